Background: an optimization exercise with open tools, aiming at a short achievable clock period and few clock cycles. Do not read the settings as production practice.
RTL that was checked went through simulation tests only; none was proved equivalent to the original.
The runs stand in the order in which they began. Some may have run side by side, so a run need not build on the results above it, and the first need not be the original design.
Not every run is shown, and edits may drop behaviour that the tests do not exercise.
No functional check of the RTL was part of run 2.
Power and IR drop assume default switching activity.

$ cat design/flow/run.sh
#!/bin/bash
# synth_recipe.tcl (not shown) runs the flow's synth.tcl, then flattens the netlist and writes it again
# the make line also repeats each setting of config.mk as NAME=value (left out here)
make -C /OpenROAD-flow-scripts/flow DESIGN_CONFIG=/design/flow/config.mk WORK_HOME=/design/flow/orfs CLKGATE_MAP_FILE= SYNTH_SCRIPT=/design/flow/synth_recipe.tcl finish
$ cat design/flow/config.mk
export PLATFORM = sky130hd
export DESIGN_NAME = CPU_RV32I
export DESIGN_NICKNAME = CPU_RV32I
export VERILOG_FILES = /design/flow/design.v
export SDC_FILE = /design/flow/constraint.sdc
export NUM_CORES = 4
export LEC_CHECK = 0
export CAP_MARGIN = 20
export CORE_MARGIN = 2
export CORE_UTILIZATION = 40
export SLEW_MARGIN = 20
$ cat design/flow/constraint.sdc
create_clock -name core_clock -period 8.0 [get_ports {clk}]
set_input_delay 1.6000 -clock core_clock [delete_from_list [all_inputs] [get_ports {clk}]]
set_output_delay 1.6000 -clock core_clock [all_outputs]
set_load 0.01 [all_outputs]
$ cat design/flow/design.v
`timescale 1ns / 1ps
`timescale 1ns / 1ps
 `timescale 1ns / 1ps
module ControlUnit (
    input  logic        clk,
    input  logic        reset,
    input  logic [31:0] instrCode,
    output logic        PCEn,
    output logic        regFileWe,
    output logic        aluSrcMuxSel,
    output logic [ 3:0] aluControl,
    output logic [ 2:0] RFWDSrcMuxSel,
    output logic        branch,
    output logic        jal,
    output logic        jalr,
    output logic        busWe,
    output logic        transfer,
    input  logic        ready
);
    wire  [ 6:0] opcode = instrCode[6:0];
    wire  [ 3:0] operator = {instrCode[30], instrCode[14:12]};
    logic [10:0] signals;
    assign {PCEn, regFileWe, aluSrcMuxSel, busWe, RFWDSrcMuxSel, branch, jal, jalr, transfer} = signals;
    typedef enum {
        FETCH,
        DECODE,
        R_EXE,
        I_EXE,
        B_EXE,
        LU_EXE,
        AU_EXE,
        J_EXE,
        JL_EXE,
        S_EXE,
        S_MEM,
        L_EXE,
        L_MEM,
        L_WB
    } state_t;
    state_t state, state_next;
    always_ff @(posedge clk, posedge reset) begin
        if (reset) begin
            state <= FETCH;
        end else begin
            state <= state_next;
        end
    end
    always_comb begin
        state_next = state;
        case (state)
            FETCH:  state_next = DECODE;
            DECODE: begin
                state_next = R_EXE;
                case (opcode)
                    7'b0110011:  state_next = R_EXE;
                    7'b0010011:  state_next = I_EXE;
                    7'b1100011:  state_next = B_EXE;
                    7'b0110111: state_next = LU_EXE;
                    7'b0010111: state_next = AU_EXE;
                    7'b1101111:  state_next = J_EXE;
                    7'b1100111: state_next = JL_EXE;
                    7'b0100011:  state_next = S_EXE;
                    7'b0000011:  state_next = L_EXE;
                    default:     state_next = R_EXE;
                endcase
            end
            R_EXE:  state_next = FETCH;
            I_EXE:  state_next = FETCH;
            B_EXE:  state_next = FETCH;
            LU_EXE: state_next = FETCH;
            AU_EXE: state_next = FETCH;
            J_EXE:  state_next = FETCH;
            JL_EXE: state_next = FETCH;
            S_EXE:   state_next = S_MEM;
            S_MEM:   if(ready) state_next = FETCH;
            L_EXE:   state_next = L_MEM;
            L_MEM:   if(ready) state_next = L_WB;
            L_WB:    state_next = FETCH;
            default: state_next = FETCH;
        endcase
    end
    always_comb begin
        signals = 0;
        aluControl = 4'b0000;
        case (state)
            FETCH:  signals = 11'b1_0_0_0_000_0_0_0_0;
            DECODE: signals = 11'b0_0_0_0_000_0_0_0_0;
            R_EXE: begin
                signals = 11'b0_1_0_0_000_0_0_0_0;
                aluControl = operator;
            end
            I_EXE: begin
                signals = 11'b0_1_1_0_000_0_0_0_0;
                if (operator == 4'b1101) aluControl = operator;
                else aluControl = {1'b0, operator[2:0]};
            end
            B_EXE: begin
                signals = 11'b0_0_0_0_000_1_0_0_0;
                aluControl = operator;
            end
            LU_EXE: signals = 11'b0_1_0_0_010_0_0_0_0;
            AU_EXE: signals = 11'b0_1_0_0_011_0_0_0_0;
            J_EXE:  signals = 11'b0_1_0_0_100_0_1_0_0;
            JL_EXE: signals = 11'b0_1_0_0_100_0_1_1_0;
            S_EXE:  signals = 11'b0_0_1_0_000_0_0_0_0;
            S_MEM:  signals = 11'b0_0_1_1_000_0_0_0_1;
            L_EXE:  signals = 11'b0_0_1_0_001_0_0_0_0;
            L_MEM:  signals = 11'b0_0_1_0_001_0_0_0_1;
            L_WB:   signals = 11'b0_1_1_0_001_0_0_0_0;
            default: begin
                signals = 0;
                aluControl = 4'b0000;
            end
        endcase
    end
endmodule
`timescale 1ns / 1ps
 `timescale 1ns / 1ps
module DataPath (
    input  logic        clk,
    input  logic        reset,
    input  logic [31:0] instrCode,
    input  logic        PCEn,
    input  logic        regFileWe,
    input  logic        aluSrcMuxSel,
    input  logic [ 3:0] aluControl,
    output logic [31:0] instrMemAddr,
    output logic [31:0] busAddr,
    output logic [31:0] busWData,
    input  logic [31:0] busRData,
    input  logic [ 2:0] RFWDSrcMuxSel,
    input  logic        branch,
    input  logic        jal,
    input  logic        jalr
);
    logic [31:0] RFReadData1, RFReadData2, RFWriteData;
    logic [31:0] PC_4_AdderResult;
    logic [31:0] immExt;
    logic [31:0] aluSrcMuxOut, PC_Out;
    logic [31:0] aluResult, RFWDSrcMuxOut;
    logic [31:0] PC_Imm_AdderResult, PCSrcMuxOut;
    logic [31:0] PC_Imm_AdderSrcMuxOut;
    logic PCSrcMuxSel, btaken;
    logic [31:0] ExeReg_aluResult, ExeReg_RFRData2;
    logic [31:0] ExeReg_PCSrcMuxOut;
    logic [31:0] DecReg_immExt;
    logic [31:0] DecReg_RFRData1, DecReg_RFRData2;
    logic [31:0] WBReg_busRData;
    assign RFWriteData  = aluResult;
    assign busAddr      = ExeReg_aluResult;
    assign busWData     = ExeReg_RFRData2;
    assign instrMemAddr = PC_Out;
    assign PCSrcMuxSel  = jal | (btaken & branch);
    register U_ExeReg_ALU (
        .clk  (clk),
        .reset(reset),
        .en   (1'b1),
        .d    (aluResult),
        .q    (ExeReg_aluResult)
    );
    register U_ExeReg_RFRD2 (
        .clk  (clk),
        .reset(reset),
        .en   (1'b1),
        .d    (DecReg_RFRData2),
        .q    (ExeReg_RFRData2)
    );
    RegisterFile U_RegFile (
        .clk(clk),
        .we (regFileWe),
        .RA1(instrCode[19:15]),
        .RA2(instrCode[24:20]),
        .WA (instrCode[11:7]),
        .WD (RFWDSrcMuxOut),
        .RD1(RFReadData1),
        .RD2(RFReadData2)
    );
    register U_DecReg_RFRD1 (
        .clk  (clk),
        .reset(reset),
        .en   (1'b1),
        .d    (RFReadData1),
        .q    (DecReg_RFRData1)
    );
    register U_DecReg_RFRD2 (
        .clk  (clk),
        .reset(reset),
        .en   (1'b1),
        .d    (RFReadData2),
        .q    (DecReg_RFRData2)
    );
    mux_2x1 U_AluSrcMux (
        .sel(aluSrcMuxSel),
        .x0 (DecReg_RFRData2),
        .x1 (DecReg_immExt),
        .y  (aluSrcMuxOut)
    );
    alu U_ALU (
        .aluControl(aluControl),
        .a         (DecReg_RFRData1),
        .b         (aluSrcMuxOut),
        .result    (aluResult),
        .btaken    (btaken)
    );
    register U_WBReg_busRData (
        .clk  (clk),
        .reset(reset),
        .en   (1'b1),
        .d    (busRData),
        .q    (WBReg_busRData)
    );
    mux_5x1 U_RFWDSrcMux (
        .sel(RFWDSrcMuxSel),
        .x0 (aluResult),
        .x1 (WBReg_busRData),
        .x2 (DecReg_immExt),
        .x3 (PC_Imm_AdderResult),
        .x4 (PC_4_AdderResult),
        .y  (RFWDSrcMuxOut)
    );
    immExtend U_ImmExtend (
        .instrCode(instrCode),
        .immExt(immExt)
    );
    register U_DecReg_immExt (
        .clk  (clk),
        .reset(reset),
        .en   (1'b1),
        .d    (immExt),
        .q    (DecReg_immExt)
    );
    adder U_4Adder (
        .a(32'd4),
        .b(PC_Out),
        .y(PC_4_AdderResult)
    );
    mux_2x1 U_PC_Imm_AdderSrcMux (
        .sel(jalr),
        .x0 (PC_Out),
        .x1 (DecReg_RFRData1),
        .y  (PC_Imm_AdderSrcMuxOut)
    );
    adder U_PC_Imm_Adder (
        .a(DecReg_immExt),
        .b(PC_Imm_AdderSrcMuxOut),
        .y(PC_Imm_AdderResult)
    );
    mux_2x1 U_PCSrcMux (
        .sel(PCSrcMuxSel),
        .x0 (PC_4_AdderResult),
        .x1 (PC_Imm_AdderResult),
        .y  (PCSrcMuxOut)
    );
    register U_ExeReg_PCSrcMux (
        .clk  (clk),
        .reset(reset),
        .en   (1'b1),
        .d    (PCSrcMuxOut),
        .q    (ExeReg_PCSrcMuxOut)
    );
    register U_PC (
        .clk  (clk),
        .reset(reset),
        .en   (PCEn),
        .d    (ExeReg_PCSrcMuxOut),
        .q    (PC_Out)
    );
endmodule
module alu (
    input logic [3:0] aluControl,
    input logic [31:0] a,
    input logic [31:0] b,
    output logic [31:0] result,
    output logic btaken
);
    always_comb begin
        result = 0;
        case (aluControl)
            4'b0000: result = a + b;
            4'b1000: result = a - b;
            4'b0001: result = a << b[4:0];
            4'b0101: result = a >> b[4:0];
            4'b1101: result = $signed(a) >>> b[4:0];
            4'b0010: result = ($signed(a) < $signed(b)) ? 1 : 0;
            4'b0011: result = a < b ? 1 : 0;
            4'b0100: result = a ^ b;
            4'b0110: result = a | b;
            4'b0111: result = a & b;
            default: result = 0;
        endcase
    end
    always_comb begin
        btaken = 1'b0;
        case (aluControl[2:0])
            3'b000: btaken = (a == b);
            3'b001: btaken = (a != b);
            3'b100: btaken = ($signed(a) < $signed(b));
            3'b101: btaken = ($signed(a) >= $signed(b));
            3'b110: btaken = (a < b);
            3'b111: btaken = (a >= b);
            default: btaken = 1'b0;
        endcase
    end
endmodule
module RegisterFile (
    input  logic        clk,
    input  logic        we,
    input  logic [ 4:0] RA1,
    input  logic [ 4:0] RA2,
    input  logic [ 4:0] WA,
    input  logic [31:0] WD,
    output logic [31:0] RD1,
    output logic [31:0] RD2
);
    logic [31:0] mem[0:2**5-1];
    always_ff @(posedge clk) begin
        if (we) mem[WA] <= WD;
    end
    assign RD1 = (RA1 != 0) ? mem[RA1] : 32'b0;
    assign RD2 = (RA2 != 0) ? mem[RA2] : 32'b0;
endmodule
module register (
    input  logic        clk,
    input  logic        reset,
    input  logic        en,
    input  logic [31:0] d,
    output logic [31:0] q
);
    always_ff @(posedge clk, posedge reset) begin
        if (reset) begin
            q <= 0;
        end else begin
            if (en) q <= d;
        end
    end
endmodule
module adder (
    input  logic [31:0] a,
    input  logic [31:0] b,
    output logic [31:0] y
);
    assign y = a + b;
endmodule
module mux_2x1 (
    input  logic        sel,
    input  logic [31:0] x0,
    input  logic [31:0] x1,
    output logic [31:0] y
);
    always_comb begin
        y = 32'b0;
        case (sel)
            1'b0: y = x0;
            1'b1: y = x1;
            default: y = 32'b0;
        endcase
    end
endmodule
module immExtend (
    input  logic [31:0] instrCode,
    output logic [31:0] immExt
);
    wire [6:0] opcode = instrCode[6:0];
    always_comb begin
        immExt = 32'b0;
        case (opcode)
            7'b0010011: immExt = {{20{instrCode[31]}}, instrCode[31:20]};
            7'b0000011: immExt = {{20{instrCode[31]}}, instrCode[31:20]};
            7'b0100011:
            immExt = {{20{instrCode[31]}}, instrCode[31:25], instrCode[11:7]};
            7'b1100011:
            immExt = {
                {20{instrCode[31]}},
                instrCode[7],
                instrCode[30:25],
                instrCode[11:8],
                1'b0
            };
            7'b0110111: immExt = {instrCode[31:12], 12'b0};
            7'b0010111: immExt = {instrCode[31:12], 12'b0};
            7'b1101111:
            immExt = {
                {12{instrCode[31]}},
                instrCode[19:12],
                instrCode[20],
                instrCode[30:21],
                1'b0
            };
            7'b1100111: immExt = {{20{instrCode[31]}}, instrCode[31:20]};
            default immExt = 32'b0;
        endcase
    end
endmodule
module mux_5x1 (
    input  logic [ 2:0] sel,
    input  logic [31:0] x0,
    input  logic [31:0] x1,
    input  logic [31:0] x2,
    input  logic [31:0] x3,
    input  logic [31:0] x4,
    output logic [31:0] y
);
    always_comb begin
        y = 0;
        case (sel)
            3'd0: y = x0;
            3'd1: y = x1;
            3'd2: y = x2;
            3'd3: y = x3;
            3'd4: y = x4;
            default: y = 0;
        endcase
    end
endmodule
`timescale 1ns / 1ps
module CPU_RV32I (
    input  logic        clk,
    input  logic        reset,
    input  logic [31:0] instrCode,
    output logic [31:0] instrMemAddr,
    output logic        busWe,
    output logic [31:0] busAddr,
    output logic [31:0] busWData,
    input  logic [31:0] busRData,
    output logic        transfer,
    input  logic        ready
);
    logic       PCEn;
    logic       regFileWe;
    logic       aluSrcMuxSel;
    logic [3:0] aluControl;
    logic [2:0] RFWDSrcMuxSel;
    logic       branch;
    logic       jal;
    logic       jalr;
    ControlUnit U_ControlUnit (.*);
    DataPath U_DataPath (.*);
endmodule
==> results of run 1 <==
cells by family after synthesis:
family,Yosys count
buf+inv,431
mux,939
simple gates,787
flops,1284
compound gates,744
fa+ha+maj,126
xor+xnor,80
final timing paths:
kind	cells after the start	end	slack [ns]	from
worst max-delay path	19	U_DataPath.U_RegFile.mem[22][31]	0.92	U_ControlUnit.state[1]
worst min-delay path	0	U_DataPath.U_ExeReg_RFRD2.q[13]	0.45	U_DataPath.U_DecReg_RFRD2.q[13]
worst max register to register	19	U_DataPath.U_RegFile.mem[22][31]	0.92	U_ControlUnit.state[1]
worst min register to register	0	U_DataPath.U_ExeReg_RFRD2.q[13]	0.45	U_DataPath.U_DecReg_RFRD2.q[13]
max in group asynchronous	4	U_DataPath.U_ExeReg_ALU.q[5]	5.28	reset
min in group asynchronous	3	U_DataPath.U_DecReg_immExt.q[25]	1.30	reset
layer usage:
metal  vias up  GRT usage [%]  part of all wire, %
li1      18099              -                    -
met1     23517           35.7                   38
met2      2408           45.1                   48
met3       575           4.64                  8.0
met4         2           13.4                  5.4
met5         -              0               0.0054
power by group through the flow:
stage               logic, mW  registers, mW  clock network [mW]
floorplan                4.70           9.81                   0
finish                   8.23           9.84                6.87
CTS                      8.02           9.84                6.96
global placement         7.95           9.96                   0
global route             8.71           9.87                7.20
detailed placement       7.99           9.98                   0
worst max-delay path, cell delays in order (launching register included):
cell,delay [ns]
dfrtp_1,0.63
and2b_1,0.38
o22ai_4,0.84
buf_4,0.31
nand2_1,0.07
nand2_1,0.11
inv_1,0.07
ha_1,0.60
and3_1,0.26
and2_1,0.18
nand3_1,0.10
o21bai_1,0.23
a211oi_1,0.74
o41a_1,0.36
a221o_1,0.24
nor3_1,0.06
nor3_1,0.63
o21ai_0,0.16
a211o_1,0.45
buf_4,0.29
cell type report:
cell class | count | area (sq um) | share of cell area [%]
Antenna cell | 9 | 22.5 | 0.0292
Tap cell | 2204 | 2760 | 3.57
Inverter | 125 | 475 | 0.616
Sequential cell | 1284 | 37300 | 48.3
Clock buffer | 188 | 3860 | 5.00
Clock inverter | 76 | 1030 | 1.33
Multi-Input combinational cell | 2676 | 29000 | 37.6
Timing Repair Buffer | 291 | 2710 | 3.52
layout by cell type, fill, tap and decap left out, types with 30 or more instances in the layout:
cell             instances
nor2_4                  36
nand2_1                237
a22oi_1                 30
o21ai_0                127
clkdlybuf4s50_1        153
buf_4                  121
edfxtp_1              1024
a211oi_1                44
clkbuf_1                36
nor2_1                 245
nor3_1                  38
nand3_1                 50
mux4_2                 650
xnor2_1                 45
a21oi_1                152
mux2_2                  70
o211ai_1                33
dfrtp_1                260
xor2_1                  35
mux2i_1                216
clkbuf_16              145
a21o_1                  65
ha_1                   124
inv_1                  120
through the flow:
step           hold WS, ns  power (mW)  cell area [sq um]
3_5_place_dp         0.436        18.0              72200
3_3_place_gp         0.430        17.9              72200
5_1_grt              0.459        25.8              77100
6_report             0.448        24.9              77100
2_1_floorplan        0.350        14.5              67600
4_1_cts              0.454        24.8              77100
==> metrics.md, run 1 <==
| Metric | Value |
|---|---|
| Result of the run | `finished clean` |
| Post-synthesis adder-cell area fraction | `2.36%` |
| Initial antenna violation count | `10` |
| Post-layout util | `46.1%` |
| Remaining global-route overflow | `0` |
| Pre-CTS setup slack | `1.26 ns` |
| I/O pin cnt | `165` |
| Fin. Hold Viols | `0` |
| Hold buffers post-CTS | `0` |
| Full die area | `172000 sq um` |
| 1st-pass router iterations | `7` |
| Top cells by count, synth | `1024 x edfxtp_1, 650 x mux4_2, 282 x nor2_1, 260 x dfrtp_1, 238 x nand2_1` |
| RSZ-0062 raised after global routing | `no` |
| Nets | `about 4700` |
| Synth Instances | `about 4400` |
| Number of remaining DRC errors | `0` |
| Maximum vdd drop | `~0.21 mV` |
| Primary FF master, synth | `edfxtp_1` |
| DRC violation total after the first TritonRoute iteration | `5569` |
| CP max FO | `32` |
| Biggest area consumer among synthesized cells | `edfxtp_1` |
| Critical path required time | `about 8.5 ns` |
| CTS Buf Count | `143` |
| Sw Pwr | `8.96 mW` |
| First-pass GRT wire length | `338 mm` |
| Synthesized flop and latch total | `1284` |
| Final Wtd Congestion | `between 1 and 1.5` |
| PortBufs | `164` |
| Largest family of logic cells by synthesized area | `multiplexers` |
| EDFF count, synth | `1024` |
| Total negative setup slack | `0 ns` |
| Netlist cell types | `93` |
| Sw frac | `a little over a third` |
| Placement Rows | `150` |
| Peak Freq | `roughly 0.14 GHz` |
| TritonCTS clock tree | `built` |
| Final setup vio count | `0` |
| Yosys top cell area share | `45.5%` |
| CP Launch Type | `flop` |
| H-tree levels | `4` |
| Most flops, register | `U_DataPath.U_RegFile.mem` |
| Worst skew pair latency | `about 0.79 ns` |
| Core area | `167000 sq um` |
| Most common cell in the netlist | `edfxtp_1` |
| Max-cap violations | `0` |
| Overall Global Routing Usage | `27.6%` |
| Hold Path Class | `reg -> reg` |
| Detailed Route WL | `around 240 mm` |
| Clock group share of total power | `27.5%` |
| Die width | `415 um` |
| Sequential area share after synthesis | `55.1%` |
| Synth Area in Simple Gates | `under 10%` |
| Leak pwr | `27.4 nW` |
| Power share of the combinational group | `33.0%` |
| Max transition margin | `19.7%` |
| Arr. time, crit path | `7.56 ns` |
| Share of cells above drive strength 1 | `25.0%` |
| Max Buffers Root-to-Sink | `3` |
| FILL cells | `around 14000` |
| Min cycle time layout | `about 7 ns` |
| Layout area overhead | `14.2%` |
| Setup Skew | `0.0444 ns` |
| Slew at the pin with the worst max-slew slack | `1.21 ns` |
| Avg Cell Area, Syn | `15.4 sq um` |
| DRT antenna net count | `0` |
| Sequential share of power | `39.5%` |
| Synth Area in Compound Gates | `7.64%` |
| Wire length per cell | `between 30 and 40 um` |
| Vias in the first global route | `44359` |
| Final worst slack | `0.920 ns` |
| HPWL Detailed | `157 mm` |
| Root Driver | `clkbuf_16` |
| Internal power | `16.0 mW` |
| Routed via count | `about 45000` |
| Ratio of final minimum period to clock period | `roughly nine tenths` |
| Dpl cells | `roughly 6600` |
| Max reg flops | `1024` |
| Setup Buffers After CTS | `0` |
| Worst Setup Path Type | `reg -> reg` |
| PwrDens | `323 nW/um^2` |
| Post-Synth XOR/XNOR Area | `1.04%` |
| Via density | `roughly 6.5` |
| Pins Over Slew Limit | `0` |
| Clk pin slew, worst setup/hold paths | `0.06 ns` |
| PostCTS Resize Cnt | `0` |
| Die Ht | `415 um` |
| Pin count of the biggest net entering global routing | `163` |
| Fraction of synthesized area in multiplexers | `26.1%` |
| Cell area after synthesis | `slightly below 70000 sq um` |
| Fin cells | `6853` |
| Starting density of the core | `40.4%` |
| Synth warn | `7` |
| Ys async rst share | `20.2%` |
| TritonCTS sink count | `1284` |
| Area contributors post-synth | `edfxtp_1 46%, mux4_2 22%, dfrtp_1 9.6%` |
| CP endpoint kind | `flop` |
Testbench counts, summed over its fixed seeds: cycles 215,014.
==> run 2, diff against run 1 <==
==> design/flow/design.v (replaced) <==
`timescale 1ns / 1ps
module ControlUnit (
    input  logic [31:0] instrCode,
    output logic        isR,
    output logic        isI,
    output logic        isLd,
    output logic        isSt,
    output logic        isBr,
    output logic        isLui,
    output logic        isAui,
    output logic        isJal,
    output logic        isJalr,
    output logic        usesRs1,
    output logic        usesRs2,
    output logic        writesRd,
    output logic [31:0] imm
);
    wire [4:0] opc = instrCode[6:2];
    assign isR    = (opc == 5'b01100);
    assign isI    = (opc == 5'b00100);
    assign isLd   = (opc == 5'b00000);
    assign isSt   = (opc == 5'b01000);
    assign isBr   = (opc == 5'b11000);
    assign isLui  = (opc == 5'b01101);
    assign isAui  = (opc == 5'b00101);
    assign isJal  = (opc == 5'b11011);
    assign isJalr = (opc == 5'b11001);
    assign usesRs1  = isR | isI | isLd | isSt | isBr | isJalr;
    assign usesRs2  = isR | isSt | isBr;
    assign writesRd = (isR | isI | isLd | isLui | isAui | isJal | isJalr) & (instrCode[11:7] != 5'd0);
    always_comb begin
        if (isSt)
            imm = {{20{instrCode[31]}}, instrCode[31:25], instrCode[11:7]};
        else if (isBr)
            imm = {{20{instrCode[31]}}, instrCode[7], instrCode[30:25], instrCode[11:8], 1'b0};
        else if (isLui | isAui)
            imm = {instrCode[31:12], 12'b0};
        else if (isJal)
            imm = {{12{instrCode[31]}}, instrCode[19:12], instrCode[20], instrCode[30:21], 1'b0};
        else
            imm = {{20{instrCode[31]}}, instrCode[31:20]};
    end
endmodule
`timescale 1ns / 1ps
module RegisterFile (
    input  logic        clk,
    input  logic        weA,
    input  logic [ 4:0] waA,
    input  logic [31:0] wdA,
    input  logic        weB,
    input  logic [ 4:0] waB,
    input  logic [31:0] wdB,
    input  logic [ 4:0] ra1,
    input  logic [ 4:0] ra2,
    output logic [31:0] rd1,
    output logic [31:0] rd2
);
    logic [31:0][31:0] regs;
    assign regs[0] = 32'd0;
    genvar i;
    generate
        for (i = 1; i < 32; i++) begin : g_reg
            always_ff @(posedge clk) begin
                if (weA && waA == i) regs[i] <= wdA;
                else if (weB && waB == i) regs[i] <= wdB;
            end
        end
    endgenerate
    assign rd1 = regs[ra1];
    assign rd2 = regs[ra2];
endmodule
module add32 (
    input  logic [31:0] a,
    input  logic [31:0] b,
    input  logic        cin,
    output logic [31:0] s,
    output logic        cout
);
    logic [31:0] g [0:5];
    logic [31:0] p [0:5];
    logic [31:0] x;
    assign x    = a ^ b;
    assign g[0] = (a & b) | {31'b0, x[0] & cin};
    assign p[0] = {x[31:1], 1'b0};
    genvar l, i;
    generate
        for (l = 0; l < 5; l++) begin : g_lvl
            for (i = 0; i < 32; i++) begin : g_bit
                if (i >= (1 << l)) begin : g_op
                    assign g[l+1][i] = g[l][i] | (p[l][i] & g[l][i-(1<<l)]);
                    assign p[l+1][i] = p[l][i] & p[l][i-(1<<l)];
                end else begin : g_pass
                    assign g[l+1][i] = g[l][i];
                    assign p[l+1][i] = p[l][i];
                end
            end
        end
    endgenerate
    assign s    = x ^ {g[5][30:0], cin};
    assign cout = g[5][31];
endmodule
module alu (
    input  logic [31:0] a,
    input  logic [31:0] b,
    input  logic [31:0] bx,
    input  logic        sub,
    input  logic        sra,
    input  logic [ 7:0] sel,       
    output logic [31:0] sum,
    output logic [31:0] result,
    output logic        eq,
    output logic        lt,
    output logic        ltu
);
    logic cout;
    add32 U_ADD (.a(a), .b(bx), .cin(sub), .s(sum), .cout(cout));
    wire [31:0] axb = a ^ b;
    assign eq  = ~|axb;
    assign ltu = ~cout;
    assign lt  = (a[31] ^ b[31]) ? a[31] : sum[31];
    logic [31:0] sll, srx;
    assign sll = a << b[4:0];
    assign srx = $signed({sra & a[31], a}) >>> b[4:0];
    assign result = ({32{sel[0]}} & sum)
                  | ({32{sel[1]}} & sll)
                  | ({32{sel[2]}} & {31'b0, lt})
                  | ({32{sel[3]}} & {31'b0, ltu})
                  | ({32{sel[4]}} & axb)
                  | ({32{sel[5]}} & srx)
                  | ({32{sel[6]}} & (a | b))
                  | ({32{sel[7]}} & (a & b));
endmodule
`timescale 1ns / 1ps
module CPU_RV32I (
    input  logic        clk,
    input  logic        reset,
    input  logic [31:0] instrCode,
    output logic [31:0] instrMemAddr,
    output logic        busWe,
    output logic [31:0] busAddr,
    output logic [31:0] busWData,
    input  logic [31:0] busRData,
    output logic        transfer,
    input  logic        ready
);
    localparam int QB = 4;   
    localparam int QW = $clog2(QB);
    logic [31:0] pc;
    logic        d_valid;
    logic [31:0] d_ir, d_pc;
    logic        e_valid;
    logic [31:0] e_a, e_b, e_bx, e_s, e_alt, e_link;
    logic        e_fwdA, e_fwdB, e_fwdS;
    logic        e_sub, e_sra;
    logic [ 7:0] e_sel;
    logic        e_linksel;
    logic        e_isLd, e_isSt, e_isBr, e_isJalr, e_pred;
    logic [ 2:0] e_bf3;
    logic        e_wr;
    logic [ 4:0] e_rd;
    logic        w_we;
    logic [ 4:0] w_rd;
    logic [31:0] w_res;
    logic        q0_v, q0_we;
    logic [31:0] q0_addr, q0_data;
    logic [ 4:0] q0_rd;         
    logic          b_we  [QB];
    logic [31:0]   b_addr[QB];
    logic [31:0]   b_data[QB];
    logic [ 4:0]   b_rd  [QB];  
    logic [QW-1:0] b_rp, b_wp;
    logic [QW:0]   b_cnt;
    logic        l_v;
    logic [ 4:0] l_rd;
    logic [31:0] l_data;
    assign instrMemAddr = pc;
    assign transfer     = q0_v;
    assign busWe        = q0_we;
    assign busAddr      = q0_addr;
    assign busWData     = q0_data;
    logic isR, isI, isLd, isSt, isBr, isLui, isAui, isJal, isJalr;
    logic usesRs1, usesRs2, writesRd;
    logic [31:0] imm;
    ControlUnit U_ControlUnit (
        .instrCode(d_ir),
        .isR(isR), .isI(isI), .isLd(isLd), .isSt(isSt), .isBr(isBr),
        .isLui(isLui), .isAui(isAui), .isJal(isJal), .isJalr(isJalr),
        .usesRs1(usesRs1), .usesRs2(usesRs2), .writesRd(writesRd),
        .imm(imm)
    );
    wire [4:0] rd  = d_ir[11:7];
    wire [4:0] rs1 = d_ir[19:15];
    wire [4:0] rs2 = d_ir[24:20];
    wire [2:0] f3  = d_ir[14:12];
    logic [31:0] rf1, rf2;
    RegisterFile U_RegFile (
        .clk(clk),
        .weA(w_we), .waA(w_rd), .wdA(w_res),
        .weB(l_v), .waB(l_rd), .wdB(l_data),
        .ra1(rs1), .ra2(rs2),
        .rd1(rf1), .rd2(rf2)
    );
    wire [31:0] v1 = (w_we && w_rd == rs1) ? w_res : ((l_v && l_rd == rs1) ? l_data : rf1);
    wire [31:0] v2 = (w_we && w_rd == rs2) ? w_res : ((l_v && l_rd == rs2) ? l_data : rf2);
    wire [4:0] e_ldrd = (e_valid & e_isLd) ? e_rd : 5'd0;
    logic pend1, pend2;
    always_comb begin
        pend1 = (e_ldrd == rs1) | (q0_rd == rs1);
        pend2 = (e_ldrd == rs2) | (q0_rd == rs2);
        for (int k = 0; k < QB; k++) begin
            pend1 = pend1 | (b_rd[k] == rs1);
            pend2 = pend2 | (b_rd[k] == rs2);
        end
        pend1 = pend1 & (rs1 != 5'd0);
        pend2 = pend2 & (rs2 != 5'd0);
    end
    wire e_mem = e_valid & (e_isLd | e_isSt);
    wire haz_ld  = (usesRs1 & pend1) | (usesRs2 & pend2);
    wire haz_mem = (isLd | isSt) & ((b_cnt + q0_v + e_mem) >= QB + 1);
    wire d_stall = d_valid & (haz_ld | haz_mem);
    wire e_fw = e_valid & e_wr;
    wire fwdA = usesRs1 & e_fw & (e_rd == rs1);
    wire fwdB = (isR | isBr) & e_fw & (e_rd == rs2);
    wire fwdS = isSt & e_fw & (e_rd == rs2);
    logic [31:0] d_tgt, d_pc4;
    logic        co0, co1;
    add32 U_TGT (.a(d_pc), .b(imm), .cin(1'b0), .s(d_tgt), .cout(co0));
    add32 U_PC4 (.a(d_pc), .b(32'd4), .cin(1'b0), .s(d_pc4), .cout(co1));
    wire d_pred = isJal | (isBr & d_ir[31]);
    logic ex_redirect;
    wire  d_go       = d_valid & ~d_stall & ~ex_redirect;
    wire  d_redirect = d_valid & ~d_stall & d_pred;
    wire d_sub = (isR & d_ir[30] & (f3 == 3'b000)) | ((isR | isI) & (f3[2:1] == 2'b01)) | isBr;
    wire [31:0] d_b = (isR | isBr) ? v2 : imm;
    wire [31:0] A  = e_fwdA ? w_res : e_a;
    wire [31:0] B  = e_fwdB ? w_res : e_b;
    wire [31:0] Bx = e_fwdB ? (w_res ^ {32{e_sub}}) : e_bx;
    wire [31:0] S  = e_fwdS ? w_res : e_s;
    logic [31:0] sum, alu_res;
    logic        eq, lt, ltu;
    alu U_ALU (
        .a(A), .b(B), .bx(Bx), .sub(e_sub), .sra(e_sra), .sel(e_sel),
        .sum(sum), .result(alu_res), .eq(eq), .lt(lt), .ltu(ltu)
    );
    wire [31:0] e_result = e_linksel ? e_link : alu_res;
    logic taken;
    always_comb begin
        case (e_bf3)
            3'b000:  taken = eq;
            3'b001:  taken = ~eq;
            3'b100:  taken = lt;
            3'b101:  taken = ~lt;
            3'b110:  taken = ltu;
            default: taken = ~ltu;
        endcase
    end
    assign ex_redirect = e_valid & (e_isJalr | (e_isBr & (taken ^ e_pred)));
    wire [31:0] ex_target = e_isJalr ? {sum[31:1], 1'b0} : e_alt;
    wire deq     = q0_v & ready;
    wire q0_free = ~q0_v | deq;
    wire b_empty = (b_cnt == '0);
    wire b_deq   = q0_free & ~b_empty;                  
    wire e_to_q0 = q0_free & b_empty & e_mem;           
    wire b_enq   = e_mem & ~(q0_free & b_empty);        
    wire       cancel = e_valid & (e_wr | e_isLd);
    wire [4:0] e_nrd  = e_isLd ? e_rd : 5'd0;
    function automatic logic [4:0] kept(input logic [4:0] r);
        kept = (cancel && r == e_rd) ? 5'd0 : r;
    endfunction
    always_ff @(posedge clk, posedge reset) begin
        if (reset) begin
            pc      <= 32'd0;
            d_valid <= 1'b0;
            e_valid <= 1'b0;
            w_we    <= 1'b0;
            q0_v    <= 1'b0;
            q0_rd   <= 5'd0;
            b_rp    <= '0;
            b_wp    <= '0;
            b_cnt   <= '0;
            l_v     <= 1'b0;
            for (int k = 0; k < QB; k++) b_rd[k] <= 5'd0;
        end else begin
            if (ex_redirect) pc <= ex_target;
            else if (d_redirect) pc <= d_tgt;
            else if (!d_stall) pc <= pc + 32'd4;
            if (ex_redirect || d_redirect) d_valid <= 1'b0;
            else if (!d_stall) d_valid <= 1'b1;
            e_valid <= d_go;
            w_we    <= e_valid & e_wr;
            l_v     <= deq & ~q0_we & (kept(q0_rd) != 5'd0);
            if (q0_free) begin
                if (!b_empty) begin
                    q0_v  <= 1'b1;
                    q0_rd <= kept(b_rd[b_rp]);
                end else if (e_mem) begin
                    q0_v  <= 1'b1;
                    q0_rd <= e_nrd;
                end else begin
                    q0_v  <= 1'b0;
                    q0_rd <= 5'd0;
                end
            end else begin
                q0_rd <= kept(q0_rd);
            end
            for (int k = 0; k < QB; k++) begin
                if (b_enq && b_wp == k) b_rd[k] <= e_nrd;
                else if (b_deq && b_rp == k) b_rd[k] <= 5'd0;
                else b_rd[k] <= kept(b_rd[k]);
            end
            if (b_enq) b_wp <= b_wp + 1'b1;
            if (b_deq) b_rp <= b_rp + 1'b1;
            b_cnt <= b_cnt + b_enq - b_deq;
        end
    end
    always_ff @(posedge clk) begin
        if (!d_stall) begin
            d_ir <= instrCode;
            d_pc <= pc;
        end
        e_a       <= isLui ? 32'd0 : (isAui ? d_pc : v1);
        e_b       <= d_b;
        e_bx      <= d_sub ? ~d_b : d_b;
        e_s       <= v2;
        e_alt     <= d_pred ? d_pc4 : d_tgt;
        e_link    <= d_pc4;
        e_fwdA    <= fwdA;
        e_fwdB    <= fwdB;
        e_fwdS    <= fwdS;
        e_sub     <= d_sub;
        e_sra     <= d_ir[30];
        e_sel[0]  <= ~(isR | isI) | (f3 == 3'b000);
        e_sel[1]  <= (isR | isI) & (f3 == 3'b001);
        e_sel[2]  <= (isR | isI) & (f3 == 3'b010);
        e_sel[3]  <= (isR | isI) & (f3 == 3'b011);
        e_sel[4]  <= (isR | isI) & (f3 == 3'b100);
        e_sel[5]  <= (isR | isI) & (f3 == 3'b101);
        e_sel[6]  <= (isR | isI) & (f3 == 3'b110);
        e_sel[7]  <= (isR | isI) & (f3 == 3'b111);
        e_linksel <= isJal | isJalr;
        e_isLd    <= isLd;
        e_isSt    <= isSt;
        e_isBr    <= isBr;
        e_isJalr  <= isJalr;
        e_pred    <= d_pred;
        e_bf3     <= f3;
        e_wr      <= writesRd & ~isLd;
        e_rd      <= rd;
        w_rd      <= e_rd;
        w_res     <= e_result;
        l_rd      <= q0_rd;
        l_data    <= busRData;
        if (q0_free) begin
            if (!b_empty) begin
                q0_we   <= b_we[b_rp];
                q0_addr <= b_addr[b_rp];
                q0_data <= b_data[b_rp];
            end else begin
                q0_we   <= e_isSt;
                q0_addr <= sum;
                q0_data <= S;
            end
        end
        for (int k = 0; k < QB; k++) begin
            if (e_mem && b_wp == k) begin
                b_we[k]   <= e_isSt;
                b_addr[k] <= sum;
                b_data[k] <= S;
            end
        end
    end
endmodule
--- a/design/flow/config.mk
+++ b/design/flow/config.mk
@@ -6,6 +6,8 @@
 export NUM_CORES = 4
 export LEC_CHECK = 0
+export ABC_CLOCK_PERIOD_IN_PS = 2800
 export CAP_MARGIN = 20
 export CORE_MARGIN = 2
 export CORE_UTILIZATION = 40
+export SETUP_SLACK_MARGIN = 4.8
 export SLEW_MARGIN = 20
==> metrics.md, run 2 <==
| Metric | Value |
|---|---|
| Final setup vio count | `0 (unchanged)` |
| Fin cells | `11133 (was 6853)` |
| Overall Global Routing Usage | `31.9% (was 27.6%)` |
| Die Ht | `498 um (was 415 um)` |
| Area contributors post-synth | `edfxtp_1 42%, mux2_2 13%, mux4_2 13% (was edfxtp_1 46%, mux4_2 22%, dfrtp_1 9.6%)` |
| Via density | `6.56 (was 6.51)` |
| PwrDens | `364 nW/um^2 (was 323 nW/um^2)` |
| Cell area after synthesis | `97600 sq um (was 67600 sq um)` |
| Final hold slack | `0.437 ns (was 0.448 ns)` |
| Worst skew pair latency | `0.90 ns (was 0.79 ns)` |
| Internal power | `26.8 mW (was 16.0 mW)` |
| Wire length per cell | `37.2 um (was 35.0 um)` |
| Yosys top cell area share | `42.4% (was 45.5%)` |
| Synthesized flop and latch total | `1742 (was 1284)` |
| Placement Rows | `181 (was 150)` |
| H-tree levels | `4 (unchanged)` |
| Min cycle time layout | `4.20 ns (was 7.08 ns)` |
| Setup Skew | `0.0720 ns (was 0.0444 ns)` |
| CTS Buf Count | `195 (was 143)` |
| Critical Path Max Stage Delay | `0.43 ns (was 0.84 ns)` |
| DRC violation total after the first TritonRoute iteration | `9719 (was 5569)` |
| Most common cell after layout, fill and taps aside | `edfxtp_1 (unchanged)` |
| HPWL Detailed | `225 mm (was 157 mm)` |
| Layout area overhead | `26.4% (was 14.2%)` |
| Top cells by count, synth | `1379 x edfxtp_1, 1161 x mux2_2, 578 x mux4_2, 560 x clkbuf_1, 386 x nand2_1 (was 1024 x edfxtp_1, 650 x mux4_2, 282 x nor2_1, 260 x dfrtp_1, 238 x nand2_1)` |
| Total negative setup slack | `0 ns (unchanged)` |
| Pin count of the biggest net entering global routing | `77 (was 163)` |
| Sequential share of power | `28.5% (was 39.5%)` |
| Dpl cells | `10065 (was 6578)` |
| Slew at the pin with the worst max-slew slack | `1.23 ns (was 1.21 ns)` |
| EDFF count, synth | `1379 (was 1024)` |
| Primary FF master, synth | `edfxtp_1 (unchanged)` |
| Post-layout util | `50.8% (was 46.1%)` |
| Routed via count | `72977 (was 44601)` |
| CP endpoint kind | `flop (unchanged)` |
| Die width | `498 um (was 415 um)` |
| Clk pin slew, worst setup/hold paths | `0.06 ns (about the same)` |
| Max reg flops | `992 (was 1024)` |
| Netlist cell types | `84 (was 93)` |
| Maximum vdd drop | `0.243 mV (was 0.208 mV)` |
| CP Buf/Inv Count | `4 (was 3)` |
| Final worst slack | `3.80 ns (was 0.920 ns)` |
| Number of remaining DRC errors | `0 (unchanged)` |
| First-pass GRT wire length | `558 mm (was 338 mm)` |
| Cell family with most CP delay | `compound AO/OA/AOI/OAI gates (unchanged)` |
| Remaining global-route overflow | `0 (unchanged)` |
| Ys async rst share | `3.96% (was 20.2%)` |
| Max Buffers Root-to-Sink | `3 (unchanged)` |
| Critical path required time | `8.80 ns (was 8.48 ns)` |
| Commonest cells after routing, fill and taps aside | `1379 x edfxtp_1, 1099 x mux2_2, 578 x mux4_2, 500 x buf_4, 347 x nand2_1 (was 1024 x edfxtp_1, 650 x mux4_2, 260 x dfrtp_1, 245 x nor2_1, 237 x nand2_1)` |
| Vias in the first global route | `70263 (was 44359)` |
| PortBufs | `162 (was 164)` |
| TritonCTS clock tree | `built (unchanged)` |
| Detailed Route WL | `414 mm (was 240 mm)` |
| Final Wtd Congestion | `0.977 (was 1.01)` |
| Biggest area consumer among synthesized cells | `edfxtp_1 (unchanged)` |
| Hold Path Class | `reg -> reg (unchanged)` |
| Sw Pwr | `18.2 mW (was 8.96 mW)` |
| Sequential area share after synthesis | `50.2% (was 55.1%)` |
| RSZ-0062 raised after global routing | `yes (was no)` |
| Synth warn | `10 (was 7)` |
| Pre-CTS setup slack | `2.18 ns (was 1.26 ns)` |
| Nets | `7967 (was 4714)` |
| Hold buffers post-CTS | `0 (unchanged)` |
| Most flops, register | `U_RegFile.regs (was U_DataPath.U_RegFile.mem)` |
| Pins Over Slew Limit | `0 (unchanged)` |
| CP max-delay cell | `edfxtp_1 (was o22ai_4)` |
| TritonCTS sink count | `1742 (was 1284)` |
| Fin. Hold Viols | `0 (unchanged)` |
| Critical path cell sequence | `buf_12 > nor2b_4 > nand3_2 > inv_2 > and2_4 > nand2b_4 > o21ai_4 > ha_4 > inv_2 > fa_2 > nor2b_2 > o211ai_1 > a21oi_2 > o21ai_2 > and2_4 > o211ai_1 > a41oi_1 > xnor2_1 > buf_4 > nor2_2 > nor2_1 (was and2b_1 > o22ai_4 > buf_4 > nand2_1 > nand2_1 > inv_1 > ha_1 > and3_1 > and2_1 > nand3_1 > o21bai_1 > a211oi_1 > o41a_1 > a221o_1 > nor3_1 > nor3_1 > o21ai_0 > a211o_1 > buf_4)` |
| Full die area | `248000 sq um (was 172000 sq um)` |
| Leak pwr | `43.5 nW (was 27.4 nW)` |
| Peak Freq | `0.238 GHz (was 0.141 GHz)` |
| Starting density of the core | `40.2% (was 40.4%)` |
| Core area | `243000 sq um (was 167000 sq um)` |
| Sw frac | `40.4% (was 35.9%)` |
| DRT antenna net count | `0 (unchanged)` |
| Clock group share of total power | `20.6% (was 27.5%)` |
| 1st-pass router iterations | `7 (unchanged)` |
| CP Launch Type | `flop (unchanged)` |
| Initial antenna violation count | `11 (was 10)` |
| Avg Cell Area, Syn | `13.5 sq um (was 15.4 sq um)` |
| Arr. time, crit path | `4.99 ns (was 7.56 ns)` |
| Max transition margin | `17.2% (was 19.7%)` |
| Max-cap violations | `0 (unchanged)` |
| Power share of the combinational group | `50.9% (was 33.0%)` |
| Ratio of final minimum period to clock period | `52.5% (was 88.5%)` |
| CP max FO | `3 (was 32)` |
| Largest regs | `U_RegFile.regs: 992 flops, b_addr: 128 flops, b_data: 128 flops` |
| Worst Setup Path Type | `reg -> reg (unchanged)` |
| Most common cell in the netlist | `edfxtp_1 (unchanged)` |
| Result of the run | `finished clean (unchanged)` |
| Root Driver | `clkbuf_16 (unchanged)` |
| Share of cells above drive strength 1 | `46.0% (was 25.0%)` |
| Synth Instances | `7237 (was 4391)` |
| I/O pin cnt | `165 (unchanged)` |
## run 2: cell types whose count changed after synthesis, moves of 104 or more
cell      change
a21oi_1     +129
dfxtp_1     +294
edfxtp_1    +355
mux2_2     +1091
o21ai_0     +104
xnor2_1     +131
nand2_1     +148
clkbuf_1    +353
dfrtp_1     -191
## run 2: final timing paths
path / from / endpoint / depth (start not counted) / slack (ns)
max in group asynchronous: reset / pc[21] / 3 / 6.01
max reg2reg: d_ir[5] / e_alt[28] / 21 / 3.80
min reg2reg: e_link[2] / w_res[2] / 2 / 0.44
min: e_link[2] / w_res[2] / 2 / 0.44
min in group asynchronous: reset / b_cnt[1] / 3 / 1.29
max: d_ir[5] / e_alt[28] / 21 / 3.80
## run 2: power groups by stage
stage | logic [mW] | registers (mW) | clock network (mW)
2_1_floorplan | 9.88 | 12.4 | 0
3_3_place_gp | 15.6 | 12.9 | 0
3_5_place_dp | 15.7 | 12.9 | 0
4_1_cts | 20.3 | 12.8 | 9.32
5_1_grt | 23.6 | 12.9 | 9.67
6_report | 22.8 | 12.8 | 9.25
## run 2: stage by stage
stage | area [sq um] | power [mW]
final | 123000 | 44.9
after global routing | 123000 | 46.2
after CTS | 119000 | 42.4
after detailed placement | 103000 | 28.6
after global placement | 103000 | 28.5
after floorplan | 98000 | 22.3
## run 2: per-layer routing
layer | share of wire [%] | up-vias | GRT usage, %
met5 | 0.0099 | - | 0
met4 | 8.6 | 6 | 20.8
met3 | 11 | 1397 | 7.43
met2 | 45 | 4966 | 49.9
met1 | 36 | 37410 | 39.8
li1 | - | 29198 | -
## run 2: cell families (layout without fill, tap and decap cells)
logic type,Yosys count,in the layout,share of synthesized area (%)
simple gates,1097,1103,5.05
fa+ha+maj,147,147,1.92
xor+xnor,263,263,2.37
flops,1742,1742,50.2
buf+inv,889,1565,3.58
mux,2003,2003,29.4
other cells,0,9,0
compound gates,1096,1099,7.44
## run 2: area by class of cell
class | count | area (sq um)
tap | 3202 | 4010
inverter | 129 | 542
clock inverter | 105 | 1170
antenna | 9 | 22.5
timing repair inverter | 5 | 37.5
fill | 20321 | 120000
multi-input combinational | 4615 | 50200
sequential | 1742 | 49100
clock buffer | 261 | 5330
timing repair buffer | 1065 | 12900
## run 2: repair_timing
action,CTS,global route
resized for setup,1117,392
setup endpoints to repair,976,455
pin swaps,189,189
gates cloned,88,39
setup buffers,407,158
## run 2: worst register-to-register path: cells and delay by family (launching register included)
| kind | cells | cell delay [ns] |
|---|---|---|
| adders and majority gates | 2 | 0.55 |
| and+or+nand+nor | 8 | 0.97 |
| DFF | 1 | 0.43 |
| buffers and inverters | 4 | 0.41 |
| AOI/OAI and AO/OA | 6 | 1.47 |
| xor gates and xnor gates | 1 | 0.26 |
==> run 3, diff against run 2 <==
--- a/design/flow/design.v
+++ b/design/flow/design.v
@@ -145,5 +145,5 @@
 );
     localparam int QB = 4;   
-    localparam int QW = $clog2(QB);
+    localparam int QW = 2;      
     logic [31:0] pc;
     logic        d_valid;
==> metrics.md, run 3 <==
| Metric | Value |
|---|---|
| Result of the run | `finished clean (unchanged)` |
| Leak pwr | `43.5 nW (unchanged)` |
| Clk pin slew, worst setup/hold paths | `0.06 ns (about the same)` |
| Post-synthesis adder-cell area fraction | `1.92% (unchanged)` |
| H-tree levels | `4 (unchanged)` |
| CP max FO | `3 (unchanged)` |
| Share of cells above drive strength 1 | `46.0% (unchanged)` |
| Final setup vio count | `0 (unchanged)` |
| Number of remaining DRC errors | `0 (unchanged)` |
| Synth warn | `10 (unchanged)` |
| Max reg flops | `992 (unchanged)` |
| Largest regs | `U_RegFile.regs: 992 flops, b_addr: 128 flops, b_data: 128 flops (unchanged)` |
| Die width | `498 um (unchanged)` |
| Placed Area | `103000 sq um (unchanged)` |
| Biggest area consumer among synthesized cells | `edfxtp_1 (unchanged)` |
| Fin. Hold Viols | `0 (unchanged)` |
| Min cycle time layout | `4.20 ns (unchanged)` |
| First-pass GRT wire length | `558 mm (unchanged)` |
| Remaining global-route overflow | `0 (unchanged)` |
| Final Wtd Congestion | `0.977 (unchanged)` |
| Synth Area in Simple Gates | `5.05% (unchanged)` |
| CTS Buf Count | `195 (unchanged)` |
| Setup Skew | `0.0720 ns (unchanged)` |
| Core area | `243000 sq um (unchanged)` |
| Post-Synth XOR/XNOR Area | `2.37% (unchanged)` |
| Synthesized flop and latch total | `1742 (unchanged)` |
| TritonCTS clock tree | `built (unchanged)` |
| Final worst slack | `3.80 ns (unchanged)` |
| Placement Rows | `181 (unchanged)` |
| Ratio of final minimum period to clock period | `52.5% (unchanged)` |
| Worst skew pair latency | `0.90 ns (about the same)` |
| Initial antenna violation count | `11 (unchanged)` |
| Maximum vdd drop | `0.243 mV (unchanged)` |
| Wire length per cell | `37.2 um (unchanged)` |
| Synth Instances | `7237 (unchanged)` |
| Routed via count | `72977 (unchanged)` |
| Slew at the pin with the worst max-slew slack | `1.23 ns (unchanged)` |
| I/O pin cnt | `165 (unchanged)` |
| Area contributors post-synth | `edfxtp_1 42%, mux2_2 13%, mux4_2 13% (unchanged)` |
| Most common cell after layout, fill and taps aside | `edfxtp_1 (unchanged)` |
| Vias in the first global route | `70263 (unchanged)` |
| Final hold slack | `0.437 ns (unchanged)` |
| Worst R2R Start | `d_ir[5] (unchanged)` |
| Max transition margin | `17.2% (unchanged)` |
| Ys async rst share | `3.96% (unchanged)` |
| Pin count of the biggest net entering global routing | `77 (unchanged)` |
| Worst Setup Path Type | `reg -> reg (unchanged)` |
| Primary FF master, synth | `edfxtp_1 (unchanged)` |
| Hold Path Class | `reg -> reg (unchanged)` |
| Max Buffers Root-to-Sink | `3 (unchanged)` |
| Critical path required time | `8.80 ns (about the same)` |
| Crit path from | `d_ir[5] (unchanged)` |
| DRT antenna net count | `0 (unchanged)` |
| Nets | `7967 (unchanged)` |
| Arr. time, crit path | `4.99 ns (about the same)` |
| FILL cells | `20321 (unchanged)` |
| Detailed Route WL | `414 mm (unchanged)` |
| Yosys top cell area share | `42.4% (unchanged)` |
| PwrDens | `364 nW/um^2 (unchanged)` |
| Avg Cell Area, Syn | `13.5 sq um (unchanged)` |
| Via density | `6.56 (unchanged)` |
| Root Driver | `clkbuf_16 (unchanged)` |
| Cell area after synthesis | `97600 sq um (unchanged)` |
| Hold buffers post-CTS | `0 (unchanged)` |
| FF-to-FF setup slack | `3.80 ns (about the same)` |
| RSZ-0062 raised after global routing | `yes (unchanged)` |
| CP endpoint | `e_alt[28] (unchanged)` |
| Netlist cell types | `84 (unchanged)` |
| Die Ht | `498 um (unchanged)` |
| Layout area overhead | `26.4% (unchanged)` |
| DRC violation total after the first TritonRoute iteration | `9719 (unchanged)` |
| Fraction of synthesized area in multiplexers | `29.4% (unchanged)` |
| Starting density of the core | `40.2% (unchanged)` |
| R2R depth | `21 (unchanged)` |
| Overall Global Routing Usage | `31.9% (unchanged)` |
| Total negative setup slack | `0 ns (unchanged)` |
| Full die area | `248000 sq um (unchanged)` |
| CP Launch Type | `flop (unchanged)` |
| Top cells by count, synth | `1379 x edfxtp_1, 1161 x mux2_2, 578 x mux4_2, 560 x clkbuf_1, 386 x nand2_1 (unchanged)` |
| Largest family of logic cells by synthesized area | `multiplexers (unchanged)` |
| Max-cap violations | `0 (unchanged)` |
| Most flops, register | `U_RegFile.regs (unchanged)` |
| Sequential area share after synthesis | `50.2% (unchanged)` |
| EDFF count, synth | `1379 (unchanged)` |
| PortBufs | `162 (unchanged)` |
| TritonCTS sink count | `1742 (unchanged)` |
| Fin area | `123000 sq um (unchanged)` |
| Peak Freq | `0.238 GHz (unchanged)` |
| Pins Over Slew Limit | `0 (unchanged)` |
| FF-to-FF End | `e_alt[28] (unchanged)` |
| CP endpoint kind | `flop (unchanged)` |
| Commonest cells after routing, fill and taps aside | `1379 x edfxtp_1, 1099 x mux2_2, 578 x mux4_2, 500 x buf_4, 347 x nand2_1 (unchanged)` |
| Most common cell in the netlist | `edfxtp_1 (unchanged)` |
| Synth Area in Compound Gates | `7.44% (unchanged)` |
| Pre-CTS setup slack | `2.18 ns (unchanged)` |
| 1st-pass router iterations | `7 (unchanged)` |
| HPWL Detailed | `225 mm (unchanged)` |
[run 3: cell counts in the layout (fill, tap and decap cells not counted)]
No cell type changed its count.
[run 3: final cells by class]
class | instances | area, sq um | share of cell area [%]
antenna | 9 | 22.5 | 0.0183
inverter | 129 | 542 | 0.439
sequential | 1742 | 49100 | 39.8
clock inverter | 105 | 1170 | 0.952
timing repair buffer | 1065 | 12900 | 10.5
clock buffer | 261 | 5330 | 4.32
timing repair inverter | 5 | 37.5 | 0.0304
multi-input combinational | 4615 | 50200 | 40.7
tap | 3202 | 4010 | 3.25
[run 3: through the flow]
stage	total power, mW	instances	util (%)
floorplan	22.3	7237	-
global placement	28.5	10063	42.4
detailed placement	28.6	10065	42.4
CTS	42.4	10926	49.2
global route	46.2	11125	50.8
finish	44.9	11133	50.8
[run 3: kinds of logic after synthesis]
kind of cell / after synthesis
DFF: 1742
AOI/OAI and AO/OA: 1096
muxes: 2003
and+or+nand+nor: 1097
xor gates and xnor gates: 263
adders and majority gates: 147
buffers and inverters: 889
[run 3: what timing repair did]
action,in CTS,in global routing
gates cloned,88,39
pin swaps,189,189
setup endpoints to repair,976,455
gates resized for setup,1117,392
buffers inserted,407,158
[run 3: power breakdown]
| group | internal (mW) | leakage (nW) | total [mW] | switching (mW) |
|---|---|---|---|---|
| registers | 11.7 | 15.9 | 12.8 | 1.09 |
| clock network | 5.26 | 3.14 | 9.25 | 4.00 |
| logic | 9.78 | 24.5 | 22.8 | 13.1 |
[run 3: worst max-delay path, stage by stage, from the launching register on]
cell      delay, ns
edfxtp_1       0.43
buf_12         0.16
nor2b_4        0.12
nand3_2        0.09
inv_2          0.05
and2_4         0.13
nand2b_4       0.16
o21ai_4        0.32
ha_4           0.20
inv_2          0.04
fa_2           0.34
nor2b_2        0.14
o211ai_1       0.17
a21oi_2        0.31
o21ai_2        0.13
and2_4         0.21
o211ai_1       0.34
a41oi_1        0.20
xnor2_1        0.26
buf_4          0.16
nor2_2         0.03
nor2_1         0.09
[run 3: layer usage]
metal / vias to the layer above / global-route usage [%] / wire (um)
li1: 29198 / - / -
met5: - / 0 / 41
met1: 37410 / 39.8 / 149000
met2: 4966 / 49.9 / 186000
met4: 6 / 20.8 / 35700
met3: 1397 / 7.43 / 44000
[run 3: worst min-delay path by stage]
stage	endpoint	slack (ns)	cells past startpoint	start
after floorplan	w_rd[4]	0.35	0	e_rd[4]
after global placement	w_res[2]	0.42	2	e_link[2]
after detailed placement	w_res[2]	0.42	2	e_link[2]
after CTS	w_res[2]	0.43	2	e_link[2]
after global routing	w_res[2]	0.47	2	e_link[2]
final	w_res[2]	0.44	2	e_link[2]
Testbench counts for the RTL of run 3, summed over its fixed seeds: cycles 76,895.
==> run 4, diff against run 3 <==
==> design/flow/design.v (replaced) <==
`timescale 1ns / 1ps
module ControlUnit (
    input  logic [31:0] instrCode,
    output logic        isR,
    output logic        isI,
    output logic        isLd,
    output logic        isSt,
    output logic        isBr,
    output logic        isLui,
    output logic        isAui,
    output logic        isJal,
    output logic        isJalr,
    output logic        usesRs1,
    output logic        usesRs2,
    output logic        writesRd,
    output logic [31:0] imm
);
    wire [4:0] opc = instrCode[6:2];
    assign isR    = (opc == 5'b01100);
    assign isI    = (opc == 5'b00100);
    assign isLd   = (opc == 5'b00000);
    assign isSt   = (opc == 5'b01000);
    assign isBr   = (opc == 5'b11000);
    assign isLui  = (opc == 5'b01101);
    assign isAui  = (opc == 5'b00101);
    assign isJal  = (opc == 5'b11011);
    assign isJalr = (opc == 5'b11001);
    assign usesRs1  = isR | isI | isLd | isSt | isBr | isJalr;
    assign usesRs2  = isR | isSt | isBr;
    assign writesRd = (isR | isI | isLd | isLui | isAui | isJal | isJalr) & (instrCode[11:7] != 5'd0);
    always_comb begin
        if (isSt)
            imm = {{20{instrCode[31]}}, instrCode[31:25], instrCode[11:7]};
        else if (isBr)
            imm = {{20{instrCode[31]}}, instrCode[7], instrCode[30:25], instrCode[11:8], 1'b0};
        else if (isLui | isAui)
            imm = {instrCode[31:12], 12'b0};
        else if (isJal)
            imm = {{12{instrCode[31]}}, instrCode[19:12], instrCode[20], instrCode[30:21], 1'b0};
        else
            imm = {{20{instrCode[31]}}, instrCode[31:20]};
    end
endmodule
`timescale 1ns / 1ps
module RegRead (
    input  logic [31:1][31:0] q,
    input  logic [31:1]       sel,
    input  logic              hit0,
    input  logic [31:0]       wd0,
    input  logic              hit1,
    input  logic [31:0]       wd1,
    input  logic              hit2,
    input  logic [31:0]       wd2,
    output logic [31:0]       rd
);
    logic [31:0] rq;
    always_comb begin
        rq = 32'd0;
        for (int i = 1; i < 32; i++)
            rq = rq | ({32{sel[i]}} & q[i]);
        if (hit0) rd = wd0;
        else if (hit1) rd = wd1;
        else if (hit2) rd = wd2;
        else rd = rq;
    end
endmodule
module ksadd #(
    parameter int W = 32,
    parameter int L = 5        
) (
    input  logic [W-1:0] a,
    input  logic [W-1:0] b,
    input  logic         cin,
    output logic [W-1:0] s,
    output logic         cout
);
    logic [W-1:0] g [0:L];
    logic [W-1:0] p [0:L];
    logic [W-1:0] x;
    assign x    = a ^ b;
    assign g[0] = (a & b) | {{(W-1){1'b0}}, x[0] & cin};
    assign p[0] = {x[W-1:1], 1'b0};
    genvar l, i;
    generate
        for (l = 0; l < L; l++) begin : g_lvl
            for (i = 0; i < W; i++) begin : g_bit
                if (i >= (1 << l)) begin : g_op
                    assign g[l+1][i] = g[l][i] | (p[l][i] & g[l][i-(1<<l)]);
                    assign p[l+1][i] = p[l][i] & p[l][i-(1<<l)];
                end else begin : g_pass
                    assign g[l+1][i] = g[l][i];
                    assign p[l+1][i] = p[l][i];
                end
            end
        end
    endgenerate
    assign s    = x ^ {g[L][W-2:0], cin};
    assign cout = g[L][W-1];
endmodule
`timescale 1ns / 1ps
module CPU_RV32I (
    input  logic        clk,
    input  logic        reset,
    input  logic [31:0] instrCode,
    output logic [31:0] instrMemAddr,
    output logic        busWe,
    output logic [31:0] busAddr,
    output logic [31:0] busWData,
    input  logic [31:0] busRData,
    output logic        transfer,
    input  logic        ready
);
    localparam int QN = 4;      
    localparam int QW = 2;      
    localparam int CI = 5;      
    localparam int CT = 10 - CI;
    logic [31:0] pc;
    logic        d_valid;
    logic [31:0] d_ir, d_pc, d_pc4, d_btgt, d_imm;
    logic        d_isR, d_isI, d_isLd, d_isSt, d_isBr, d_isLui, d_isAui, d_isJal, d_isJalr;
    logic        d_usesRs1, d_usesRs2, d_writesRd, d_pred;
    logic [31:0] d_rv1, d_rv2;    
    logic        e_valid;
    logic [31:0] e_a, e_b, e_bx, e_x, e_s, e_alt, e_link;
    logic [ 4:0] e_shamt;
    logic        e_sub, e_sra;
    logic [ 7:0] e_sel;
    logic        e_linksel;
    logic        e_isLd, e_isSt, e_isBr, e_isJal, e_isJalr, e_pred;
    logic [ 2:0] e_bf3;
    logic        e_wr;
    logic [ 4:0] e_rd;
    logic        l_red;
    logic [31:0] l_tgt;
    logic        w_we;
    logic [31:1] w_oh, l_oh, h_oh;    
    logic [ 4:0] w_rd;
    logic [31:0] w_res;
    logic          m_v, m_we;
    logic [31:0]   m_addr, m_data;
    logic [ 4:0]   m_rd;
    logic [2**CI-1:0] m_oh;     
    logic          h_v;
    logic [ 4:0]   h_rd;
    logic [31:0]   h_data;
    logic          c_v   [2**CI];
    logic [CT-1:0] c_tag [2**CI];
    logic [31:0]   c_data[2**CI];
    logic          b_we  [QN];
    logic [31:0]   b_addr[QN];
    logic [31:0]   b_data[QN];
    logic [ 4:0]   b_rd  [QN];  
    logic          b_sv  [QN];  
    logic [QW-1:0] b_rp, b_wp;  
    logic [QN-1:0] q_occ;       
    logic        q0_v, q0_we;
    logic [31:0] q0_addr, q0_data;
    logic          l_v;
    logic [ 4:0]   l_rd;
    logic [31:0]   l_data;
    logic          l_fill;
    logic [CI-1:0] l_idx;
    logic [CT-1:0] l_tag;
    assign instrMemAddr = pc;
    assign transfer     = q0_v;
    assign busWe        = q0_we;
    assign busAddr      = q0_addr;
    assign busWData     = q0_data;
    logic isR, isI, isLd, isSt, isBr, isLui, isAui, isJal, isJalr;
    logic usesRs1, usesRs2, writesRd;
    logic [31:0] imm;
    ControlUnit U_ControlUnit (
        .instrCode(instrCode),
        .isR(isR), .isI(isI), .isLd(isLd), .isSt(isSt), .isBr(isBr),
        .isLui(isLui), .isAui(isAui), .isJal(isJal), .isJalr(isJalr),
        .usesRs1(usesRs1), .usesRs2(usesRs2), .writesRd(writesRd),
        .imm(imm)
    );
    wire f_pred = isBr & (instrCode[31] | instrCode[12]);
    logic [31:0] f_pc4;
    logic [18:0] bhi_p1, bhi_m1;
    logic        co0, co1, co2;
    ksadd #(32, 5) U_FPC4 (.a(pc), .b(32'd4), .cin(1'b0), .s(f_pc4), .cout(co0));
    ksadd #(19, 5) U_BHP1 (.a(pc[31:13]), .b(19'd1), .cin(1'b0), .s(bhi_p1), .cout(co1));
    ksadd #(19, 5) U_BHM1 (.a(pc[31:13]), .b(19'h7ffff), .cin(1'b0), .s(bhi_m1), .cout(co2));
    wire [12:0] immB = {instrCode[31], instrCode[7], instrCode[30:25], instrCode[11:8], 1'b0};
    logic [12:0] blo;
    logic        bc;
    ksadd #(13, 4) U_BLO (.a(pc[12:0]), .b(immB), .cin(1'b0), .s(blo), .cout(bc));
    logic [18:0] bhi;
    always_comb begin
        case ({instrCode[31], bc})
            2'b01:   bhi = bhi_p1;
            2'b10:   bhi = bhi_m1;
            default: bhi = pc[31:13];
        endcase
    end
    wire [31:0] f_btgt = {bhi, blo};
    wire [31:0] f_next = f_pred ? f_btgt : f_pc4;
    logic [31:1] f_oh1, f_oh2;
    always_comb begin
        for (int i = 1; i < 32; i++) begin
            f_oh1[i] = (instrCode[19:15] == i);
            f_oh2[i] = (instrCode[24:20] == i);
        end
    end
    logic [31:1][31:0] regs;
    logic [31:0]       f_rv1, f_rv2;
    RegRead U_RD1 (
        .q(regs), .sel(f_oh1),
        .hit0(w_we & (w_rd == instrCode[19:15])), .wd0(w_res),
        .hit1(l_v & (l_rd == instrCode[19:15])), .wd1(l_data),
        .hit2(h_v & (h_rd == instrCode[19:15])), .wd2(h_data),
        .rd(f_rv1)
    );
    RegRead U_RD2 (
        .q(regs), .sel(f_oh2),
        .hit0(w_we & (w_rd == instrCode[24:20])), .wd0(w_res),
        .hit1(l_v & (l_rd == instrCode[24:20])), .wd1(l_data),
        .hit2(h_v & (h_rd == instrCode[24:20])), .wd2(h_data),
        .rd(f_rv2)
    );
    wire [4:0] rd  = d_ir[11:7];
    wire [4:0] rs1 = d_ir[19:15];
    wire [4:0] rs2 = d_ir[24:20];
    wire [2:0] f3  = d_ir[14:12];
    always_ff @(posedge clk) begin
        for (int i = 1; i < 32; i++) begin
            if (w_oh[i]) regs[i] <= w_res;
            else if (l_oh[i]) regs[i] <= l_data;
            else if (h_oh[i]) regs[i] <= h_data;
        end
    end
    logic [31:0] v1, v2;
    always_comb begin
        if (w_we && w_rd == rs1) v1 = w_res;
        else if (l_v && l_rd == rs1) v1 = l_data;
        else if (h_v && h_rd == rs1) v1 = h_data;
        else v1 = d_rv1;
        if (w_we && w_rd == rs2) v2 = w_res;
        else if (l_v && l_rd == rs2) v2 = l_data;
        else if (h_v && h_rd == rs2) v2 = h_data;
        else v2 = d_rv2;
    end
    wire [4:0] e_ldrd = (e_valid & e_isLd) ? e_rd : 5'd0;
    wire [4:0] m_ldrd = (m_v & ~m_we) ? m_rd : 5'd0;
    logic pend1, pend2;
    always_comb begin
        pend1 = (e_ldrd == rs1) | (m_ldrd == rs1);
        pend2 = (e_ldrd == rs2) | (m_ldrd == rs2);
        for (int k = 0; k < QN; k++) begin
            pend1 = pend1 | (b_rd[k] == rs1);
            pend2 = pend2 | (b_rd[k] == rs2);
        end
        pend1 = pend1 & (rs1 != 5'd0);
        pend2 = pend2 & (rs2 != 5'd0);
    end
    wire e_mem = e_valid & (e_isLd | e_isSt);
    wire haz_ld  = (d_usesRs1 & pend1) | (d_usesRs2 & pend2);
    wire q_full  = q_occ[QN-1] | (q_occ[QN-2] & (e_mem | m_v)) | (q_occ[QN-3] & e_mem & m_v);
    wire haz_mem = (d_isLd | d_isSt) & q_full;
    wire d_stall = d_valid & (haz_ld | haz_mem);
    wire e_fw = e_valid & e_wr;
    wire fwdA = d_usesRs1 & e_fw & (e_rd == rs1);
    wire fwdB = (d_isR | d_isBr) & e_fw & (e_rd == rs2);
    wire fwdS = d_isSt & e_fw & (e_rd == rs2);
    logic [31:0] e_result;
    logic ex_redirect;
    wire  d_go  = d_valid & ~d_stall & ~ex_redirect & ~l_red;
    wire        f_go   = ~l_red & ~ex_redirect & ~d_stall;
    wire [31:0] pc_alt = l_red ? l_tgt : (ex_redirect ? e_alt : pc);
    logic [31:0] d_jtgt;
    logic        co3;
    ksadd #(32, 5) U_JTGT (.a(d_pc), .b(d_imm), .cin(1'b0), .s(d_jtgt), .cout(co3));
    wire d_alu = d_isR | d_isI;
    wire d_sub = (d_isR & d_ir[30] & (f3 == 3'b000)) | (d_alu & (f3[2:1] == 2'b01)) | d_isBr;
    wire [31:0] d_a0 = d_isLui ? 32'd0 : (d_isAui ? d_pc : v1);
    wire [31:0] d_b0 = (d_isR | d_isBr) ? v2 : d_imm;
    wire [31:0] d_a  = fwdA ? e_result : d_a0;
    wire [31:0] d_b  = fwdB ? e_result : d_b0;
    wire [31:0] d_bx = d_b ^ {32{d_sub}};
    wire [31:0] d_x  = d_a ^ d_bx;
    wire e_ok = e_valid & ~l_red;
    wire [31:0] A  = e_a;
    wire [31:0] Bx = e_bx;
    wire [31:0] S  = e_s;
    logic [31:0] ag [0:5];
    logic [31:0] ap [0:5];
    assign ag[0] = (A & Bx) | {31'b0, e_x[0] & e_sub};
    assign ap[0] = {e_x[31:1], 1'b0};
    for (genvar l = 0; l < 5; l++) begin : g_alvl
        for (genvar i = 0; i < 32; i++) begin : g_abit
            if (i >= (1 << l)) begin : g_op
                assign ag[l+1][i] = ag[l][i] | (ap[l][i] & ag[l][i-(1<<l)]);
                assign ap[l+1][i] = ap[l][i] & ap[l][i-(1<<l)];
            end else begin : g_pass
                assign ag[l+1][i] = ag[l][i];
                assign ap[l+1][i] = ap[l][i];
            end
        end
    end
    wire [31:0] sum  = e_x ^ {ag[5][30:0], e_sub};
    wire        cout = ag[5][31];
    wire [31:0] lx  = e_x ^ {32{e_sub}};
    wire        eq  = &e_x;
    wire        ltu = ~cout;
    wire        lt  = (A[31] ^ e_b[31]) ? A[31] : sum[31];
    wire [31:0] sll = A << e_shamt;
    wire [31:0] srx = $signed({e_sra & A[31], A}) >>> e_shamt;
    wire [31:0] e_rest = ({32{e_sel[1]}} & sll)
                    | ({32{e_sel[2]}} & {31'b0, lt})
                    | ({32{e_sel[3]}} & {31'b0, ltu})
                    | ({32{e_sel[4]}} & lx)
                    | ({32{e_sel[5]}} & srx)
                    | ({32{e_sel[6]}} & (A | e_b))
                    | ({32{e_sel[7]}} & (A & e_b))
                    | ({32{e_linksel}} & e_link);
    assign e_result = ({32{e_sel[0]}} & sum) | e_rest;
    wire eq_type  = ~e_bf3[2];
    wire eq_taken = eq ^ e_bf3[0];
    wire lt_taken = (e_bf3[1] ? ltu : lt) ^ e_bf3[0];
    assign ex_redirect = e_ok & (e_isJal | (e_isBr & eq_type & (eq_taken ^ e_pred)));
    wire   late_red    = e_ok & (e_isJalr | (e_isBr & ~eq_type & (lt_taken ^ e_pred)));
    wire [CI-1:0] m_idx = m_addr[CI+1:2];
    wire [CT-1:0] m_tag = m_addr[11:CI+2];
    logic         m_hit;
    always_comb begin
        m_hit = 1'b0;
        for (int j = 0; j < 2**CI; j++)
            m_hit = m_hit | (m_oh[j] & c_v[j] & (c_tag[j] == m_tag));
    end
    wire          m_enq = m_v & (m_we | ~m_hit);
    wire          m_st  = m_v & m_we;
    wire deq = q0_v & ready;
    wire [QW-1:0] rp_n   = deq ? b_rp + 1'b1 : b_rp;
    wire          m_head = m_enq & (b_wp == rp_n);
    wire       cancel = e_ok & (e_wr | e_isLd);
    function automatic logic [4:0] kept(input logic [4:0] r);
        kept = (cancel && r == e_rd) ? 5'd0 : r;
    endfunction
    wire [4:0] m_nrd = m_we ? 5'd0 : kept(m_rd);
    wire [4:0] q0_rd = b_rd[b_rp];
    wire [CI-1:0] q0_idx = q0_addr[CI+1:2];
    logic         fill_skip;
    always_comb begin
        fill_skip = m_st & (m_idx == q0_idx);
        for (int k = 0; k < QN; k++)
            fill_skip = fill_skip | (b_sv[k] & (b_addr[k][CI+1:2] == q0_idx));
    end
    always_ff @(posedge clk, posedge reset) begin
        if (reset) begin
            pc      <= 32'd0;
            d_valid <= 1'b0;
            e_valid <= 1'b0;
            l_red   <= 1'b0;
            w_we    <= 1'b0;
            h_v     <= 1'b0;
            w_oh    <= '0;
            l_oh    <= '0;
            h_oh    <= '0;
            q0_v    <= 1'b0;
            b_rp    <= '0;
            b_wp    <= '0;
            q_occ   <= '0;
            l_v     <= 1'b0;
            l_fill  <= 1'b0;
            m_v     <= 1'b0;
            for (int k = 0; k < QN; k++) begin
                b_rd[k] <= 5'd0;
                b_sv[k] <= 1'b0;
            end
            for (int j = 0; j < 2**CI; j++) c_v[j] <= 1'b0;
        end else begin
            if (f_go) pc <= f_next;
            else pc <= pc_alt;
            if (l_red || ex_redirect) d_valid <= 1'b0;
            else if (!d_stall) d_valid <= 1'b1;
            e_valid <= d_go;
            l_red   <= late_red;
            w_we    <= e_ok & e_wr;
            h_v     <= m_v & ~m_we & m_hit & (m_rd != 5'd0);
            l_v     <= deq & ~q0_we & (kept(q0_rd) != 5'd0);
            for (int i = 1; i < 32; i++) begin
                w_oh[i] <= e_ok & e_wr & (e_rd == i);
                l_oh[i] <= deq & ~q0_we & (kept(q0_rd) == i);
                h_oh[i] <= m_v & ~m_we & m_hit & (m_rd == i);
            end
            l_fill  <= deq & ~q0_we & ~fill_skip;
            m_v     <= e_ok & (e_isLd | e_isSt);
            for (int j = 0; j < 2**CI; j++) begin
                if ((m_st && m_idx == j) || (l_fill && l_idx == j)) c_v[j] <= 1'b1;
            end
            q0_v <= q_occ[1] | (q_occ[0] & ~deq) | m_enq;
            for (int k = 0; k < QN; k++) begin
                if (m_enq && b_wp == k) begin
                    b_rd[k] <= m_nrd;
                    b_sv[k] <= m_we;
                end else if (deq && b_rp == k) begin
                    b_rd[k] <= 5'd0;
                    b_sv[k] <= 1'b0;
                end else begin
                    b_rd[k] <= kept(b_rd[k]);
                end
            end
            if (m_enq) b_wp <= b_wp + 1'b1;
            b_rp <= rp_n;
            case ({m_enq, deq})
                2'b10:   q_occ <= {q_occ[QN-2:0], 1'b1};
                2'b01:   q_occ <= {1'b0, q_occ[QN-1:1]};
                default: q_occ <= q_occ;
            endcase
        end
    end
    always_ff @(posedge clk) begin
        if (!d_stall) begin
            d_ir       <= instrCode;
            d_pc       <= pc;
            d_pc4      <= f_pc4;
            d_btgt     <= f_btgt;
            d_imm      <= imm;
            d_isR      <= isR;
            d_isI      <= isI;
            d_isLd     <= isLd;
            d_isSt     <= isSt;
            d_isBr     <= isBr;
            d_isLui    <= isLui;
            d_isAui    <= isAui;
            d_isJal    <= isJal;
            d_isJalr   <= isJalr;
            d_usesRs1  <= usesRs1;
            d_usesRs2  <= usesRs2;
            d_writesRd <= writesRd;
            d_pred     <= f_pred;
            d_rv1      <= f_rv1;
            d_rv2      <= f_rv2;
        end else begin
            d_rv1      <= v1;
            d_rv2      <= v2;
        end
        e_a       <= d_a;
        e_b       <= d_b;
        e_bx      <= d_bx;
        e_x       <= d_x;
        e_shamt   <= d_b[4:0];
        e_s       <= fwdS ? e_result : v2;
        e_alt     <= d_isJal ? d_jtgt : (d_pred ? d_pc4 : d_btgt);
        e_link    <= d_pc4;
        e_sub     <= d_sub;
        e_sra     <= d_ir[30];
        e_sel[0]  <= (~d_alu & ~d_isJal & ~d_isJalr) | (d_alu & (f3 == 3'b000));
        e_sel[1]  <= d_alu & (f3 == 3'b001);
        e_sel[2]  <= d_alu & (f3 == 3'b010);
        e_sel[3]  <= d_alu & (f3 == 3'b011);
        e_sel[4]  <= d_alu & (f3 == 3'b100);
        e_sel[5]  <= d_alu & (f3 == 3'b101);
        e_sel[6]  <= d_alu & (f3 == 3'b110);
        e_sel[7]  <= d_alu & (f3 == 3'b111);
        e_linksel <= d_isJal | d_isJalr;
        e_isLd    <= d_isLd;
        e_isSt    <= d_isSt;
        e_isBr    <= d_isBr;
        e_isJal   <= d_isJal;
        e_isJalr  <= d_isJalr;
        e_pred    <= d_pred;
        e_bf3     <= f3;
        e_wr      <= d_writesRd & ~d_isLd;
        e_rd      <= rd;
        l_tgt     <= e_isJalr ? {sum[31:1], 1'b0} : e_alt;
        w_rd      <= e_rd;
        w_res     <= e_result;
        h_rd      <= m_rd;
        h_data    <= c_data[m_idx];
        l_rd      <= q0_rd;
        l_data    <= busRData;
        l_idx     <= q0_addr[CI+1:2];
        l_tag     <= q0_addr[11:CI+2];
        m_we      <= e_isSt;
        m_addr    <= sum;
        m_data    <= S;
        m_rd      <= e_isLd ? e_rd : 5'd0;
        for (int j = 0; j < 2**CI; j++) m_oh[j] <= (sum[CI+1:2] == j);
        for (int j = 0; j < 2**CI; j++) begin
            if (m_st && m_idx == j) begin
                c_tag[j]  <= m_tag;
                c_data[j] <= m_data;
            end else if (l_fill && l_idx == j) begin
                c_tag[j]  <= l_tag;
                c_data[j] <= l_data;
            end
        end
        if (m_head) begin
            q0_we   <= m_we;
            q0_addr <= m_addr;
            q0_data <= m_data;
        end else begin
            q0_we   <= b_we[rp_n];
            q0_addr <= b_addr[rp_n];
            q0_data <= b_data[rp_n];
        end
        for (int k = 0; k < QN; k++) begin
            if (m_enq && b_wp == k) begin
                b_we[k]   <= m_we;
                b_addr[k] <= m_addr;
                b_data[k] <= m_data;
            end
        end
    end
endmodule
--- a/design/flow/config.mk
+++ b/design/flow/config.mk
@@ -8,6 +8,10 @@
 export ABC_CLOCK_PERIOD_IN_PS = 2800
 export CAP_MARGIN = 20
+export CELL_PAD_IN_SITES_DETAIL_PLACEMENT = 1
+export CELL_PAD_IN_SITES_GLOBAL_PLACEMENT = 2
 export CORE_MARGIN = 2
-export CORE_UTILIZATION = 40
+export CORE_UTILIZATION = 35
+export PLACE_DENSITY = 0.45
 export SETUP_SLACK_MARGIN = 4.8
 export SLEW_MARGIN = 20
+export SYNTH_HIERARCHICAL = 1
==> metrics.md, run 4 <==
| Metric | Value |
|---|---|
| DR top layer | `met5 (unchanged)` |
| PwrDens | `376 nW/um^2 (was 364 nW/um^2)` |
| Cell area after synthesis | `182000 sq um (was 97600 sq um)` |
| Placed Area | `193000 sq um (was 103000 sq um)` |
| Number of remaining DRC errors | `0 (unchanged)` |
| R2R depth | `10 (was 21)` |
| Hold Path Class | `reg -> reg (unchanged)` |
| Final Wtd Congestion | `0.951 (was 0.977)` |
| DRC violation total after the first TritonRoute iteration | `24405 (was 9719)` |
| Layout area overhead | `24.5% (was 26.4%)` |
| Total area of sequential cells | `96200 sq um (was 49100 sq um)` |
| RSZ-0062 raised after global routing | `yes (unchanged)` |
| Hold wc startpoint | `e_s[2] (was e_link[2])` |
| Met2 WL post-DR | `483 mm (was 186 mm)` |
| Synth Instances | `15764 (was 7237)` |
| Initial antenna violation count | `122 (was 11)` |
| PortBufs | `162 (unchanged)` |
| Full die area | `526000 sq um (was 248000 sq um)` |
| HPWL Detailed | `660 mm (was 225 mm)` |
| Hold depth | `0 (was 2)` |
| Starting density of the core | `35.2% (was 40.2%)` |
| Max Buffers Root-to-Sink | `4 (was 3)` |
| Die Ht | `725 um (was 498 um)` |
| Leak pwr | `76.0 nW (was 43.5 nW)` |
| Min cycle time layout | `3.56 ns (was 4.20 ns)` |
| Nets | `16446 (was 7967)` |
| Core area | `518000 sq um (was 243000 sq um)` |
| Most flops, register | `c_data (was U_RegFile.regs)` |
| Avg Cell Area, Syn | `11.6 sq um (was 13.5 sq um)` |
| Fin cells | `23661 (was 11133)` |
| Pins Over Slew Limit | `0 (unchanged)` |
| Post-layout util | `43.8% (was 50.8%)` |
| Fin area | `227000 sq um (was 123000 sq um)` |
| CTS Buf Count | `415 (was 195)` |
| Placement Rows | `264 (was 181)` |
| Max transition margin | `14.0% (was 17.2%)` |
| Wl on met1 | `432 mm (was 149 mm)` |
| First-pass GRT wire length | `1450 mm (was 558 mm)` |
| Pin count of the biggest net entering global routing | `128 (was 77)` |
| Hold EP | `m_data[2] (was w_res[2])` |
| Arr. time, crit path | `4.47 ns (was 4.99 ns)` |
| FILL cells | `53126 (was 20321)` |
| Ratio of final minimum period to clock period | `44.5% (was 52.5%)` |
| Final setup vio count | `0 (unchanged)` |
| Fin. Hold Viols | `0 (unchanged)` |
| Result of the run | `finished clean (unchanged)` |
| Root Driver | `clkbuf_16 (unchanged)` |
| Share of cells above drive strength 1 | `31.7% (was 46.0%)` |
| CP endpoint kind | `flop (unchanged)` |
| Wire length per cell | `47.2 um (was 37.2 um)` |
| Total negative setup slack | `0 ns (unchanged)` |
| Max reg flops | `1024 (was 992)` |
| Via density | `6.75 (was 6.56)` |
| CP max FO | `5 (was 3)` |
| DRT antenna net count | `0 (unchanged)` |
| Die width | `725 um (was 498 um)` |
| Worst Setup Path Type | `in -> reg (was reg -> reg)` |
| H-tree levels | `5 (was 4)` |
| Final worst slack | `4.44 ns (was 3.80 ns)` |
| Routed via count | `159688 (was 72977)` |
| Hold buffers post-CTS | `0 (unchanged)` |
| Worst skew pair latency | `1.06 ns (was 0.90 ns)` |
| Peak Freq | `0.281 GHz (was 0.238 GHz)` |
| Slew at the pin with the worst max-slew slack | `1.29 ns (was 1.23 ns)` |
| Largest regs | `c_data: 1024 flops, regs: 992 flops, c_tag: 160 flops (was U_RegFile.regs: 992 flops, b_addr: 128 flops, b_data: 128 flops)` |
| Remaining global-route overflow | `0 (unchanged)` |
| Area occupied by multi-input gates | `87200 sq um (was 50200 sq um)` |
| Synth warn | `28 (was 10)` |
| Worst R2R Start | `e_shamt[0] (was d_ir[5])` |
| Clk pin slew, worst setup/hold paths | `0.06 ns (about the same)` |
| 1st-pass router iterations | `7 (unchanged)` |
| Pre-CTS setup slack | `1.94 ns (was 2.18 ns)` |
| CP Launch Type | `input port (was flop)` |
| FF-to-FF End | `e_x[12] (was e_alt[28])` |
| Dpl cells | `21780 (was 10065)` |
| I/O pin cnt | `165 (unchanged)` |
| Maximum vdd drop | `0.339 mV (was 0.243 mV)` |
| TritonCTS sink count | `3428 (was 1742)` |
| Overall Global Routing Usage | `40.5% (was 31.9%)` |
| Vias in the first global route | `154516 (was 70263)` |
| TritonCTS clock tree | `built (unchanged)` |
| Critical path required time | `8.91 ns (was 8.80 ns)` |
| Setup Skew | `0.0861 ns (was 0.0720 ns)` |
| Max-cap violations | `0 (unchanged)` |
| Met3 wire length | `118 mm (was 44.0 mm)` |
| Commonest cells after routing, fill and taps aside | `2596 x edfxtp_1, 1455 x nand2_1, 1241 x mux2_2, 1204 x o21ai_0, 1105 x mux2i_1 (was 1379 x edfxtp_1, 1099 x mux2_2, 578 x mux4_2, 500 x buf_4, 347 x nand2_1)` |
| Detailed Route WL | `1120 mm (was 414 mm)` |
| Most common cell after layout, fill and taps aside | `edfxtp_1 (unchanged)` |
| FF-to-FF setup slack | `4.49 ns (was 3.80 ns)` |
run 4: worst max path at each step:
| stage | slack [ns] | cells after the start | start | endpoint |
|---|---|---|---|---|
| 2_1_floorplan | 3.83 | 14 | instrCode[28] | pc[22] |
| 3_3_place_gp | 1.79 | 12 | instrCode[16] | d_rv1[4] |
| 3_5_place_dp | 1.94 | 12 | instrCode[30] | pc[31] |
| 4_1_cts | 4.44 | 3 | pc[13] | instrMemAddr[13] |
| 5_1_grt | 4.38 | 14 | instrCode[8] | pc[31] |
| 6_report | 4.44 | 14 | instrCode[19] | d_rv1[9] |
run 4: timing repair:
action / CTS / global route
endpoints found under the setup margin: 3077 / 898
buffers inserted: 608 / 250
pin swaps: 324 / 341
gates cloned: 77 / 25
gates resized for setup: 1944 / 703
run 4: critical path, stage by stage:
cell,delay [ns]
buf_16,0.12
buf_12,0.15
nand2b_4,0.17
nor3_4,0.06
buf_12,0.15
buf_6,0.12
buf_6,0.11
a22o_1,0.23
a221oi_2,0.21
nand4_1,0.47
nor3_2,0.39
buf_4,0.25
o31ai_4,0.11
mux2_4,0.28
run 4: layer usage:
| metal | up-vias | GRT usage (%) |
|---|---|---|
| met5 | - | 0.272 |
| met4 | 30 | 25.3 |
| met3 | 3005 | 9.79 |
| met2 | 11094 | 60.7 |
| met1 | 84301 | 52.5 |
| li1 | 61258 | - |
run 4: area by class of cell:
cell class	instances	area share, %
Sequential cell	3428	42.4
Clock inverter	192	0.741
Clock buffer	579	5.17
Inverter	131	0.230
Antenna cell	148	0.163
Tap cell	6916	3.82
Timing Repair Buffer	1782	9.00
Multi-Input combinational cell	10485	38.4
run 4: metrics by stage:
step	total power, mW	hold WS (ns)
after floorplan	42.9	0.310
after CTS	82.1	0.322
final	85.3	0.320
after global routing	87.5	0.328
after detailed placement	57.6	0.313
after global placement	57.1	0.316
run 4: where the power goes:
group | switching, mW | internal (mW)
Combinational | 24.7 | 14.6
Sequential | 3.44 | 23.3
Clock | 8.43 | 10.8
Total | 36.5 | 48.7
Testbench counts for the RTL of run 4, summed over its fixed seeds: cycles 69,834.

-- static timing again, ports no longer ideal --
Ports are ideal in the flow. The routed layouts listed here were re-timed in OpenROAD. Step 1 (the two cells are an assumption about what drives the block):
set clk [get_ports {clk}]
set_driving_cell -lib_cell sky130_fd_sc_hd__clkbuf_16 $clk
set_driving_cell -lib_cell sky130_fd_sc_hd__buf_2 [delete_from_list [all_inputs] $clk]
Step 2, shift: input delay + t, output delay - t, t = (earliest + latest rising clock arrival at the registers) / 2. This alone moves slack from input paths to output paths. Slacks: no drivers / after step 1 / after step 2; pairs: no drivers / after step 1.
run | shift t [ns] | slack for setup (ns) | hold WS [ns] | latest minus earliest clock arrival (ns) | worst register clock-pin slew, ns
run 1 | 0.849 | 0.920 / 0.920 / 0.920 | 0.448 / 0.448 / 0.448 | 0.045 / 0.044 | 0.07 / 0.07
run 2 | 0.955 | 3.803 / 3.803 / 3.803 | 0.437 / 0.437 / 0.437 | 0.072 / 0.072 | 0.07 / 0.07
run 3 | 0.955 | 3.803 / 3.803 / 3.803 | 0.437 / 0.437 / 0.437 | 0.072 / 0.072 | 0.07 / 0.07
run 4 | 1.170 | 4.440 / 4.368 / 3.325 | 0.320 / 0.320 / 0.320 | 0.104 / 0.103 | 0.07 / 0.07
After both steps setup and hold are still met in every run listed. For run 4, which loses most, drivers alone change the setup slack by -0.072 ns; drivers and shift together by -1.115 ns.
